Source: an optimization exercise on an open RTL-to-GDS flow (aim: small area and a short achievable clock period). Production flows keep margins and buffers that such runs may drop.
The RTL was checked by simulation tests, not by an equivalence proof against the original design.
The runs stand in the order in which they began. Some may have run side by side, so a run need not build on the results above it, and the first need not be the original design.
The series may have gaps, and a smaller design here may also do less where the tests do not look.
Power figures rest on the tool's default switching activity, not on a simulated workload.

**design/flow/run.sh**
```bash
#!/bin/bash
# synth_recipe.tcl (not shown) runs the flow's synth.tcl, then flattens the netlist and writes it again
# the make line also repeats each setting of config.mk as NAME=value (left out here)
make -C /OpenROAD-flow-scripts/flow DESIGN_CONFIG=/design/flow/config.mk WORK_HOME=/design/flow/orfs CLKGATE_MAP_FILE= SYNTH_SCRIPT=/design/flow/synth_recipe.tcl finish
```
**design/flow/design.v**
```verilog
module alu (
    input wire [31:0] inst,
    input wire [31:0] regA, regB,
    input wire C_in, V_in,
    output reg [31:0] out,
    output wire update_CPSR, ignore_C_flag,
    output reg N_flag, Z_flag, C_flag, V_flag
  );
  wire reg_shift;
  assign reg_shift = inst[25];
  wire [3:0] opcode;
  assign opcode = inst[24:21];
  assign update_CPSR = (opcode == 4'b1000) || (opcode == 4'b1001) ||
                       (opcode == 4'b1010) || (opcode == 4'b1011) ||
                       inst[20];
  wire shifter_carry;
  wire [31:0] shifter_out;
  shifter s (.inst(inst), .reg_shift_value(regB), .ignore_C_flag(ignore_C_flag),
             .result(shifter_out), .carry(shifter_carry));
  always @(*) begin
    N_flag = out[31];
    Z_flag = (out == 0);
  end
  always @(*) begin
    case (opcode)
      4'b0000: begin out = regA & shifter_out; C_flag = shifter_carry; V_flag = V_in; end
      4'b0001: begin out = regA ^ shifter_out; C_flag = shifter_carry; V_flag = V_in; end
      4'b0010: begin out = regA + (~shifter_out + 1); C_flag = ~(regA < shifter_out);  V_flag = (regA[31] == ~(shifter_out[31])) & ( regA[31] != out[31]); end
      4'b0011: begin out = shifter_out + (~regA + 1); C_flag = ~(regA > shifter_out); V_flag = (~(regA[31]) == shifter_out[31]) & ( shifter_out[31] != out[31]); end
      4'b0100: begin {C_flag, out} = regA + shifter_out; V_flag = (regA[31] == shifter_out[31]) & ( regA[31] != out[31]); end
      4'b0101: begin {C_flag, out} = regA + shifter_out + C_in; V_flag = (regA[31] == shifter_out[31]) & ( regA[31] != out[31]); end
      4'b0110: begin out = regA + (~shifter_out + 1) + (~{31'b0,~C_in} + 1); C_flag = ~(regA < shifter_out);  V_flag = (regA[31] == ~(shifter_out[31])) & ( regA[31] != out[31]); end
      4'b0111: begin out = shifter_out + (~regA + 1) + (~{31'b0,~C_in} + 1); C_flag = ~( regA < (~C_in + shifter_out)); V_flag = (~(regA[31]) == shifter_out[31]) & ( shifter_out[31] != out[31]); end
      4'b1000: begin out = regA & shifter_out; C_flag = shifter_carry; V_flag = V_in; end
      4'b1001: begin out = regA ^ shifter_out; C_flag = shifter_carry; V_flag = V_in; end
      4'b1010: begin out = regA + (~shifter_out + 1); C_flag = ~(regA < shifter_out);  V_flag = (regA[31] == ~(shifter_out[31])) & ( regA[31] != out[31]); end
      4'b1011: begin {C_flag, out} = regA + shifter_out; V_flag = (regA[31] == shifter_out[31]) & ( regA[31] != out[31]); end
      4'b1110: begin out = regA | shifter_out; C_flag = shifter_carry;  V_flag = V_in; end
      4'b1101: begin out = shifter_out; C_flag = shifter_carry; V_flag = V_in; end
      4'b1110: begin out = regA & (~shifter_out); C_flag = shifter_carry; V_flag = V_in; end
      4'b1111: begin out = ~(regA); C_flag = shifter_carry; V_flag = V_in; end
      default: begin out = 32'b0; C_flag = 1'b0;  V_flag = 1'b0; end
    endcase
  end
endmodule
module shifter (
  	input wire [31:0]	inst, reg_shift_value,
  	output reg [31:0] result,
    output reg carry, ignore_C_flag
	);
  wire reg_shift;
  wire [1:0] reg_shift_code;
  wire [4:0] reg_shift_imm;
  wire [3:0] imm_rotate_imm;
  wire [7:0] imm_shift_val;
  reg [31:0] imm_rotate_result_temp;
  assign reg_shift = ~inst[25];
  assign reg_shift_code = inst[6:5];
  assign reg_shift_imm = inst[11:7];
  assign imm_rotate_imm = inst[11:8];
  assign imm_shift_val = inst[7:0];
  always @(*) begin
    if (reg_shift && reg_shift_imm == 0)
      ignore_C_flag = 1;
    else if (!reg_shift && imm_rotate_imm == 0)
      ignore_C_flag = 1;
    else
      ignore_C_flag = 0;
  end
	always @(*) begin
    if (reg_shift) begin
      case (reg_shift_code)
        2'b00: begin result = reg_shift_value >> reg_shift_imm; carry = (reg_shift_imm == 0) ? 1'b0 : reg_shift_value[reg_shift_imm-5'd1]; end
        2'b01: begin result = reg_shift_value << reg_shift_imm; carry = reg_shift_value[5'd31-reg_shift_imm]; end
        2'b10: begin result = reg_shift_value >>> reg_shift_imm; carry = (reg_shift_imm == 0) ? 1'b0 : reg_shift_value[reg_shift_imm-5'd1]; end
        2'b11: begin result = {reg_shift_value, reg_shift_value} >> reg_shift_imm; carry = (reg_shift_imm == 0) ? 1'b0 : reg_shift_value[reg_shift_imm-5'd1]; end
      endcase
      imm_rotate_result_temp = 32'b0;
    end
    else begin
      imm_rotate_result_temp = { 24'b0, imm_shift_val };
      result = {imm_rotate_result_temp, imm_rotate_result_temp} >> ({1'b0, imm_rotate_imm} << 1);
      case (imm_rotate_imm)
        4'd1: carry = imm_shift_val[1];
        4'd2: carry = imm_shift_val[3];
        4'd3: carry = imm_shift_val[5];
        4'd4: carry = imm_shift_val[7];
        default: carry = 1'b0;
      endcase
    end
	end
endmodule
module cpsr (
    input wire clk, reset, update_CPSR, ignore_C_flag,
    input wire N_flag_temp, Z_flag_temp, C_flag_temp, V_flag_temp,
    output reg N_flag, Z_flag, C_flag, V_flag
  );
  always @(posedge clk) begin
    if (reset) begin
      N_flag <= 0;
      Z_flag <= 0;
      V_flag <= 0;
      C_flag <= 0;
    end
    else if (update_CPSR) begin
      N_flag <= N_flag_temp;
      Z_flag <= Z_flag_temp;
      V_flag <= V_flag_temp;
      if (~ignore_C_flag)
        C_flag <= C_flag_temp;
    end
  end
endmodule
module decode_inst (
    input wire [31:0] inst,
    input wire Z_flag, N_flag, C_flag, V_flag,
    input wire noop_curr,
    output wire noop_next,
    output reg [16:0] ctrl
  );
  always @(*) begin
    case (inst[27:25])
      3'b101:        ctrl[15:14] = 3'b11;
      3'b000:    ctrl[15:14] = 3'b00;
      3'b001:    ctrl[15:14] = 3'b00;
      3'b010:   begin
                        if (inst[20])
                          ctrl[15:14] = 3'b01;
                        else
                          ctrl[15:14] = 3'b10;
                      end
      default: ctrl[15:14] = 3'b00;
    endcase
  end
  assign noop_next = ctrl[15:14] == 3'b11;
  always @(*) begin
    ctrl[13:10] = inst[19:16];
    if (ctrl[15:14] == 3'b11)
      ctrl[5:2] = 14;
    else
      ctrl[5:2] = inst[15:12];
    if (ctrl[15:14] == 3'b10)
      ctrl[9:6] = inst[15:12];
    else
      ctrl[9:6] = inst[3:0];
  end
  wire branch_link = ctrl[15:14] == 3'b11 && inst[24];
  wire data_write = ctrl[15:14] == 3'b00;
  wire load_write = ctrl[15:14] == 3'b01;
  wire ls_preindex = inst[24];
  wire writeback_bit = inst[21];
  wire str_reg_writeback = (ctrl[15:14] == 3'b10) && (!ls_preindex || writeback_bit);
  always @(*) begin
    ctrl[1:1] = ctrl[0:0] && (branch_link || data_write || load_write);
    ctrl[16:16] = ctrl[0:0] && (ctrl[15:14] == 3'b10);
  end
  reg cond_valid;
  always @(*) begin
    case (inst[31:28])
     	4'b0000: begin cond_valid =  Z_flag; end
  	  4'b0001: begin cond_valid = ~Z_flag; end
  	  4'b0010: begin cond_valid =  C_flag; end
  	  4'b0011: begin cond_valid = ~C_flag; end
  	  4'b0100: begin cond_valid =  N_flag; end
  	  4'b0101: begin cond_valid = ~N_flag; end
  	  4'b0110: begin cond_valid =  V_flag; end
  	  4'b0111: begin cond_valid = ~V_flag; end
  	  4'b1000: begin cond_valid =  C_flag && ~Z_flag; end
  	  4'b1001: begin cond_valid = ~C_flag || Z_flag; end
  	  4'b1010: begin cond_valid =  N_flag == V_flag; end
  	  4'b1011: begin cond_valid =  N_flag != V_flag; end
  	  4'b1100: begin cond_valid = (Z_flag == 0) && (N_flag == V_flag); end
  	  4'b1101: begin cond_valid = (Z_flag == 0) && (N_flag != V_flag); end
  	  4'b1110: begin cond_valid =  1'b1; end
  	  4'b1111: begin cond_valid =  1'b0; end
	     default: begin cond_valid =  1'b0; end
    endcase
  end
  always @(*) ctrl[0:0] = cond_valid && !noop_curr;
endmodule
module regfile (
    input wire clk,
    input wire reset,
    input wire write_en,
    input wire [3:0] write_reg,
    input wire [31:0] write_data,
    input wire [3:0] read_regA,
    input wire [3:0] read_regB,
    output reg [31:0] data_regA,
    output reg [31:0] data_regB
  );
  reg [31:0] data [0:15];
  integer i;
  always @(posedge clk) begin
    if (reset) begin
      for (i = 0; i < 16; i = i + 1)
        data[i] <= 32'b0;
      data_regA <= 32'b0;
      data_regB <= 32'b0;
    end else begin
      if (write_en)
        data[write_reg] <= write_data;
      data_regA <= (write_en && write_reg == read_regA) ? write_data : data[read_regA];
      data_regB <= (write_en && write_reg == read_regB) ? write_data : data[read_regB];
    end
  end
endmodule
module update_pc(
    input wire [16:0] ctrl,
    input wire stall,
    input wire [31:0] pc_in,
    input wire [31:0] inst,
    output reg [31:0] pc_out
  );
  wire branch_inst = ctrl[15:14] == 3'b11;
  wire cond_execute = ctrl[0:0];
  wire [23:0] offset_field;
  wire [31:0] extended_offset;
  assign offset_field = inst[23:0];
  sign_extend #(.IN(24), .OUT(32)) s (.in_wire(offset_field),
   .out_wire(extended_offset));
  always @ (*) begin
    if (stall)
      pc_out = pc_in;
    else if (branch_inst && cond_execute)
      pc_out = pc_in + (extended_offset << 2);  
    else
      pc_out = pc_in + 4;
  end
endmodule
module sign_extend
  #(parameter IN=8,
    parameter OUT=16) (
	input wire [IN-1:0] in_wire,
	output wire [OUT-1:0] out_wire
  );
  assign out_wire = { {OUT-IN {in_wire[IN-1]}}, in_wire };
endmodule
module datapath (
    input wire clk, reset,
    input wire [16:0] decd_ctrl, exec_ctrl, memw_ctrl, wrbk_ctrl,
    input wire [31:0] decd_inst, exec_inst, memw_inst, wrbk_inst, pc_curr, alu_output,
    input wire [31:0] mem_read_data, data_regA, data_regB,
    output wire [31:0] mem_read_addr, mem_write_addr,
    output reg [31:0] mem_write_data, reg_write_data,
    output reg [31:0] alu_inA, alu_inB,
    output reg stall
  );
  reg [31:0] adjusted_mem_address;
  reg [31:0] data_write_value;
  reg [31:0] memw_alu_out, wrbk_alu_out;
  reg [31:0] wrbk_prepost_index;
  reg [31:0] memw_store_addr_buffer, memw_store_data_buffer;
  reg [31:0] exec_bnl_target, memw_bnl_target, wrbk_bnl_target;
  wire [3:0] forwarding_reg = memw_ctrl[5:2];
  wire [31:0] forwarding_data = memw_alu_out;
  wire [3:0] regfile_bypass_reg = wrbk_ctrl[5:2];
  wire [31:0] regfile_bypass_data = reg_write_data;
  reg [3:0] str_delay_reg_buffer;
  reg [31:0] str_delay_data_buffer;
  reg str_delay_write_executed;
  wire [3:0] memw_store_addr_reg = memw_ctrl[13:10];
  wire [3:0] memw_store_data_reg = memw_ctrl[9:6];
  wire data_inst_after_ldr_to_reg = (exec_ctrl[5:2] == decd_ctrl[13:10] || exec_ctrl[5:2] == decd_ctrl[9:6])
         && exec_ctrl[15:14] == 3'b01 && exec_ctrl[0:0]
         && decd_ctrl[15:14] == 3'b00 && decd_ctrl[0:0];
  always @(*) begin
    if (data_inst_after_ldr_to_reg || 0)
      stall = 1;
    else 
      stall = 0;
  end
  always @(*) begin
    if (exec_ctrl[13:10] == forwarding_reg && memw_ctrl[0:0])
      alu_inA = forwarding_data;
    else if (exec_ctrl[13:10] == regfile_bypass_reg && wrbk_ctrl[0:0])
      alu_inA = regfile_bypass_data;
    else
      alu_inA = data_regA;
    if (exec_ctrl[9:6] == forwarding_reg && memw_ctrl[0:0])
      alu_inB = forwarding_data;
    else if (exec_ctrl[9:6] == regfile_bypass_reg && wrbk_ctrl[0:0])
      alu_inB = regfile_bypass_data;
    else
      alu_inB = data_regB;
  end
  reg [31:0] raw_mem_address;
  always @(*) begin
    if (memw_store_addr_reg == regfile_bypass_reg && wrbk_ctrl[0:0])
      raw_mem_address = regfile_bypass_data;
    else if (memw_store_addr_reg == str_delay_reg_buffer && str_delay_write_executed)
      raw_mem_address = str_delay_data_buffer;
    else
      raw_mem_address = memw_store_addr_buffer;
    if (memw_store_data_reg == regfile_bypass_reg && wrbk_ctrl[0:0])
      mem_write_data = regfile_bypass_data;
    else if (memw_store_data_reg == str_delay_reg_buffer && str_delay_write_executed)
      mem_write_data = str_delay_data_buffer;
    else
      mem_write_data = memw_store_data_buffer;
  end
  always @(posedge clk) begin
    exec_bnl_target <= pc_curr + 4;
    memw_bnl_target <= exec_bnl_target;
    wrbk_bnl_target <= memw_bnl_target;
    memw_alu_out <= alu_output;
    wrbk_alu_out <= memw_alu_out;
    str_delay_reg_buffer <= wrbk_ctrl[5:2];
    str_delay_data_buffer <= reg_write_data;
    str_delay_write_executed <= wrbk_ctrl[0:0];
    wrbk_prepost_index <= adjusted_mem_address;
  end
  wire wrbk_ldr_str = wrbk_ctrl[15:14] == 3'b01
                   || wrbk_ctrl[15:14] == 3'b10;
  always @(*) begin
    if (wrbk_ctrl[15:14] == 3'b11)  
      reg_write_data = wrbk_bnl_target;
    else if (wrbk_ctrl[15:14] == 3'b00)  
      reg_write_data = wrbk_alu_out;
    else if (wrbk_ctrl[15:14] == 3'b01)  
      reg_write_data = mem_read_data;
    else
      reg_write_data = 32'b0;
  end
  wire [11:0] ls_imm_offset = memw_inst[11:0];
  wire add_not_sub = memw_inst[23];
  wire memw_ldr_str = memw_ctrl[15:14] == 3'b01
                   || memw_ctrl[15:14] == 3'b10;
  reg [31:0] mem_access_addr;
  always @(posedge clk) begin
    memw_store_addr_buffer <= data_regA;
    memw_store_data_buffer <= data_regB;
  end
  assign mem_write_addr = mem_access_addr;
  assign mem_read_addr = mem_access_addr;
  always @(*) begin
    if (add_not_sub)
      adjusted_mem_address = raw_mem_address + ls_imm_offset;
    else
      adjusted_mem_address = raw_mem_address + ~{20'b0, ls_imm_offset} + 1;
  end
  wire ls_preindex = memw_inst[24];
  always @(*) begin
    if (memw_ldr_str)
      if (ls_preindex)
        mem_access_addr = adjusted_mem_address;
      else
        mem_access_addr = raw_mem_address;
    else
        mem_access_addr = 32'b0;
  end
endmodule
module cpu(
    input wire clk,
    input wire resetn,
    output wire [7:0] imem_addr,
    input wire [31:0] imem_rdata,
    output wire [9:0] dmem_addr,
    output wire dmem_we,
    output wire [31:0] dmem_wdata,
    input wire [31:0] dmem_rdata,
    output wire wb_en,
    output wire [3:0] wb_reg,
    output wire [31:0] wb_data
  );
  wire reset;
  assign reset = !resetn;
  reg [31:0] pc_curr;
  wire [31:0] pc_next;
  wire [31:0] next_inst;
  assign next_inst = pc_curr + 4;
  wire ftch_noop, stall;
  reg decd_noop;
  wire reg_write_en;
  wire [31:0] alu_output;
  wire [31:0] data_regA, data_regB;
  wire [3:0] read_regA, read_regB, write_reg;
  wire [31:0] reg_write_data;
  wire [31:0] alu_inA, alu_inB;
  wire update_CPSR, ignore_C_flag;
  wire N_flag, Z_flag, C_flag, V_flag;
  wire N_flag_temp, Z_flag_temp, C_flag_temp, V_flag_temp;
  wire [31:0] mem_access_addr, mem_read_addr, mem_write_addr;
  wire [31:0] mem_read_data, mem_write_data;
  wire mem_write_en;
  wire [31:0] code_mem_out;
  reg [31:0] ftch_inst, decd_inst, exec_inst, wrbk_inst, memw_inst;
  always @(*) begin
    ftch_inst = imem_rdata;
  end
  always @(posedge clk) begin
    if (reset) begin
      decd_inst <= 32'b0;
      exec_inst <= 32'b0;
      wrbk_inst <= 32'b0;
      memw_inst <= 32'b0;
    end else if (stall) begin
      decd_inst <= decd_inst;
      exec_inst <= 32'b0;
      memw_inst <= exec_inst;
      wrbk_inst <= memw_inst;
    end else begin
      decd_inst <= ftch_inst;
      exec_inst <= decd_inst;
      memw_inst <= exec_inst;
      wrbk_inst <= memw_inst;
    end
  end
  wire [16:0] decd_ctrl;
  reg [16:0] exec_ctrl;
  reg [16:0] memw_ctrl;
  reg [16:0] wrbk_ctrl;
  always @(posedge clk) begin
    if (reset) begin
      exec_ctrl <= (17'b0);
      memw_ctrl <= (17'b0);
      wrbk_ctrl <= (17'b0);
    end else if (stall) begin
      exec_ctrl <= (17'b0);
      memw_ctrl <= exec_ctrl;
      wrbk_ctrl <= memw_ctrl;
    end else begin
      exec_ctrl <= decd_ctrl;
      memw_ctrl <= exec_ctrl;
      wrbk_ctrl <= memw_ctrl;
    end
  end
  assign mem_write_en = memw_ctrl[16:16];
  assign read_regA = decd_ctrl[13:10];
  assign read_regB = decd_ctrl[9:6];
  assign write_reg = wrbk_ctrl[5:2];
  assign reg_write_en = wrbk_ctrl[1:1] && wrbk_ctrl[0:0];
  always @(posedge clk) begin
    if (reset)
      decd_noop <= 1;
    else if (pc_curr == 0)
      decd_noop <= 0;
    else
      decd_noop <= ftch_noop;
  end
  update_pc u (.inst(decd_inst), .stall(stall), .ctrl(decd_ctrl), .pc_in(pc_curr), .pc_out(pc_next));
  cpsr c (.clk(clk), .reset(reset), .update_CPSR(update_CPSR), .ignore_C_flag(ignore_C_flag),
      .N_flag_temp(N_flag_temp), .Z_flag_temp(Z_flag_temp), .C_flag_temp(C_flag_temp), .V_flag_temp(V_flag_temp),
      .N_flag(N_flag), .Z_flag(Z_flag), .C_flag(C_flag), .V_flag(V_flag));
  assign imem_addr = reset ? 8'b0 : pc_next[9:2];
  decode_inst di (.inst(decd_inst), .ctrl(decd_ctrl), .noop_curr(decd_noop), .noop_next(ftch_noop),
      .Z_flag(Z_flag), .C_flag(C_flag), .N_flag(N_flag), .V_flag(V_flag));
  regfile r (.clk(clk), .reset(reset), .write_en(reg_write_en),
      .write_reg(write_reg), .write_data(reg_write_data), .read_regA(read_regA),
      .data_regA(data_regA), .read_regB(read_regB), .data_regB(data_regB));
  alu a (.inst(exec_inst), .regA(alu_inA), .regB(alu_inB),
      .C_in(C_flag), .V_in(V_flag),
      .out(alu_output), .update_CPSR(update_CPSR), .ignore_C_flag(ignore_C_flag),
      .N_flag(N_flag_temp), .Z_flag(Z_flag_temp), .C_flag(C_flag_temp), .V_flag(V_flag_temp));
  assign dmem_addr = mem_read_addr[11:2];
  assign dmem_we = mem_write_en;
  assign dmem_wdata = mem_write_data;
  assign mem_read_data = dmem_rdata;
  datapath d (.clk(clk), .reset(reset), .decd_inst(decd_inst), .exec_inst(exec_inst), .memw_inst(memw_inst), .wrbk_inst(wrbk_inst),
      .decd_ctrl(decd_ctrl), .exec_ctrl(exec_ctrl), .memw_ctrl(memw_ctrl), .wrbk_ctrl(wrbk_ctrl),
      .pc_curr(pc_curr), .alu_output(alu_output), .alu_inA(alu_inA), .alu_inB(alu_inB), .stall(stall),
      .mem_read_data(mem_read_data), .data_regA(data_regA), .data_regB(data_regB), .reg_write_data(reg_write_data),
      .mem_write_addr(mem_write_addr), .mem_read_addr(mem_read_addr), .mem_write_data(mem_write_data));
  always @(posedge clk) begin
    if (reset)
      pc_curr <= 0;
    else
      if (!stall)
        if (write_reg == 15)
          pc_curr <= alu_output;
        else
          pc_curr <= pc_next;
  end
  assign wb_en = reg_write_en;
  assign wb_reg = write_reg;
  assign wb_data = reg_write_data;
endmodule
```
**design/flow/constraint.sdc**
```tcl
create_clock -name core_clock -period 13.0 [get_ports {clk}]
set_input_delay 2.6000 -clock core_clock [delete_from_list [all_inputs] [get_ports {clk}]]
set_output_delay 2.6000 -clock core_clock [all_outputs]
set_load 0.01 [all_outputs]
```
**design/flow/config.mk**
```make
export PLATFORM = sky130hd
export DESIGN_NAME = cpu
export DESIGN_NICKNAME = cpu
export VERILOG_FILES = /design/flow/design.v
export SDC_FILE = /design/flow/constraint.sdc
export NUM_CORES = 4
export LEC_CHECK = 0
export CAP_MARGIN = 20
export CORE_MARGIN = 2
export CORE_UTILIZATION = 40
export PLACE_DENSITY = 0.6
export SLEW_MARGIN = 20
```
==> results of run 1 <==
==> layer usage <==
layer | global-route usage [%] | vias to the layer above
met5 | 0 | -
met4 | 25.7 | 16
met3 | 7.39 | 1046
met1 | 46.7 | 31367
li1 | - | 27390
met2 | 59.0 | 4179
==> state kept, by name, indices dropped and copies added (netlist names), 14 cells and up <==
signal,cells
d.exec_bnl_target,32
d.memw_alu_out,32
d.memw_bnl_target,32
d.memw_store_data_buffer,32
d.str_delay_data_buffer,32
d.wrbk_alu_out,32
d.wrbk_bnl_target,32
decd_inst,32
exec_ctrl,17
exec_inst,18
memw_ctrl,17
memw_inst,14
pc_curr,32
r.data,512
r.data_regA,32
r.data_regB,32
==> power by group <==
group / leakage, nW / internal, mW / switching [mW]
Sequential: 8.97 / 3.38 / 0.171
Clock: 1.51 / 1.48 / 1.26
Combinational: 17.5 / 1.84 / 3.09
Total: 28.0 / 6.70 / 4.52
==> per-stage QoR <==
stage          util (%)  setup slack (ps)
3_3_place_gp       43.9               423
2_1_floorplan         -              2990
4_1_cts            45.8              1090
5_1_grt            45.8               488
6_report           45.8               899
3_5_place_dp       43.9               399
==> critical path: cells and delay by family <==
| family | cells | cell delay [ps] |
|---|---|---|
| simple gates | 8 | 1720 |
| xor+xnor | 2 | 450 |
| compound gates | 16 | 4820 |
| mux | 3 | 850 |
| fa+ha+maj | 2 | 890 |
| buf+inv | 6 | 1370 |
==> final timing paths <==
check,start,endpoint,slack (ps),depth (start not counted)
setup / recovery,dmem_rdata[22],c.Z_flag,900,37
setup reg to reg,wrbk_ctrl[2],c.Z_flag,1870,37
hold reg to reg,d.exec_bnl_target[11],d.memw_bnl_target[11],320,0
hold / removal,d.exec_bnl_target[11],d.memw_bnl_target[11],320,0
==> logic make-up (layout without fill, tap and decap cells) <==
family,after synthesis,in the layout,share of synthesized area [%]
compound gates,1789,1789,18.8
xor+xnor,300,300,4.04
fa+ha+maj,286,286,5.55
buf+inv,779,1008,4.69
flops,960,960,37.3
mux,362,362,9.30
other cells,0,7,0
simple gates,2941,2941,20.3
==> layout by cell type, fill, tap and decap left out, drive strengths merged, types with 31 or more instances in the layout <==
cell type / netlist / final
o21ai: 309 / 309
buf: 127 / 472
a21o: 67 / 67
xor2: 80 / 80
nand2: 1007 / 1007
o22ai: 61 / 61
a2bb2oi: 38 / 38
mux2: 31 / 31
dfxtp: 448 / 448
o221ai: 50 / 50
o21bai: 32 / 32
a311oi: 104 / 104
a211oi: 105 / 105
a31oi: 91 / 91
nor2: 919 / 919
a221oi: 53 / 53
nor4: 37 / 37
o311ai: 58 / 58
o31ai: 68 / 68
clkbuf: 444 / 133
o211ai: 57 / 57
nand4: 39 / 39
inv: 198 / 204
mux2i: 139 / 139
and2: 134 / 134
nand2b: 57 / 57
edfxtp: 512 / 512
clkinv: 10 / 41
ha: 280 / 280
nand3: 287 / 287
clkdlybuf4s50: 0 / 152
nor3: 88 / 88
nor2b: 138 / 138
and3: 134 / 134
mux4: 192 / 192
xnor2: 220 / 220
a21oi: 419 / 419
o31a: 35 / 35
==> area by class of cell <==
| type | count | area (um2) | share of cell area (%) |
|---|---|---|---|
| Multi-Input combinational cell | 5678 | 38300 | 51.5 |
| Sequential cell | 960 | 24400 | 32.8 |
| Timing Repair Buffer | 624 | 5160 | 6.93 |
| Tap cell | 2175 | 2720 | 3.66 |
| Clock buffer | 133 | 2690 | 3.61 |
| Inverter | 208 | 781 | 1.05 |
| Clock inverter | 43 | 382 | 0.513 |
| Antenna cell | 7 | 17.5 | 0.0235 |
==> impl_metrics.py, run 1 <==
metrics = {
    "yosys": {
        "synth_common_cells": "nand2_1, nor2_1, edfxtp_1",
        "synth_top_area_share_pct": 23.6,
        "ys_types": 105,
        "synth_ff_type": "edfxtp_1",
        "synthArstFlopShare_pct": 0,
        "synth_area_um2": 65200,
        "ys_ff_latch": 960,
        "yosys-top-cells-area": "edfxtp_1, dfxtp_1, mux4_2",
        "yosysTopAreaCell": "edfxtp_1",
        "ys_warn_count": 8,
        "synth_most_common_cell": "nand2_1",
        "yosysSeqAreaShare_pct": 37.3,
        "mappedNetlistNets": 7769,
        "syn_area_per_cell_um2": 8.80,
        "synthCells": 7417,
        "synth_edf_count": 512,
    },
    "pwr": {
        "peakVddDrop_uv": 114,
        "p_leak_nw": 28.0,
        "power.total_mw": 11.2,
        "p_per_area_nw_per_um2": 151,
    },
    "worst_hold_path": {
        "hp-class": "flop to flop",
    },
    "sta": {
        "worst_pin_slew_ps": 1350,
        "hold_slack_ps": 322,
        "period_needed_ps": 12100,
        "max_freq_mhz": 82.6,
        "rsz0062_at_grt": "false",
        "maxSlewViolCount": 0,
        "slew_headroom_pct": 9.77,
        "setup_viol": 0,
        "fin_worst_skew_ps": 44.2,
        "hold_viol": 0,
        "period_share_pct": 93.1,
        "tns_ps": 0,
    },
    "cts": {
        "postCtsSetupBuffers": 0,
        "cts_htree_levels": 3,
        "cts_sinks": 960,
        "clk_path_buf_depth": 3,
        "cts_tree": "built",
        "root_buffer": "clkbuf_16",
        "cts.repair.resized": 0,
        "cts_buffers": 95,
        "clk-insertion-delay-late_ps": 730,
        "hold_buffers": 0,
        "path_clk_slew_ps": 70,
    },
    "cells_and_area": {
        "drive_gt1_share_pct": 13.3,
        "areaGrowthSynthToFinish_pct": 14.0,
        "fin_cells": 9828,
        "nFillCells": 15855,
        "postLayoutCellArea_um2": 74400,
        "nNetsFinal": 7919,
    },
    "grt": {
        "groute.usage.overall_pct": 37.6,
        "overflow": 0,
        "antenna_found_initial": 16,
        "grt_max_degree": 161,
        "grt_pass1_wl_mm": 455,
        "grt_pass1_vias": 61097,
    },
    "setup_path": {
        "cp-start-kind": "input pin",
        "worstPathRequired_ps": 13630,
        "worstSetupPathType": "input pin to flop",
        "cp_max_fo": 7,
        "slowest_delay_ps": 870,
        "crit_slowest_cell": "o31ai_1",
        "worstSetupEndpointType": "flop",
        "cpMostUsedCell": "buf_4",
        "worstPathArrival_ps": 12730,
    },
    "detailed_routing": {
        "drcViolationCount": 0,
        "postRouteAntennaNets": 0,
        "wl_met3_mm": 31.8,
        "num_vias": 63998,
        "routed-wl-met2_mm": 145,
        "drt-met1-wl_mm": 121,
        "highest-signal-layer": "met5",
        "viasPerCell": 6.51,
        "avgRoutedWirePerCell_um": 33.0,
        "wl_mm": 324,
        "firstDrtPassIters": 9,
        "dr.first_iter.drc_count": 8832,
    },
    "floorplanning": {
        "row_count": 148,
        "die_area_um2": 166000,
        "die_y_um": 408,
        "start_util_pct": 40.2,
        "core_um2": 162000,
        "fp.dieW_um": 408,
        "io_pins": 154,
    },
    "place": {
        "dpl.hpwl_mm": 229,
        "dp_cells": 9643,
        "portBuffers": 153,
        "placedInstanceArea_um2": 71300,
        "place.gp.congestion": 1.11,
    },
    "outcome": {
        "status": "no timing/DRC/antenna violations",
    },
    "run": {
        "drv_cap": 0,
    },
}
==> run 2: changes to the inputs <==
==> design/flow/design.v (replaced) <==
module cpu(
    input wire clk,
    input wire resetn,
    output wire [7:0] imem_addr,
    input wire [31:0] imem_rdata,
    output wire [9:0] dmem_addr,
    output wire dmem_we,
    output wire [31:0] dmem_wdata,
    input wire [31:0] dmem_rdata,
    output wire wb_en,
    output wire [3:0] wb_reg,
    output wire [31:0] wb_data
  );
  wire rst = !resetn;
  reg [31:0] pc;
  reg [31:0] d_inst;
  reg        d_noop;
  reg        fN, fZ, fC, fV;
  reg [25:0] e_inst;           
  reg [1:0]  e_type;
  reg [3:0]  e_ra, e_rb, e_wr;
  reg        e_rwe, e_mwe, e_ex;
  reg [31:0] e_opA, e_opB;     
  reg [1:0]  m_type;
  reg [3:0]  m_ra, m_rb, m_wr;
  reg        m_rwe, m_mwe, m_ex;
  reg [31:0] m_alu;
  reg [11:0] m_off;            
  reg [11:0] m_base;           
  reg [31:0] m_sdata;          
  reg        w_load;
  reg [3:0]  w_wr;
  reg        w_rwe, w_ex;
  reg [31:0] w_res;            
  reg [31:0] e_bnl, m_bnl;
  reg [31:0] rf [0:15];
  wire [2:0] d_code = d_inst[27:25];
  wire d_is_b  = (d_code == 3'b101);
  wire d_is_ls = (d_code == 3'b010);
  wire [1:0] d_type = d_is_b ? 2'b11 :
                      d_is_ls ? (d_inst[20] ? 2'b01 : 2'b10) : 2'b00;
  wire d_is_data  = (d_type == 2'b00);
  wire d_is_load  = (d_type == 2'b01);
  wire d_is_store = (d_type == 2'b10);
  wire [3:0] d_ra = d_inst[19:16];
  wire [3:0] d_wr = d_is_b ? 4'd14 : d_inst[15:12];
  wire [3:0] d_rb = d_is_store ? d_inst[15:12] : d_inst[3:0];
  reg cond_valid;
  always @(*) begin
    case (d_inst[31:28])
      4'b0000: cond_valid =  fZ;
      4'b0001: cond_valid = ~fZ;
      4'b0010: cond_valid =  fC;
      4'b0011: cond_valid = ~fC;
      4'b0100: cond_valid =  fN;
      4'b0101: cond_valid = ~fN;
      4'b0110: cond_valid =  fV;
      4'b0111: cond_valid = ~fV;
      4'b1000: cond_valid =  fC & ~fZ;
      4'b1001: cond_valid = ~fC | fZ;
      4'b1010: cond_valid =  fN == fV;
      4'b1011: cond_valid =  fN != fV;
      4'b1100: cond_valid = ~fZ & (fN == fV);
      4'b1101: cond_valid = ~fZ & (fN != fV);
      4'b1110: cond_valid =  1'b1;
      default: cond_valid =  1'b0;
    endcase
  end
  wire d_ex  = cond_valid & ~d_noop;
  wire d_rwe = d_ex & ((d_is_b & d_inst[24]) | d_is_data | d_is_load);
  wire d_mwe = d_ex & d_is_store;
  wire stall = (e_type == 2'b01) & e_ex & d_is_data & d_ex &
               ((e_wr == d_ra) | (e_wr == d_rb));
  wire [31:0] pc_inc = pc + 32'd4;
  wire [31:0] pc_br  = pc + {{6{d_inst[23]}}, d_inst[23:0], 2'b00};
  wire take_b = d_is_b & d_ex;
  wire [31:0] pc_next = stall ? pc : (take_b ? pc_br : pc_inc);
  assign imem_addr = rst ? 8'b0 : pc_next[9:2];
  wire [31:0] rwd = w_load ? dmem_rdata : w_res;
  wire rf_we = w_rwe;
  wire fwdA_m = (e_ra == m_wr) & m_ex;
  wire fwdA_w = (e_ra == w_wr) & w_ex;
  wire fwdB_m = (e_rb == m_wr) & m_ex;
  wire fwdB_w = (e_rb == w_wr) & w_ex;
  wire [31:0] A = fwdA_m ? m_alu : fwdA_w ? rwd : e_opA;
  wire [31:0] B = fwdB_m ? m_alu : fwdB_w ? rwd : e_opB;
  wire [3:0] op   = e_inst[24:21];
  wire       imm  = e_inst[25];
  wire       upd  = (op[3:2] == 2'b10) | e_inst[20];
  wire [4:0] n    = e_inst[11:7];
  wire [1:0] sc   = e_inst[6:5];
  wire [3:0] rr   = e_inst[11:8];
  wire [4:0] rot_amt = imm ? {rr, 1'b0} : ((sc == 2'b01) ? (5'd0 - n) : n);
  wire [31:0] rot_in = imm ? {24'b0, e_inst[7:0]} : B;
  wire [31:0] r0 = rot_amt[0] ? {rot_in[0],    rot_in[31:1]}  : rot_in;
  wire [31:0] r1 = rot_amt[1] ? {r0[1:0],   r0[31:2]}   : r0;
  wire [31:0] r2 = rot_amt[2] ? {r1[3:0],   r1[31:4]}   : r1;
  wire [31:0] r3 = rot_amt[3] ? {r2[7:0],   r2[31:8]}   : r2;
  wire [31:0] r4 = rot_amt[4] ? {r3[15:0],  r3[31:16]}  : r3;
  wire [31:0] mask = imm ? 32'hFFFFFFFF :
                     (sc == 2'b11) ? 32'hFFFFFFFF :
                     (sc == 2'b01) ? (32'hFFFFFFFF << n) : (32'hFFFFFFFF >> n);
  wire [31:0] S = r4 & mask;
  wire sh_carry = r4[31];
  wire ignC = imm ? (rr == 4'd0) : (n == 5'd0);
  wire is_sub = (op == 4'd2) | (op == 4'd6) | (op == 4'd10);
  wire is_rsb = (op == 4'd3) | (op == 4'd7);
  wire use_c  = (op == 4'd5) | (op == 4'd6) | (op == 4'd7);
  wire cin    = use_c ? fC : (is_sub | is_rsb);
  wire [31:0] X = A ^ {32{is_rsb}};
  wire [31:0] Y = S ^ {32{is_sub}};
  wire [33:0] sum_full = {1'b0, X, 1'b1} + {1'b0, Y, cin};
  wire [31:0] sum = sum_full[32:1];
  wire        cout = sum_full[33];
  wire [31:0] xy_x = X ^ Y;
  wire [31:0] xy_o = X | Y;
  wire hz = ~sum[2] & (xy_x[31:3] == xy_o[30:2]);
  wire sum_small = hz & (fC ? (sum[1:0] != 2'b11) : (sum[1:0] == 2'b00));
  wire sum_zero  = hz & (sum[1:0] == 2'b00);
  wire s_wrap = (S[31:1] == 31'b0) & (~S[0] | fC);
  wire c_rsc  = s_wrap ? (~cout & sum_small) : (~cout | sum_small);
  wire c_sbc  = cout | (~fC & (A == S));
  wire is_arith = (op[3:1] == 3'b001) | (op[3:2] == 2'b01) | (op[3:1] == 3'b101);
  reg [31:0] logic_out;
  always @(*) begin
    case (op)
      4'd0, 4'd8:  logic_out = A & S;
      4'd1, 4'd9:  logic_out = A ^ S;
      4'd13:       logic_out = S;
      4'd14:       logic_out = A | S;
      4'd15:       logic_out = ~A;
      default:     logic_out = 32'b0;
    endcase
  end
  wire [31:0] alu_out = is_arith ? sum : logic_out;
  wire flag_N = alu_out[31];
  wire flag_Z = is_arith ? sum_zero : (logic_out == 32'b0);
  wire flag_C = (op == 4'd6) ? c_sbc :
                (op == 4'd7) ? c_rsc :
                is_arith ? cout :
                (op == 4'd12) ? 1'b0 : sh_carry;
  wire flag_V = is_arith ? ((X[31] == Y[31]) & (X[31] != sum[31])) :
                (op == 4'd12) ? 1'b0 : fV;
  wire fwdM_a = (m_ra == w_wr) & w_ex;
  wire fwdM_d = (m_rb == w_wr) & w_ex;
  wire [11:0] base = fwdM_a ? rwd[11:0] : m_base;
  wire [11:0] maddr = base + m_off;
  assign dmem_addr  = maddr[11:2];
  assign dmem_we    = m_mwe;
  assign dmem_wdata = fwdM_d ? rwd : m_sdata;
  wire [11:0] e_off = e_inst[11:0];
  wire [11:0] e_adj = ~e_inst[24] ? 12'd0 : (e_inst[23] ? e_off : (12'd0 - e_off));
  always @(posedge clk) begin
    if (rst)
      d_inst <= 32'b0;
    else if (!stall)
      d_inst <= imem_rdata;
    if (rst)
      d_noop <= 1'b1;
    else if (pc == 32'b0)
      d_noop <= 1'b0;
    else
      d_noop <= d_is_b;
    if (rst)
      pc <= 32'b0;
    else if (!stall)
      pc <= (w_wr == 4'd15) ? alu_out : pc_next;
    e_bnl <= pc_inc;
    m_bnl <= e_bnl;
    if (stall) begin
      e_inst <= 26'b0;
      e_type <= 2'b0;
      e_ra <= 4'b0; e_rb <= 4'b0; e_wr <= 4'b0;
      e_rwe <= 1'b0; e_mwe <= 1'b0; e_ex <= 1'b0;
    end else begin
      e_inst <= d_inst[25:0];
      e_type <= d_type;
      e_ra <= d_ra; e_rb <= d_rb; e_wr <= d_wr;
      e_rwe <= d_rwe; e_mwe <= d_mwe; e_ex <= d_ex;
    end
    if (rst) begin
      fN <= 1'b0; fZ <= 1'b0; fC <= 1'b0; fV <= 1'b0;
    end else if (upd) begin
      fN <= flag_N; fZ <= flag_Z; fV <= flag_V;
      if (!ignC)
        fC <= flag_C;
    end
    m_type <= e_type;
    m_ra <= e_ra; m_rb <= e_rb; m_wr <= e_wr;
    m_rwe <= e_rwe; m_ex <= e_ex;
    m_mwe <= rst ? 1'b0 : e_mwe;
    m_alu <= alu_out;
    m_off <= e_adj;
    m_base  <= ((e_ra == w_wr) & w_ex) ? rwd[11:0] : e_opA[11:0];
    m_sdata <= ((e_rb == w_wr) & w_ex) ? rwd : e_opB;
    w_load <= (m_type == 2'b01);
    w_wr <= m_wr;
    w_ex <= m_ex;
    w_rwe <= rst ? 1'b0 : m_rwe;
    w_res <= (m_type == 2'b11) ? m_bnl :
             (m_type == 2'b10) ? 32'b0 : m_alu;
  end
  wire [31:0] rf_wd = rwd & {32{resetn}};
  genvar gi;
  generate
    for (gi = 0; gi < 16; gi = gi + 1) begin : g_rf
      always @(posedge clk)
        if (rst | (rf_we & (w_wr == gi)))
          rf[gi] <= rf_wd;
    end
  endgenerate
  always @(posedge clk) begin
    e_opA <= (rf_we & (w_wr == d_ra)) ? rwd : rf[d_ra];
    e_opB <= (rf_we & (w_wr == d_rb)) ? rwd : rf[d_rb];
  end
  assign wb_en   = w_rwe;
  assign wb_reg  = w_wr;
  assign wb_data = rwd;
endmodule
==> impl_metrics.py, run 2 <==
metrics = {
    "yosys": {
        "synth_ff_type": "edfxtp_1",
        "ys_types": 87,
        "yosysTopAreaCell": "edfxtp_1",
        "yosysSeqAreaShare_pct": 49.4,
        "mappedNetlistNets": 4944,
        "ys_ff_latch": 888,
        "synth_top_area_share_pct": 33.1,
        "syn_area_per_cell_um2": 9.86,
        "synth_area_um2": 46400,
        "synthArstFlopShare_pct": 0,
        "synth_most_common_cell": "edfxtp_1",
        "synth_common_cells": "edfxtp_1, a22oi_1, a21oi_1",
        "synth_edf_count": 512,
        "synthCells": 4704,
        "yosys-top-cells-area": "edfxtp_1, dfxtp_1, a22oi_1",
        "ys_warn_count": 2,
    },
    "pwr": {
        "p_int_mw": 6.16,
        "seqPwrFrac_pct": 38.7,
        "p_switching_mw": 3.69,
        "p_per_area_nw_per_um2": 184,
        "p_clk_share_pct": 29.2,
        "p_sw_share_pct": 37.5,
        "pwr-share-comb_pct": 32.1,
        "p_leak_nw": 19.8,
        "peakVddDrop_uv": 129,
    },
    "cells_and_area": {
        "nNetsFinal": 5019,
        "final_util_pct": 46.7,
        "final_common_cell": "edfxtp_1",
        "areaGrowthSynthToFinish_pct": 15.3,
        "nFillCells": 10668,
        "drive_gt1_share_pct": 9.09,
        "ff_latch_area_um2": 22900,
        "final_cell_mix": "edfxtp_1, a22oi_1, a21oi_1, dfxtp_1, nand2_1",
        "largest_reg_flops": 512,
        "regMostFlops": "rf",
        "multi_input_area_um2": 22000,
    },
    "sta": {
        "maxSlewViolCount": 0,
        "max_freq_mhz": 100,
        "worst_pin_slew_ps": 1220,
        "slew_headroom_pct": 17.7,
        "fin_worst_skew_ps": 60.6,
        "period_share_pct": 76.6,
        "tns_ps": 0,
        "period_needed_ps": 9960,
        "hold_viol": 0,
        "rsz0062_at_grt": "false",
        "setup_viol": 0,
    },
    "cts": {
        "root_buffer": "clkbuf_16",
        "clk_path_buf_depth": 3,
        "cts_htree_levels": 3,
        "cts.repair.resized": 0,
        "cts_sinks": 888,
        "postCtsSetupBuffers": 0,
        "hold_buffers": 0,
        "path_clk_slew_ps": 60,
        "cts_buffers": 95,
        "clk-insertion-delay-late_ps": 730,
        "cts_tree": "built",
    },
    "setup_path": {
        "worstPathRequired_ps": 10400,
        "cp-start-kind": "input pin",
        "worstSetupEndpointType": "output port",
        "worstSetupPathType": "input pin to output port",
        "r2r.worst_path.cells": 27,
        "r2r-start": "w_wr[0]",
        "worstPathArrival_ps": 7360,
        "rr_endpoint": "fC",
        "reg2reg_slack_ps": 4190,
        "cp_max_fo": 6,
    },
    "detailed_routing": {
        "avgRoutedWirePerCell_um": 33.6,
        "num_vias": 42544,
        "wl_mm": 214,
        "viasPerCell": 6.67,
        "drcViolationCount": 0,
        "postRouteAntennaNets": 0,
        "firstDrtPassIters": 10,
        "dr.first_iter.drc_count": 7168,
    },
    "floorplanning": {
        "core_um2": 115000,
        "die_area_um2": 119000,
        "row_count": 124,
        "io_pins": 154,
        "fp.dieW_um": 345,
        "start_util_pct": 40.5,
        "die_y_um": 345,
    },
    "grt": {
        "grt_pass1_vias": 39729,
        "grt_max_degree": 65,
        "groute.usage.overall_pct": 35.2,
        "overflow": 0,
        "antenna_found_initial": 10,
        "grt_pass1_wl_mm": 297,
    },
    "worst_hold_path": {
        "hold_end": "m_bnl[16]",
        "min_from": "e_bnl[16]",
        "hold_depth": 0,
        "hp-class": "flop to flop",
    },
    "outcome": {
        "status": "no timing/DRC/antenna violations",
    },
    "place": {
        "dpl.hpwl_mm": 141,
        "portBuffers": 153,
        "place.gp.congestion": 1.05,
    },
    "run": {
        "drv_cap": 0,
    },
}
-- run 2: changes by cell type after synthesis, moves of 108 or more --
cell / delta
a22oi_1: +364
mux4_2: -185
nor2b_1: -119
and3_1: -111
nor2_1: -609
nand2_1: -660
nand3_1: -130
clkbuf_1: -173
ha_1: -108
-- run 2: worst max path at each step --
stage                   end  depth (start not counted)           start  slack [ps]
3_5_place_dp             fC                         26  dmem_rdata[10]        2670
2_1_floorplan  dmem_addr[9]                         14   dmem_rdata[0]        4760
6_report       dmem_addr[9]                         16   dmem_rdata[0]        3040
3_3_place_gp         pc[25]                         25   dmem_rdata[2]        2550
5_1_grt        dmem_addr[9]                         16   dmem_rdata[0]        2840
4_1_cts        dmem_addr[9]                         16   dmem_rdata[0]        3040
-- run 2: power by group through the flow --
stage                     registers (mW)  clock network, mW  logic, mW
after floorplan                     3.72                  0       1.67
after global placement              3.85                  0       3.02
after detailed placement            3.85                  0       3.01
after CTS                           3.79               2.88       3.03
after global routing                3.84               2.99       3.28
final                               3.81               2.88       3.16
-- run 2: final cells by class --
class	instances	area share, %
Tap cell	1512	3.54
Inverter	221	1.55
Sequential cell	888	42.8
Clock buffer	127	4.99
Multi-Input combinational cell	3280	41.1
Antenna cell	2	0.00935
Timing Repair Buffer	293	4.82
Clock inverter	53	1.23
-- run 2: per-layer routing --
| metal | vias to the layer above | wire length (um) | GRT usage (%) |
|---|---|---|---|
| li1 | 17879 | - | - |
| met1 | 20621 | 85000 | 48.9 |
| met2 | 3378 | 85900 | 48.9 |
| met3 | 650 | 29700 | 9.83 |
| met4 | 16 | 13800 | 19.9 |
| met5 | - | 109 | 0 |
-- run 2: metrics by stage --
step / power, mW / hold WS, ps / instances / cell area, um2 / worst slack, ps
global route: 10.1 / 322 / 6374 / 53500 / 2840
detailed placement: 6.86 / 312 / 6193 / 50100 / 2670
global placement: 6.86 / 312 / 6193 / 50100 / 2550
CTS: 9.70 / 308 / 6373 / 53500 / 3040
floorplan: 5.40 / 310 / 4704 / 46400 / 4760
finish: 9.85 / 314 / 6376 / 53500 / 3040
-- run 2: critical path, cell delays in order --
cell and delay [ps]:
clkdlybuf4s50_1 400, mux2i_1 730, inv_1 260, or4_1 570, a41oi_1 310, o21bai_1 130
a21o_1 260, a21o_1 230, a21o_1 200, and2_1 170, o21a_1 210, o31a_1 280
o21a_1 200, nor2_1 110, xnor2_1 120, clkdlybuf4s50_1 550
-- run 2: cells by family (layout without fill, tap and decap cells) --
family / count (synthesis) / in the layout / synth area share, %
adders and majority gates: 175 / 175 / 4.75
and+or+nand+nor: 1204 / 1204 / 12.2
muxes: 105 / 105 / 2.57
xor gates and xnor gates: 229 / 229 / 4.32
AOI/OAI and AO/OA: 1567 / 1567 / 22.4
other: 0 / 2 / 0
DFF: 888 / 888 / 49.4
buffers and inverters: 536 / 694 / 4.40
==> run 3: changes to the inputs <==
--- a/design/flow/config.mk
+++ b/design/flow/config.mk
@@ -11,2 +11,3 @@
 export PLACE_DENSITY = 0.6
+export SETUP_SLACK_MARGIN = 5
 export SLEW_MARGIN = 20
==> impl_metrics.py, run 3 <==
metrics = {
    "outcome": {
        "status": "no timing/DRC/antenna violations",
    },
    "detailed_routing": {
        "viasPerCell": 6.70,
        "postRouteAntennaNets": 0,
        "firstDrtPassIters": 9,
        "avgRoutedWirePerCell_um": 33.8,
        "dr.first_iter.drc_count": 7678,
        "num_vias": 43272,
        "drcViolationCount": 0,
        "wl_mm": 218,
    },
    "yosys": {
        "yosys-top-cells-area": "edfxtp_1, dfxtp_1, a22oi_1",
        "ys_warn_count": 2,
        "synth_ff_type": "edfxtp_1",
        "yosysTopAreaCell": "edfxtp_1",
        "synthArstFlopShare_pct": 0,
        "mappedNetlistNets": 4944,
        "synth_top_area_share_pct": 33.1,
        "synth_most_common_cell": "edfxtp_1",
        "ys_types": 87,
        "synthCells": 4704,
        "syn_area_per_cell_um2": 9.86,
        "synth_common_cells": "edfxtp_1, a22oi_1, a21oi_1",
        "synth_edf_count": 512,
        "yosysSeqAreaShare_pct": 49.4,
        "ys_ff_latch": 888,
        "synth_area_um2": 46400,
    },
    "place": {
        "pre_cts_ws_ps": 2600,
        "dp_cells": 6197,
        "place.gp.congestion": 1.07,
        "dpl.hpwl_mm": 142,
        "placedInstanceArea_um2": 50200,
        "portBuffers": 153,
    },
    "cells_and_area": {
        "nFillCells": 10537,
        "regMostFlops": "rf",
        "largest_reg_flops": 512,
        "postLayoutCellArea_um2": 55200,
        "fin_cells": 6457,
        "final_common_cell": "edfxtp_1",
        "final_util_pct": 48.2,
        "areaGrowthSynthToFinish_pct": 19.0,
        "final_cell_mix": "edfxtp_1, a22oi_1, dfxtp_1, a21oi_1, nand2_1",
        "drive_gt1_share_pct": 13.7,
        "nNetsFinal": 5104,
    },
    "setup_path": {
        "crit_family": "compound AO/OA/AOI/OAI gates",
        "crit_slowest_cell": "or4_4",
        "path_cells": "buf_6 > mux2i_4 > inv_2 > or4_4 > a41oi_2 > o21bai_1 > a21o_1 > a21o_1 > a21o_1 > and2_4 > o21a_1 > o31a_1 > buf_4 > buf_6 > nor3_2 > nor2_1 > buf_2",
        "slowest_delay_ps": 420,
        "cp_max_fo": 3,
        "worstPathRequired_ps": 10400,
        "critical_path_buf_inv_count": 5,
        "worstSetupEndpointType": "output port",
        "worstSetupPathType": "input pin to output port",
        "worstPathArrival_ps": 5600,
        "cp-start-kind": "input pin",
        "cpMostUsedCell": "a21o_1",
    },
    "floorplanning": {
        "die_area_um2": 119000,
        "fp.dieW_um": 345,
        "start_util_pct": 40.5,
        "core_um2": 115000,
        "die_y_um": 345,
        "io_pins": 154,
        "row_count": 124,
    },
    "sta": {
        "period_needed_ps": 8200,
        "slew_headroom_pct": 22.9,
        "hold_viol": 0,
        "maxSlewViolCount": 0,
        "fin_worst_skew_ps": 72.3,
        "hold_slack_ps": 321,
        "rsz0062_at_grt": "true",
        "worst_pin_slew_ps": 1150,
        "max_freq_mhz": 122,
        "worst_slack_ps": 4800,
        "tns_ps": 0,
        "period_share_pct": 63.0,
        "setup_viol": 0,
    },
    "grt": {
        "use_met2_pct": 50.5,
        "grt_max_degree": 66,
        "overflow": 0,
        "grt_pass1_wl_mm": 301,
        "use_met1_pct": 49.0,
        "groute.usage.overall_pct": 35.7,
        "busiest_layer": "met2",
        "antenna_found_initial": 8,
        "grt_util_met3_pct": 11.0,
        "grt_pass1_vias": 39843,
    },
    "cts": {
        "cts_sinks": 888,
        "cts_tree": "built",
        "clk_path_buf_depth": 3,
        "cts_buffers": 92,
        "cts_htree_levels": 3,
        "clk-insertion-delay-late_ps": 720,
        "path_clk_slew_ps": 60,
        "hold_buffers": 0,
        "root_buffer": "clkbuf_16",
    },
    "pwr": {
        "p_per_area_nw_per_um2": 183,
        "p_leak_nw": 20.5,
        "power.total_mw": 10.1,
        "peakVddDrop_uv": 109,
    },
    "run": {
        "drv_cap": 0,
    },
    "worst_hold_path": {
        "hp-class": "flop to flop",
    },
}
-- run 3: cell counts after synthesis --
No cell type changed its count.
-- run 3: layout make-up --
type	instances	area [um2]	area share, %
clock inverters	50	684	1.24
inverters	221	832	1.51
well taps	1512	1890	3.43
diodes	3	7.51	0.0136
clock buffers	122	2520	4.56
multi-input cells	3281	23100	41.9
flip-flops and latches	888	22900	41.5
repair buffers	380	3240	5.87
-- run 3: worst paths after layout --
kind | start | endpoint | slack [ps] | depth (start not counted)
min reg2reg | e_bnl[21] | m_bnl[21] | 320 | 0
max reg2reg | e_inst[7] | pc[13] | 5150 | 24
min | e_bnl[21] | m_bnl[21] | 320 | 0
max | dmem_rdata[0] | dmem_addr[8] | 4800 | 17
-- run 3: kinds of logic after synthesis --
logic type | after synthesis | synth area share [%]
AOI/OAI and AO/OA | 1567 | 22.4
xor gates and xnor gates | 229 | 4.32
adders and majority gates | 175 | 4.75
buffers and inverters | 536 | 4.40
DFF | 888 | 49.4
muxes | 105 | 2.57
and+or+nand+nor | 1204 | 12.2
-- run 3: per-layer routing --
layer,part of all wire [%],vias to the layer above
met1,39,20954
met2,41,3577
li1,-,18050
met3,14,683
met5,0.043,-
met4,6.2,8
-- run 3: worst register-to-register path, cell delays in order, from the launching register on --
cell and delay [ps]:
dfxtp_2 720, inv_1 430, ha_1 540, mux2i_4 90, buf_4 300, nor2_2 890, nor4b_1 540, a221oi_2 110
and2_1 220, a211oi_1 450, a22oi_2 150, xor2_1 180, ha_1 390, nor2b_2 190, o211ai_1 110, buf_4 170
a211oi_4 330, nor3_4 90, nor3_1 280, o21a_1 160, nor2_1 40, xor2_1 140, o221ai_1 890, o211ai_1 210
a21oi_1 170
-- run 3: report_power, final --
group          total (mW)  switching, mW  internal (mW)
Combinational        3.49           2.32           1.17
Clock                2.81           1.21           1.60
Sequential           3.83          0.309           3.52
Total                10.1           3.83           6.29
-- run 3: timing repair --
action / in CTS / in global routing
endpoints found under the hold margin: 0 / 0
endpoints found under the setup margin: 68 / 41
gates resized for setup: 122 / 139
setup buffers: 34 / 49
cloned: 1 / 0
pin swaps: 29 / 58
==> run 4: changes to the inputs <==
==> design/flow/design.v (replaced) <==
module alu_unit (
    input wire [25:0] inst,            
    input wire sA_m, sA_l, sA_w, sA_r,
    input wire sB_m, sB_l, sB_w, sB_r,
    input wire [31:0] m_alu, rdata, w_res, opA, opB,
    input wire fC, fV,
    output wire [31:0] alu_out,
    output wire upd, ignC,
    output wire flag_N, flag_Z, flag_C, flag_V
  );
  wire [31:0] A = ({32{sA_m}} & m_alu) | ({32{sA_l}} & rdata) |
                  ({32{sA_w}} & w_res) | ({32{sA_r}} & opA);
  wire [3:0] op   = inst[24:21];
  wire       imm  = inst[25];
  wire [4:0] n    = inst[11:7];
  wire [1:0] sc   = inst[6:5];
  wire [3:0] rr   = inst[11:8];
  assign upd = (op[3:2] == 2'b10) | inst[20];
  wire [4:0] rot_amt = imm ? {rr, 1'b0} : ((sc == 2'b01) ? (5'd0 - n) : n);
  wire [31:0] rot_in = ({32{sB_m}} & m_alu) | ({32{sB_l}} & rdata) |
                       ({32{sB_w}} & w_res) | ({32{sB_r}} & opB) |
                       ({32{imm}} & {24'b0, inst[7:0]});
  wire [31:0] r0 = rot_amt[0] ? {rot_in[0],    rot_in[31:1]}  : rot_in;
  wire [31:0] r1 = rot_amt[1] ? {r0[1:0],   r0[31:2]}   : r0;
  wire [31:0] r2 = rot_amt[2] ? {r1[3:0],   r1[31:4]}   : r1;
  wire [31:0] r3 = rot_amt[3] ? {r2[7:0],   r2[31:8]}   : r2;
  wire [31:0] r4 = rot_amt[4] ? {r3[15:0],  r3[31:16]}  : r3;
  wire [31:0] mask = imm ? 32'hFFFFFFFF :
                     (sc == 2'b11) ? 32'hFFFFFFFF :
                     (sc == 2'b01) ? (32'hFFFFFFFF << n) : (32'hFFFFFFFF >> n);
  wire [31:0] S = r4 & mask;
  wire sh_carry = r4[31];
  assign ignC = imm ? (rr == 4'd0) : (n == 5'd0);
  wire is_sub = (op == 4'd2) | (op == 4'd6) | (op == 4'd10);
  wire is_rsb = (op == 4'd3) | (op == 4'd7);
  wire use_c  = (op == 4'd5) | (op == 4'd6) | (op == 4'd7);
  wire cin    = use_c ? fC : (is_sub | is_rsb);
  wire [31:0] X = A ^ {32{is_rsb}};
  wire [31:0] Y = S ^ {32{is_sub}};
  wire [33:0] sum_full = {1'b0, X, 1'b1} + {1'b0, Y, cin};
  wire [31:0] sum = sum_full[32:1];
  wire        cout = sum_full[33];
  wire [31:0] xy_x = X ^ Y;
  wire [31:0] xy_o = X | Y;
  wire hz = ~sum[2] & (xy_x[31:3] == xy_o[30:2]);
  wire sum_small = hz & (fC ? (sum[1:0] != 2'b11) : (sum[1:0] == 2'b00));
  wire sum_zero  = hz & (sum[1:0] == 2'b00);
  wire s_wrap = (S[31:1] == 31'b0) & (~S[0] | fC);
  wire c_rsc  = s_wrap ? (~cout & sum_small) : (~cout | sum_small);
  wire c_sbc  = cout | (~fC & (A == S));
  wire is_arith = (op[3:1] == 3'b001) | (op[3:2] == 2'b01) | (op[3:1] == 3'b101);
  reg [31:0] logic_out;
  always @(*) begin
    case (op)
      4'd0, 4'd8:  logic_out = A & S;
      4'd1, 4'd9:  logic_out = A ^ S;
      4'd13:       logic_out = S;
      4'd14:       logic_out = A | S;
      4'd15:       logic_out = ~A;
      default:     logic_out = 32'b0;
    endcase
  end
  assign alu_out = is_arith ? sum : logic_out;
  assign flag_N = alu_out[31];
  assign flag_Z = is_arith ? sum_zero : (logic_out == 32'b0);
  assign flag_C = (op == 4'd6) ? c_sbc :
                  (op == 4'd7) ? c_rsc :
                  is_arith ? cout :
                  (op == 4'd12) ? 1'b0 : sh_carry;
  assign flag_V = is_arith ? ((X[31] == Y[31]) & (X[31] != sum[31])) :
                  (op == 4'd12) ? 1'b0 : fV;
endmodule
module decode_inst (
    input wire [31:0] inst,
    input wire noop,
    input wire fN, fZ, fC, fV,
    input wire [1:0] e_type,
    input wire e_ex,
    input wire [3:0] e_wr,
    output wire [1:0] d_type,
    output wire [3:0] d_ra, d_rb, d_wr,
    output wire d_ex, d_rwe, d_mwe, d_is_b,
    output wire stall, take_b
  );
  wire [2:0] code = inst[27:25];
  assign d_is_b  = (code == 3'b101);
  wire is_ls = (code == 3'b010);
  assign d_type = d_is_b ? 2'b11 :
                  is_ls ? (inst[20] ? 2'b01 : 2'b10) : 2'b00;
  wire is_data  = (d_type == 2'b00);
  wire is_load  = (d_type == 2'b01);
  wire is_store = (d_type == 2'b10);
  assign d_ra = inst[19:16];
  assign d_wr = d_is_b ? 4'd14 : inst[15:12];
  assign d_rb = is_store ? inst[15:12] : inst[3:0];
  reg cond_valid;
  always @(*) begin
    case (inst[31:28])
      4'b0000: cond_valid =  fZ;
      4'b0001: cond_valid = ~fZ;
      4'b0010: cond_valid =  fC;
      4'b0011: cond_valid = ~fC;
      4'b0100: cond_valid =  fN;
      4'b0101: cond_valid = ~fN;
      4'b0110: cond_valid =  fV;
      4'b0111: cond_valid = ~fV;
      4'b1000: cond_valid =  fC & ~fZ;
      4'b1001: cond_valid = ~fC | fZ;
      4'b1010: cond_valid =  fN == fV;
      4'b1011: cond_valid =  fN != fV;
      4'b1100: cond_valid = ~fZ & (fN == fV);
      4'b1101: cond_valid = ~fZ & (fN != fV);
      4'b1110: cond_valid =  1'b1;
      default: cond_valid =  1'b0;
    endcase
  end
  assign d_ex  = cond_valid & ~noop;
  assign d_rwe = d_ex & ((d_is_b & inst[24]) | is_data | is_load);
  assign d_mwe = d_ex & is_store;
  assign stall = (e_type == 2'b01) & e_ex & is_data & d_ex &
                 ((e_wr == d_ra) | (e_wr == d_rb));
  assign take_b = d_is_b & d_ex;
endmodule
module fetch_addr (
    input wire rst, stall, take_b,
    input wire [7:0] pc_w,        
    input wire [7:0] off,         
    output wire [7:0] imem_addr
  );
  wire [7:0] nxt = stall ? pc_w : (take_b ? (pc_w + off) : (pc_w + 8'd1));
  assign imem_addr = rst ? 8'b0 : nxt;
endmodule
module mem_addr (
    input wire fwd,                    
    input wire [11:0] rdata, base_reg, off,
    output wire [9:0] addr
  );
  wire [11:0] base = fwd ? rdata : base_reg;
  wire [11:0] sum = base + off;
  assign addr = sum[11:2];
endmodule
module cpu(
    input wire clk,
    input wire resetn,
    output wire [7:0] imem_addr,
    input wire [31:0] imem_rdata,
    output wire [9:0] dmem_addr,
    output wire dmem_we,
    output wire [31:0] dmem_wdata,
    input wire [31:0] dmem_rdata,
    output wire wb_en,
    output wire [3:0] wb_reg,
    output wire [31:0] wb_data
  );
  wire rst = !resetn;
  reg [31:0] pc;
  reg [31:0] d_inst;
  reg        d_noop;
  reg        fN, fZ, fC, fV;
  reg [25:0] e_inst;           
  reg [1:0]  e_type;
  reg [3:0]  e_ra, e_rb, e_wr;
  reg        e_rwe, e_mwe, e_ex;
  reg [3:0]  x_ra, x_rb;       
  reg [1:0]  m_type;
  reg [3:0]  m_ra, m_rb, m_wr;
  reg        m_rwe, m_mwe, m_ex;
  reg [31:0] m_alu;
  reg [11:0] m_off;            
  reg [11:0] m_base;           
  reg [31:0] m_sdata;          
  reg        sM_a, sM_d;       
  reg sA_m, sA_l, sA_w, sB_m, sB_l, sB_w;
  reg        w_load;
  reg [3:0]  w_wr;
  reg        w_rwe, w_ex;
  reg [31:0] w_res;            
  reg [31:0] e_bnl, m_bnl;
  reg [511:0] rf;
  wire [1:0] d_type;
  wire [3:0] d_ra, d_rb, d_wr;
  wire d_ex, d_rwe, d_mwe, d_is_b, stall, take_b;
  decode_inst u_dec (.inst(d_inst), .noop(d_noop),
      .fN(fN), .fZ(fZ), .fC(fC), .fV(fV),
      .e_type(e_type), .e_ex(e_ex), .e_wr(e_wr),
      .d_type(d_type), .d_ra(d_ra), .d_rb(d_rb), .d_wr(d_wr),
      .d_ex(d_ex), .d_rwe(d_rwe), .d_mwe(d_mwe), .d_is_b(d_is_b),
      .stall(stall), .take_b(take_b));
  fetch_addr u_fa (.rst(rst), .stall(stall), .take_b(take_b),
      .pc_w(pc[9:2]), .off(d_inst[7:0]), .imem_addr(imem_addr));
  wire [31:0] pc_inc = pc + 32'd4;
  wire [31:0] pc_br  = pc + {{6{d_inst[23]}}, d_inst[23:0], 2'b00};
  wire [31:0] pc_nxt = take_b ? pc_br : pc_inc;
  wire [31:0] rwd = w_load ? dmem_rdata : w_res;
  wire rf_we = w_rwe;
  reg [31:0] e_opA, e_opB;
  integer ri;
  always @(*) begin
    e_opA = 32'b0;
    e_opB = 32'b0;
    for (ri = 0; ri < 16; ri = ri + 1) begin
      e_opA = e_opA | (rf[32*ri +: 32] & {32{x_ra == ri}});
      e_opB = e_opB | (rf[32*ri +: 32] & {32{x_rb == ri}});
    end
  end
  wire sA_r = ~(sA_m | sA_l | sA_w);
  wire sB_r = ~(sB_m | sB_l | sB_w | e_inst[25]);
  wire [31:0] alu_out;
  wire upd, ignC, flag_N, flag_Z, flag_C, flag_V;
  alu_unit u_alu (.inst(e_inst),
      .sA_m(sA_m), .sA_l(sA_l), .sA_w(sA_w), .sA_r(sA_r),
      .sB_m(sB_m), .sB_l(sB_l), .sB_w(sB_w), .sB_r(sB_r),
      .m_alu(m_alu), .rdata(dmem_rdata), .w_res(w_res), .opA(e_opA), .opB(e_opB),
      .fC(fC), .fV(fV), .alu_out(alu_out), .upd(upd), .ignC(ignC),
      .flag_N(flag_N), .flag_Z(flag_Z), .flag_C(flag_C), .flag_V(flag_V));
  mem_addr u_ma (.fwd(sM_a), .rdata(dmem_rdata[11:0]), .base_reg(m_base), .off(m_off),
      .addr(dmem_addr));
  assign dmem_we    = m_mwe;
  assign dmem_wdata = sM_d ? dmem_rdata : m_sdata;
  wire [3:0] n_ra = stall ? 4'd0 : d_ra;
  wire [3:0] n_rb = stall ? 4'd0 : d_rb;
  wire n_imm = ~stall & d_inst[25];
  wire n_wload = (m_type == 2'b01);
  wire nA_m = (n_ra == e_wr) & e_ex;
  wire nA_w = (n_ra == m_wr) & m_ex & ~nA_m;
  wire nB_m = (n_rb == e_wr) & e_ex & ~n_imm;
  wire nB_w = (n_rb == m_wr) & m_ex & ~(nB_m | n_imm);
  wire [31:0] n_wres = (m_type == 2'b11) ? m_bnl :
                       (m_type == 2'b10) ? 32'b0 : m_alu;
  wire nM_a = (e_ra == m_wr) & m_ex;
  wire nM_d = (e_rb == m_wr) & m_ex;
  wire [11:0] n_base  = ((e_ra == w_wr) & w_ex) ? rwd[11:0] : e_opA[11:0];
  wire [31:0] n_sdata = ((e_rb == w_wr) & w_ex) ? rwd : e_opB;
  wire [11:0] e_off = e_inst[11:0];
  wire [11:0] e_adj = ~e_inst[24] ? 12'd0 : (e_inst[23] ? e_off : (12'd0 - e_off));
  always @(posedge clk) begin
    if (rst)
      d_inst <= 32'b0;
    else if (!stall)
      d_inst <= imem_rdata;
    if (rst)
      d_noop <= 1'b1;
    else if (pc == 32'b0)
      d_noop <= 1'b0;
    else
      d_noop <= d_is_b;
    if (rst)
      pc <= 32'b0;
    else if (!stall)
      pc <= (w_wr == 4'd15) ? alu_out : pc_nxt;
    e_bnl <= pc_inc;
    m_bnl <= e_bnl;
    x_ra <= d_ra;
    x_rb <= d_rb;
    if (stall) begin
      e_inst <= 26'b0;
      e_type <= 2'b0;
      e_ra <= 4'b0; e_rb <= 4'b0; e_wr <= 4'b0;
      e_rwe <= 1'b0; e_mwe <= 1'b0; e_ex <= 1'b0;
    end else begin
      e_inst <= d_inst[25:0];
      e_type <= d_type;
      e_ra <= d_ra; e_rb <= d_rb; e_wr <= d_wr;
      e_rwe <= d_rwe; e_mwe <= d_mwe; e_ex <= d_ex;
    end
    if (rst) begin
      fN <= 1'b0; fZ <= 1'b0; fC <= 1'b0; fV <= 1'b0;
    end else if (upd) begin
      fN <= flag_N; fZ <= flag_Z; fV <= flag_V;
      if (!ignC)
        fC <= flag_C;
    end
    m_type <= e_type;
    m_ra <= e_ra; m_rb <= e_rb; m_wr <= e_wr;
    m_rwe <= e_rwe; m_ex <= e_ex;
    m_mwe <= rst ? 1'b0 : e_mwe;
    m_alu <= alu_out;
    m_off <= e_adj;
    m_base  <= (nM_a & ~n_wload) ? n_wres[11:0] : n_base;
    m_sdata <= (nM_d & ~n_wload) ? n_wres : n_sdata;
    sM_a <= nM_a & n_wload;
    sM_d <= nM_d & n_wload;
    sA_m <= nA_m; sA_l <= nA_w & n_wload; sA_w <= nA_w & ~n_wload;
    sB_m <= nB_m; sB_l <= nB_w & n_wload; sB_w <= nB_w & ~n_wload;
    w_load <= n_wload;
    w_wr <= m_wr;
    w_ex <= m_ex;
    w_rwe <= rst ? 1'b0 : m_rwe;
    w_res <= n_wres;
  end
  wire [31:0] rf_wd = rwd & {32{resetn}};
  genvar gi;
  generate
    for (gi = 0; gi < 16; gi = gi + 1) begin : g_rf
      always @(posedge clk)
        if (rst | (rf_we & (w_wr == gi)))
          rf[32*gi +: 32] <= rf_wd;
    end
  endgenerate
  assign wb_en   = w_rwe;
  assign wb_reg  = w_wr;
  assign wb_data = rwd;
endmodule
--- a/design/flow/config.mk
+++ b/design/flow/config.mk
@@ -7,2 +7,3 @@
 export LEC_CHECK = 0
+export ABC_AREA = 1
 export CAP_MARGIN = 20
@@ -13 +14,2 @@
 export SLEW_MARGIN = 20
+export SYNTH_HIERARCHICAL = 1
==> impl_metrics.py, run 4 <==
metrics = {
    "outcome": {
        "status": "no timing/DRC/antenna violations",
    },
    "setup_path": {
        "worstSetupEndpointType": "flop",
        "rr_endpoint": "fC",
        "cp-start-kind": "flop",
        "slowest_delay_ps": 680,
        "worstSetupPathType": "flop to flop",
        "r2r-start": "x_rb[2]",
        "crit_slowest_cell": "a2111oi_0",
        "reg2reg_slack_ps": 5310,
        "crit_family": "simple AND/OR/NAND/NOR gates",
        "critical_path_buf_inv_count": 6,
        "r2r.worst_path.cells": 39,
        "worstPathRequired_ps": 13620,
        "worstPathArrival_ps": 8310,
        "cp_max_fo": 25,
    },
    "place": {
        "place.gp.congestion": 1.03,
        "dp_cells": 8069,
        "dpl.hpwl_mm": 153,
        "placedInstanceArea_um2": 53200,
        "portBuffers": 153,
        "pre_cts_ws_ps": 5150,
    },
    "grt": {
        "grt_max_degree": 91,
        "overflow": 0,
        "grt_pass1_wl_mm": 310,
        "groute.usage.overall_pct": 33.6,
        "grt_pass1_vias": 44759,
        "antenna_found_initial": 20,
    },
    "cts": {
        "root_buffer": "clkbuf_16",
        "cts_sinks": 832,
        "clk_path_buf_depth": 3,
        "path_clk_slew_ps": 60,
        "cts_tree": "built",
        "cts_htree_levels": 3,
        "clk-insertion-delay-late_ps": 710,
        "cts_buffers": 91,
    },
    "sta": {
        "maxSlewViolCount": 0,
        "slew_headroom_pct": 19.1,
        "worst_pin_slew_ps": 1210,
        "hold_viol": 0,
        "hold_slack_ps": 300,
        "rsz0062_at_grt": "false",
        "period_needed_ps": 7690,
        "period_share_pct": 59.2,
        "setup_viol": 0,
        "worst_slack_ps": 5310,
        "fin_worst_skew_ps": 68.0,
        "tns_ps": 0,
        "max_freq_mhz": 130,
    },
    "yosys": {
        "synthCells": 6432,
        "mappedNetlistNets": 6679,
        "synth_area_um2": 49800,
        "syn_area_per_cell_um2": 7.74,
        "ys_warn_count": 9,
    },
    "cells_and_area": {
        "fin_cells": 8245,
        "nNetsFinal": 6779,
        "drive_gt1_share_pct": 6.47,
        "nFillCells": 12475,
        "final_util_pct": 45.5,
        "final_common_cell": "nand2_1",
        "final_cell_mix": "nand2_1, inv_1, nor2_1, edfxtp_1, nand3_1",
        "postLayoutCellArea_um2": 56300,
        "regMostFlops": "rf",
        "largest_reg_flops": 512,
        "areaGrowthSynthToFinish_pct": 13.0,
    },
    "pwr": {
        "p_per_area_nw_per_um2": 164,
        "p_leak_nw": 24.9,
        "peakVddDrop_uv": 97.3,
        "power.total_mw": 9.21,
    },
    "floorplanning": {
        "core_um2": 124000,
        "die_area_um2": 127000,
        "io_pins": 154,
        "start_util_pct": 40.3,
        "die_y_um": 357,
        "row_count": 129,
        "fp.dieW_um": 357,
    },
    "run": {
        "drv_cap": 0,
    },
    "detailed_routing": {
        "drcViolationCount": 0,
        "wl_mm": 220,
        "dr.first_iter.drc_count": 7191,
        "num_vias": 48289,
        "avgRoutedWirePerCell_um": 26.7,
        "postRouteAntennaNets": 0,
        "firstDrtPassIters": 7,
        "viasPerCell": 5.86,
    },
    "worst_hold_path": {
        "hp-class": "flop to flop",
        "hold_depth": 0,
        "min_from": "e_bnl[25]",
        "hold_end": "m_bnl[25]",
    },
}
-- run 4: cell types whose count changed in the layout (fill, tap and decap cells not counted), moves of 34 or more --
cell	delta
a22oi_1	-381
mux2i_1	-45
o21ai_0	+119
xnor2_1	-94
buf_4	-111
and2_1	-47
nand2b_1	-34
nand3_1	+238
o22ai_1	+157
a21oi_1	-106
dfxtp_1	-56
inv_1	+748
nor2_1	+352
nand2_1	+1144
-- run 4: metal layers --
layer	track usage, %	routed length, um	vias up
li1	-	-	21693
met1	47.0	89600	22790
met2	47.8	88700	3210
met3	9.10	29400	582
met4	16.2	12100	14
met5	0	101	-
-- run 4: repair_timing --
action	CTS	global route
buffers inserted	0	3
endpoints found under the setup margin	0	1
hold buffers	0	0
resized for setup	0	1
-- run 4: area by class of cell --
| class | count | area (um2) | area share [%] |
|---|---|---|---|
| Tap cell | 1637 | 2050 | 3.64 |
| Sequential cell | 832 | 21800 | 38.7 |
| Clock buffer | 117 | 2480 | 4.40 |
| Multi-Input combinational cell | 4342 | 23300 | 41.4 |
| Clock inverter | 47 | 488 | 0.867 |
| Inverter | 999 | 3760 | 6.68 |
| Timing Repair Buffer | 266 | 2380 | 4.23 |
| Antenna cell | 5 | 12.5 | 0.0222 |
-- run 4: where the power goes --
group	total (mW)	switching [mW]	internal (mW)
registers	3.56	0.242	3.32
clock network	2.63	1.15	1.48
logic	3.02	2.14	0.884
-- run 4: worst max path at each step --
| stage | from | to | slack, ps | depth (start not counted) |
|---|---|---|---|---|
| 2_1_floorplan | dmem_rdata[2] | dmem_addr[7] | 6720 | 8 |
| 3_3_place_gp | dmem_rdata[3] | fC | 5220 | 29 |
| 3_5_place_dp | dmem_rdata[25] | fC | 5150 | 27 |
| 4_1_cts | dmem_rdata[3] | dmem_addr[4] | 5370 | 9 |
| 5_1_grt | x_rb[1] | fC | 5010 | 40 |
| 6_report | x_rb[2] | fC | 5310 | 39 |
==> run 5: changes to the inputs <==
==> design/flow/flow/run.sh (new file) <==
#!/bin/bash
set -euo pipefail
bash standard.sh SETUP_SLACK_MARGIN=6.5 finish > standard_flow.log 2>&1
==> design/flow/standard.sh (new file) <==
#!/bin/bash
# synth_recipe.tcl (not shown) runs the flow's synth.tcl, then flattens the netlist and writes it again
# the make line also repeats each setting of config.mk as NAME=value (left out here)
make -C /OpenROAD-flow-scripts/flow DESIGN_CONFIG=/design/flow/config.mk WORK_HOME=/design/flow/orfs CLKGATE_MAP_FILE= SYNTH_SCRIPT=/design/flow/synth_recipe.tcl "${@:-finish}"
removed: design/flow/run.sh
==> impl_metrics.py, run 5 <==
metrics = {
    "outcome": {
        "status": "no timing/DRC/antenna violations",
    },
    "cts": {
        "root_buffer": "clkbuf_16",
        "cts_buffers": 91,
        "cts_tree": "built",
        "hold_buffers": 0,
        "cts_sinks": 832,
        "clk-insertion-delay-late_ps": 720,
        "cts_htree_levels": 3,
        "path_clk_slew_ps": 60,
        "clk_path_buf_depth": 3,
    },
    "setup_path": {
        "worstPathRequired_ps": 10400,
        "worstSetupEndpointType": "output port",
        "cp_max_fo": 4,
        "worstPathArrival_ps": 3960,
        "worstSetupPathType": "input pin to output port",
        "cp-start-kind": "input pin",
    },
    "detailed_routing": {
        "drcViolationCount": 0,
        "viasPerCell": 5.88,
        "firstDrtPassIters": 8,
        "num_vias": 48831,
        "postRouteAntennaNets": 0,
        "avgRoutedWirePerCell_um": 26.9,
        "wl_mm": 223,
        "dr.first_iter.drc_count": 7618,
    },
    "sta": {
        "hold_viol": 0,
        "setup_viol": 0,
        "period_share_pct": 50.5,
        "worst_pin_slew_ps": 1250,
        "fin_worst_skew_ps": 63.1,
        "max_freq_mhz": 152,
        "rsz0062_at_grt": "true",
        "tns_ps": 0,
        "maxSlewViolCount": 0,
        "period_needed_ps": 6560,
        "slew_headroom_pct": 16.7,
    },
    "cells_and_area": {
        "nFillCells": 12367,
        "final_common_cell": "nand2_1",
        "largest_reg_flops": 512,
        "multi_input_area_um2": 24400,
        "final_util_pct": 47.0,
        "areaGrowthSynthToFinish_pct": 16.6,
        "drive_gt1_share_pct": 10.4,
        "final_cell_mix": "nand2_1, inv_1, nor2_1, edfxtp_1, nand3_1",
        "nNetsFinal": 6833,
        "ff_latch_area_um2": 21800,
        "regMostFlops": "rf",
    },
    "floorplanning": {
        "die_y_um": 357,
        "core_um2": 124000,
        "die_area_um2": 127000,
        "fp.dieW_um": 357,
        "io_pins": 154,
        "start_util_pct": 40.3,
        "row_count": 129,
    },
    "yosys": {
        "synth_area_um2": 49800,
        "ys_warn_count": 9,
        "mappedNetlistNets": 6679,
        "synthCells": 6432,
        "syn_area_per_cell_um2": 7.74,
    },
    "pwr": {
        "p_clk_share_pct": 28.0,
        "p_sw_share_pct": 38.7,
        "p_int_mw": 5.77,
        "p_switching_mw": 3.64,
        "peakVddDrop_uv": 97.8,
        "seqPwrFrac_pct": 37.8,
        "p_per_area_nw_per_um2": 162,
        "p_leak_nw": 25.7,
        "pwr-share-comb_pct": 34.2,
    },
    "place": {
        "dpl.hpwl_mm": 153,
        "place.gp.congestion": 1.03,
        "portBuffers": 153,
    },
    "worst_hold_path": {
        "hp-class": "flop to flop",
    },
    "grt": {
        "grt_pass1_vias": 45165,
        "groute.usage.overall_pct": 34.0,
        "antenna_found_initial": 16,
        "grt_max_degree": 91,
        "overflow": 0,
        "grt_pass1_wl_mm": 314,
    },
    "run": {
        "drv_cap": 0,
    },
}
## run 5: final timing paths
check	end	slack, ps	start	depth (start not counted)
setup reg to reg	fC	6500	x_rb[0]	39
hold / removal	m_bnl[25]	300	e_bnl[25]	0
hold reg to reg	m_bnl[25]	300	e_bnl[25]	0
setup / recovery	dmem_addr[5]	6440	dmem_rdata[6]	10
## run 5: cell type report
cell class                 instances  area share [%]
clock buffer                     117            4.27
antenna                            4          0.0172
sequential                       832            37.5
timing repair buffer             320            5.27
inverter                         999            6.53
clock inverter                    47           0.840
multi-input combinational       4342            42.0
tap                             1637            3.53
## run 5: worst max-delay path, cell delays in order
cell and delay [ps]:
buf_8 100, nand2_2 60, nand2_2 80, ha_4 340, nand2_4 100, o21ai_4 180, inv_1 50, nand2_1 70
xor2_1 200, buf_2 170
## run 5: metal layers
metal / share of wire, % / global-route usage, % / vias to the layer above
met5: 0.031 / 0 / -
met4: 5.8 / 16.8 / 8
met3: 14 / 9.35 / 654
met2: 40 / 48.4 / 3380
met1: 40 / 47.2 / 22989
li1: - / - / 21800
## run 5: power groups by stage
stage | logic, mW | clock network, mW | registers (mW)
floorplan | 1.69 | 0 | 3.51
global placement | 2.88 | 0 | 3.60
detailed placement | 2.89 | 0 | 3.60
CTS | 2.99 | 2.65 | 3.55
global route | 3.41 | 2.75 | 3.60
finish | 3.21 | 2.64 | 3.56
## run 5: what timing repair did
item	4_1_cts	5_1_grt
resized for setup	353	148
gates cloned	6	1
buffers inserted	20	32
pin swaps	51	59
hold endpoints to repair	0	0
setup endpoints to repair	118	83
## run 5: metrics by stage
stage | cells | worst slack (ps) | cell area [um2] | power, mW | hold slack, ps
after floorplan | 6432 | 6720 | 49800 | 5.19 | 310
after global placement | 8067 | 5220 | 53200 | 6.48 | 310
after detailed placement | 8069 | 5150 | 53200 | 6.49 | 314
after CTS | 8259 | 6350 | 57200 | 9.19 | 302
after global routing | 8295 | 6280 | 58100 | 9.76 | 326
final | 8298 | 6440 | 58100 | 9.41 | 303
==> run 6: changes to the inputs <==
--- a/design/flow/design.v
+++ b/design/flow/design.v
@@ -163,3 +163,3 @@
   reg        e_rwe, e_mwe, e_ex;
-  reg [3:0]  x_ra, x_rb;       
+  reg [15:0] x_ra, x_rb;       
   reg [1:0]  m_type;
@@ -201,4 +201,4 @@
     for (ri = 0; ri < 16; ri = ri + 1) begin
-      e_opA = e_opA | (rf[32*ri +: 32] & {32{x_ra == ri}});
-      e_opB = e_opB | (rf[32*ri +: 32] & {32{x_rb == ri}});
+      e_opA = e_opA | (rf[32*ri +: 32] & {32{x_ra[ri]}});
+      e_opB = e_opB | (rf[32*ri +: 32] & {32{x_rb[ri]}});
     end
@@ -252,4 +252,4 @@
     m_bnl <= e_bnl;
-    x_ra <= d_ra;
-    x_rb <= d_rb;
+    x_ra <= 16'd1 << d_ra;
+    x_rb <= 16'd1 << d_rb;
     if (stall) begin
==> design/flow/run.sh (new file) <==
#!/bin/bash
# synth_recipe.tcl (not shown) runs the flow's synth.tcl, then flattens the netlist and writes it again
# the make line also repeats each setting of config.mk as NAME=value (left out here)
make -C /OpenROAD-flow-scripts/flow DESIGN_CONFIG=/design/flow/config.mk WORK_HOME=/design/flow/orfs CLKGATE_MAP_FILE= SYNTH_SCRIPT=/design/flow/synth_recipe.tcl finish
removed: design/flow/flow/run.sh
removed: design/flow/standard.sh
==> impl_metrics.py, run 6 <==
metrics = {
    "setup_path": {
        "worstSetupPathType": "input pin to output port",
        "worstSetupEndpointType": "output port",
        "critical_path_buf_inv_count": 3,
        "rr_endpoint": "pc[9]",
        "crit_slowest_cell": "clkdlybuf4s50_1",
        "slowest_delay_ps": 630,
        "worstPathArrival_ps": 5230,
        "reg2reg_slack_ps": 6210,
        "worstPathRequired_ps": 10400,
        "cp-start-kind": "input pin",
        "cpMostUsedCell": "nand2_1",
        "r2r-start": "x_rb[11]",
        "cp_max_fo": 4,
        "path_cells": "clkdlybuf4s50_1 > nand2_1 > nand2_1 > ha_1 > nand2_1 > o21ai_0 > inv_1 > nand2_1 > xor2_2 > clkdlybuf4s50_1",
        "crit_family": "buffers and inverters",
        "r2r.worst_path.cells": 28,
    },
    "cts": {
        "cts_htree_levels": 3,
        "clk-insertion-delay-late_ps": 700,
        "cts_sinks": 856,
        "root_buffer": "clkbuf_16",
        "path_clk_slew_ps": 70,
        "cts_buffers": 93,
        "clk_path_buf_depth": 3,
        "hold_buffers": 0,
        "cts_tree": "built",
    },
    "sta": {
        "worst_pin_slew_ps": 1200,
        "hold_viol": 0,
        "period_share_pct": 60.2,
        "setup_viol": 0,
        "slew_headroom_pct": 19.6,
        "period_needed_ps": 7830,
        "max_freq_mhz": 128,
        "fin_worst_skew_ps": 41.9,
        "tns_ps": 0,
        "maxSlewViolCount": 0,
        "rsz0062_at_grt": "false",
    },
    "place": {
        "portBuffers": 153,
        "place.gp.congestion": 1.03,
        "placedInstanceArea_um2": 52700,
        "dpl.hpwl_mm": 144,
        "dp_cells": 7803,
    },
    "floorplanning": {
        "fp.dieW_um": 355,
        "start_util_pct": 40.4,
        "die_area_um2": 126000,
        "core_um2": 122000,
        "io_pins": 154,
        "die_y_um": 355,
        "row_count": 128,
    },
    "worst_hold_path": {
        "hold_depth": 0,
        "hp-class": "flop to flop",
        "min_from": "e_bnl[7]",
        "hold_end": "m_bnl[7]",
    },
    "pwr": {
        "peakVddDrop_uv": 109,
        "p_per_area_nw_per_um2": 166,
        "p_leak_nw": 24.2,
    },
    "detailed_routing": {
        "postRouteAntennaNets": 0,
        "avgRoutedWirePerCell_um": 26.5,
        "firstDrtPassIters": 6,
        "wl_mm": 211,
        "viasPerCell": 5.90,
        "dr.first_iter.drc_count": 6811,
        "drcViolationCount": 0,
        "num_vias": 47078,
    },
    "grt": {
        "grt_pass1_vias": 44562,
        "grt_max_degree": 71,
        "antenna_found_initial": 14,
        "grt_pass1_wl_mm": 303,
        "groute.usage.overall_pct": 32.7,
        "overflow": 0,
    },
    "outcome": {
        "status": "no timing/DRC/antenna violations",
    },
    "cells_and_area": {
        "largest_reg_flops": 512,
        "nFillCells": 12171,
        "multi_input_area_um2": 23800,
        "drive_gt1_share_pct": 7.49,
        "postLayoutCellArea_um2": 55900,
        "regMostFlops": "rf",
        "fin_cells": 7980,
        "nNetsFinal": 6521,
        "ff_latch_area_um2": 22300,
        "final_cell_mix": "nand2_1, inv_1, edfxtp_1, nor2_1, nand3_1",
        "areaGrowthSynthToFinish_pct": 13.3,
        "final_common_cell": "nand2_1",
    },
    "yosys": {
        "ys_warn_count": 9,
        "mappedNetlistNets": 6451,
        "synthCells": 6204,
        "synth_area_um2": 49300,
        "syn_area_per_cell_um2": 7.95,
    },
    "run": {
        "drv_cap": 0,
    },
}
## run 6: cell types whose count changed in the layout (fill, tap and decap cells not counted), sizes merged, moves of 42 or more
| cell | previous run | this run |
|---|---|---|
| nand4 | 89 | 150 |
| buf | 179 | 102 |
| o22ai | 255 | 20 |
| nand2 | 1525 | 1888 |
| inv | 993 | 630 |
| o21ai | 371 | 316 |
| nand3 | 412 | 454 |
| a221oi | 63 | 143 |
| clkdlybuf4s50 | 86 | 151 |
| nor2 | 654 | 489 |
## run 6: worst register-to-register path: cells and delay by family (launching register included)
| family | cells | cell delay (ps) |
|---|---|---|
| DFF | 1 | 310 |
| xor gates and xnor gates | 1 | 210 |
| buffers and inverters | 4 | 610 |
| and+or+nand+nor | 14 | 2680 |
| adders and majority gates | 1 | 430 |
| AOI/OAI and AO/OA | 8 | 2510 |
## run 6: where the power goes
part | switching (mW) | internal, mW
sequential | 0.269 | 3.40
clock | 1.17 | 1.53
combinational | 2.02 | 0.855
## run 6: layout make-up
type	count	share of cell area, %
clock buffers	121	4.62
well taps	1625	3.64
multi-input cells	4443	42.6
inverters	626	4.21
diodes	1	0.00448
flip-flops and latches	856	39.9
clock inverters	54	0.911
repair buffers	254	4.13
## run 6: how the worst max path moves through the flow
stage / from / end / slack [ps] / cells past startpoint
finish: dmem_rdata[5] / dmem_addr[5] / 5170 / 10
global route: dmem_rdata[9] / dmem_addr[9] / 5030 / 11
CTS: dmem_rdata[6] / dmem_addr[5] / 5020 / 10
detailed placement: dmem_rdata[2] / dmem_addr[7] / 4980 / 10
global placement: dmem_rdata[2] / dmem_addr[7] / 4950 / 10
floorplan: dmem_rdata[2] / dmem_addr[7] / 6720 / 8
## run 6: per-layer routing
metal,global-route usage (%),share of wire [%],vias up
met4,14.0,4.6,18
met1,44.9,41,22464
met3,8.51,12,468
met5,0,0.052,-
met2,48.5,42,2939
li1,-,-,21189
## run 6: through the flow
stage	total power, mW	setup WS [ps]	hold slack [ps]	util (%)
after detailed placement	6.48	4980	312	43.2
after global placement	6.46	4950	312	43.2
after global routing	9.58	5030	329	45.8
after CTS	9.17	5020	314	45.7
after floorplan	5.21	6720	310	-
final	9.25	5170	308	45.8
## run 6: repair_timing
item	in CTS	in global routing
buffers inserted	0	0
pin swaps	0	1
setup endpoints to repair	1	3
gates resized for setup	1	6
==> run 7: changes to the inputs <==
--- a/design/flow/design.v
+++ b/design/flow/design.v
@@ -5,6 +5,9 @@
     input wire [31:0] m_alu, rdata, w_res, opA, opB,
-    input wire fC, fV,
+    input wire fN, fZ, fC, fV,
+    input wire rst,
+    input wire pc_alu,                 
+    input wire [31:0] pc_other,        
     output wire [31:0] alu_out,
-    output wire upd, ignC,
-    output wire flag_N, flag_Z, flag_C, flag_V
+    output wire [31:0] pc_d,           
+    output wire fN_d, fZ_d, fC_d, fV_d   
   );
@@ -17,3 +20,3 @@
   wire [3:0] rr   = inst[11:8];
-  assign upd = (op[3:2] == 2'b10) | inst[20];
+  wire upd = (op[3:2] == 2'b10) | inst[20];
   wire [4:0] rot_amt = imm ? {rr, 1'b0} : ((sc == 2'b01) ? (5'd0 - n) : n);
@@ -32,3 +35,3 @@
   wire sh_carry = r4[31];
-  assign ignC = imm ? (rr == 4'd0) : (n == 5'd0);
+  wire ignC = imm ? (rr == 4'd0) : (n == 5'd0);
   wire is_sub = (op == 4'd2) | (op == 4'd6) | (op == 4'd10);
@@ -39,7 +42,19 @@
   wire [31:0] Y = S ^ {32{is_sub}};
-  wire [33:0] sum_full = {1'b0, X, 1'b1} + {1'b0, Y, cin};
-  wire [31:0] sum = sum_full[32:1];
-  wire        cout = sum_full[33];
   wire [31:0] xy_x = X ^ Y;
+  wire [31:0] xy_a = X & Y;
   wire [31:0] xy_o = X | Y;
+  wire [31:0] g0 = {xy_a[31:1], xy_a[0] | (xy_x[0] & cin)};
+  wire [31:0] p0 = xy_x;
+  wire [31:0] g1, p1, g2, p2, g3, p3, g4, p4, g5;
+  assign g1 = g0 | (p0 & {g0[30:0], 1'b0});
+  assign p1 = p0 & {p0[30:0], 1'b0};
+  assign g2 = g1 | (p1 & {g1[29:0], 2'b0});
+  assign p2 = p1 & {p1[29:0], 2'b0};
+  assign g3 = g2 | (p2 & {g2[27:0], 4'b0});
+  assign p3 = p2 & {p2[27:0], 4'b0};
+  assign g4 = g3 | (p3 & {g3[23:0], 8'b0});
+  assign p4 = p3 & {p3[23:0], 8'b0};
+  assign g5 = g4 | (p4 & {g4[15:0], 16'b0});
+  wire [31:0] sum = xy_x ^ {g5[30:0], cin};
+  wire        cout = g5[31];
   wire hz = ~sum[2] & (xy_x[31:3] == xy_o[30:2]);
@@ -49,3 +64,3 @@
   wire c_rsc  = s_wrap ? (~cout & sum_small) : (~cout | sum_small);
-  wire c_sbc  = cout | (~fC & (A == S));
+  wire c_sbc  = cout | (~fC & (&xy_x));
   wire is_arith = (op[3:1] == 3'b001) | (op[3:2] == 2'b01) | (op[3:1] == 3'b101);
@@ -54,7 +69,7 @@
     case (op)
-      4'd0, 4'd8:  logic_out = A & S;
-      4'd1, 4'd9:  logic_out = A ^ S;
-      4'd13:       logic_out = S;
-      4'd14:       logic_out = A | S;
-      4'd15:       logic_out = ~A;
+      4'd0, 4'd8:  logic_out = xy_a;
+      4'd1, 4'd9:  logic_out = xy_x;
+      4'd13:       logic_out = Y;
+      4'd14:       logic_out = xy_o;
+      4'd15:       logic_out = ~X;
       default:     logic_out = 32'b0;
@@ -63,10 +78,17 @@
   assign alu_out = is_arith ? sum : logic_out;
-  assign flag_N = alu_out[31];
-  assign flag_Z = is_arith ? sum_zero : (logic_out == 32'b0);
-  assign flag_C = (op == 4'd6) ? c_sbc :
-                  (op == 4'd7) ? c_rsc :
-                  is_arith ? cout :
-                  (op == 4'd12) ? 1'b0 : sh_carry;
-  assign flag_V = is_arith ? ((X[31] == Y[31]) & (X[31] != sum[31])) :
-                  (op == 4'd12) ? 1'b0 : fV;
+  wire flag_N = alu_out[31];
+  wire flag_Z = is_arith ? sum_zero : (logic_out == 32'b0);
+  wire flag_C = (op == 4'd6) ? c_sbc :
+                (op == 4'd7) ? c_rsc :
+                is_arith ? cout :
+                (op == 4'd12) ? 1'b0 : sh_carry;
+  wire flag_V = is_arith ? ((X[31] == Y[31]) & (X[31] != sum[31])) :
+                (op == 4'd12) ? 1'b0 : fV;
+  wire wr_f = ~rst & upd;
+  wire wr_c = ~rst & upd & ~ignC;
+  assign fN_d = wr_f ? flag_N : (fN & ~rst);
+  assign fZ_d = wr_f ? flag_Z : (fZ & ~rst);
+  assign fV_d = wr_f ? flag_V : (fV & ~rst);
+  assign fC_d = wr_c ? flag_C : (fC & ~rst);
+  assign pc_d = pc_alu ? alu_out : pc_other;
 endmodule
@@ -208,3 +230,6 @@
   wire [31:0] alu_out;
-  wire upd, ignC, flag_N, flag_Z, flag_C, flag_V;
+  wire [31:0] pc_d;
+  wire fN_d, fZ_d, fC_d, fV_d;
+  wire pc_alu = ~rst & ~stall & (w_wr == 4'd15);
+  wire [31:0] pc_other = rst ? 32'b0 : (stall ? pc : pc_nxt);
   alu_unit u_alu (.inst(e_inst),
@@ -213,4 +238,5 @@
       .m_alu(m_alu), .rdata(dmem_rdata), .w_res(w_res), .opA(e_opA), .opB(e_opB),
-      .fC(fC), .fV(fV), .alu_out(alu_out), .upd(upd), .ignC(ignC),
-      .flag_N(flag_N), .flag_Z(flag_Z), .flag_C(flag_C), .flag_V(flag_V));
+      .fN(fN), .fZ(fZ), .fC(fC), .fV(fV), .rst(rst),
+      .pc_alu(pc_alu), .pc_other(pc_other), .alu_out(alu_out), .pc_d(pc_d),
+      .fN_d(fN_d), .fZ_d(fZ_d), .fC_d(fC_d), .fV_d(fV_d));
   mem_addr u_ma (.fwd(sM_a), .rdata(dmem_rdata[11:0]), .base_reg(m_base), .off(m_off),
@@ -246,6 +272,3 @@
       d_noop <= d_is_b;
-    if (rst)
-      pc <= 32'b0;
-    else if (!stall)
-      pc <= (w_wr == 4'd15) ? alu_out : pc_nxt;
+    pc <= pc_d;
     e_bnl <= pc_inc;
@@ -265,9 +288,3 @@
     end
-    if (rst) begin
-      fN <= 1'b0; fZ <= 1'b0; fC <= 1'b0; fV <= 1'b0;
-    end else if (upd) begin
-      fN <= flag_N; fZ <= flag_Z; fV <= flag_V;
-      if (!ignC)
-        fC <= flag_C;
-    end
+    fN <= fN_d; fZ <= fZ_d; fC <= fC_d; fV <= fV_d;
     m_type <= e_type;
==> design/flow/flow/run.sh (new file) <==
#!/bin/bash
set -euo pipefail
bash standard.sh SETUP_SLACK_MARGIN=7 finish > standard_flow.log 2>&1
==> design/flow/standard.sh (new file) <==
#!/bin/bash
# synth_recipe.tcl (not shown) runs the flow's synth.tcl, then flattens the netlist and writes it again
# the make line also repeats each setting of config.mk as NAME=value (left out here)
make -C /OpenROAD-flow-scripts/flow DESIGN_CONFIG=/design/flow/config.mk WORK_HOME=/design/flow/orfs CLKGATE_MAP_FILE= SYNTH_SCRIPT=/design/flow/synth_recipe.tcl "${@:-finish}"
removed: design/flow/run.sh
==> impl_metrics.py, run 7 <==
metrics = {
    "outcome": {
        "status": "no timing/DRC/antenna violations",
    },
    "sta": {
        "hold_viol": 0,
        "worst_pin_slew_ps": 1250,
        "fin_worst_skew_ps": 67.0,
        "rsz0062_at_grt": "true",
        "period_share_pct": 51.6,
        "period_needed_ps": 6710,
        "maxSlewViolCount": 0,
        "max_freq_mhz": 149,
        "hold_slack_ps": 321,
        "tns_ps": 0,
        "slew_headroom_pct": 16.8,
        "setup_viol": 0,
        "worst_slack_ps": 6290,
    },
    "cells_and_area": {
        "ff_latch_area_um2": 22300,
        "postLayoutCellArea_um2": 58800,
        "nFillCells": 11723,
        "largest_reg_flops": 512,
        "fin_cells": 8212,
        "drive_gt1_share_pct": 16.5,
        "final_common_cell": "nand2_1",
        "areaGrowthSynthToFinish_pct": 20.9,
        "regMostFlops": "rf",
        "multi_input_area_um2": 25500,
        "nNetsFinal": 6709,
        "final_cell_mix": "nand2_1, inv_1, edfxtp_1, nor2_1, nand3_1",
    },
    "detailed_routing": {
        "drt-met1-wl_mm": 93.3,
        "viasPerCell": 5.91,
        "drcViolationCount": 0,
        "routed-wl-met2_mm": 93.0,
        "highest-signal-layer": "met5",
        "num_vias": 48524,
        "avgRoutedWirePerCell_um": 27.6,
        "wl_met3_mm": 28.5,
        "dr.first_iter.drc_count": 7403,
        "postRouteAntennaNets": 0,
        "wl_mm": 226,
        "firstDrtPassIters": 8,
    },
    "place": {
        "pre_cts_ws_ps": 5110,
        "placedInstanceArea_um2": 52200,
        "portBuffers": 153,
        "dpl.hpwl_mm": 150,
        "dp_cells": 7876,
        "place.gp.congestion": 1.05,
    },
    "yosys": {
        "syn_area_per_cell_um2": 7.71,
        "synth_area_um2": 48600,
        "ys_warn_count": 9,
        "mappedNetlistNets": 6495,
        "synthCells": 6307,
    },
    "grt": {
        "antenna_found_initial": 14,
        "overflow": 0,
        "grt_max_degree": 95,
        "groute.usage.overall_pct": 35.0,
        "grt_pass1_wl_mm": 319,
        "grt_pass1_vias": 45271,
    },
    "setup_path": {
        "worstSetupPathType": "input pin to output port",
        "cp-start-kind": "input pin",
        "cp_max_fo": 4,
        "worstPathRequired_ps": 10400,
        "worstSetupEndpointType": "output port",
        "worstPathArrival_ps": 4110,
    },
    "run": {
        "drv_cap": 0,
    },
    "cts": {
        "cts_buffers": 94,
        "clk-insertion-delay-late_ps": 730,
        "cts_tree": "built",
        "root_buffer": "clkbuf_16",
        "cts_htree_levels": 3,
        "clk_path_buf_depth": 3,
        "path_clk_slew_ps": 60,
        "cts_sinks": 856,
    },
    "pwr": {
        "p_per_area_nw_per_um2": 166,
        "p_leak_nw": 25.3,
        "peakVddDrop_uv": 119,
    },
    "floorplanning": {
        "core_um2": 120000,
        "start_util_pct": 40.4,
        "io_pins": 154,
        "die_area_um2": 124000,
        "fp.dieW_um": 353,
        "row_count": 127,
        "die_y_um": 353,
    },
    "worst_hold_path": {
        "hp-class": "flop to flop",
    },
}
## run 7: cell count changes in the layout (fill, tap and decap cells not counted), moves of 30 or more
| cell | before | now |
|---|---|---|
| nand2_1 | 1866 | 1917 |
| a22o_1 | 105 | 74 |
| a21oi_1 | 238 | 162 |
| o221ai_1 | 35 | 3 |
| buf_4 | 101 | 254 |
| a21oi_2 | 4 | 40 |
| inv_2 | 46 | 82 |
| ha_1 | 178 | 76 |
| inv_1 | 574 | 543 |
| nand2_2 | 15 | 52 |
| dlygate4sd2_1 | 0 | 30 |
| clkdlybuf4s50_1 | 151 | 38 |
| nand3_2 | 24 | 82 |
| o21ai_0 | 270 | 230 |
## run 7: timing repair
item	in CTS	in global routing
pin swaps	99	101
cloned	7	0
setup endpoints to repair	138	106
hold buffers	0	0
gates resized for setup	674	337
setup buffers	101	53
## run 7: path summary, 6_finish.rpt
check	end	cells past startpoint	slack [ps]	start
hold reg to reg	m_bnl[24]	0	320	e_bnl[24]
setup reg to reg	pc[13]	28	7170	x_rb[11]
hold / removal	m_bnl[24]	0	320	e_bnl[24]
setup / recovery	dmem_addr[3]	9	6290	dmem_rdata[4]
## run 7: routing by layer
metal	vias to the layer above	track usage [%]
li1	21633	-
met1	23127	50.0
met2	3199	50.5
met3	551	7.66
met4	14	15.6
met5	-	0
## run 7: worst max-delay path: stages
cell and delay (ps):
buf_12 110, nand2_4 60, nand2_4 100, ha_4 340
nand2_4 90, o21ai_4 150, a21oi_2 60, xnor2_2 360
buf_2 220
## run 7: per-stage QoR
step / util [%] / power (mW)
4_1_cts: 47.7 / 9.35
2_1_floorplan: - / 5.13
3_5_place_dp: 43.4 / 6.45
3_3_place_gp: 43.4 / 6.46
6_report: 48.9 / 9.75
5_1_grt: 48.9 / 10.1
## run 7: cell type report
type                       count  area share (%)
clock inverter                56           0.861
sequential                   856            38.0
timing repair inverter         3          0.0681
timing repair buffer         409            5.84
clock buffer                 116            4.23
multi-input combinational   4515            43.4
antenna                        3          0.0128
tap                         1612            3.43
inverter                     642            4.19
## run 7: power breakdown
part	switching, mW	leakage [nW]	internal [mW]	total [mW]
Sequential	0.304	8.11	3.38	3.68
Clock	1.20	1.46	1.45	2.65
Combinational	2.27	15.7	1.14	3.41
Total	3.78	25.3	5.97	9.75
==> run 8: changes to the inputs <==
--- a/design/flow/design.v
+++ b/design/flow/design.v
@@ -156,7 +156,7 @@
     input wire fwd,                    
-    input wire [11:0] rdata, base_reg, off,
+    input wire [11:0] rdata,
+    input wire [11:0] pre,             
     output wire [9:0] addr
   );
-  wire [11:0] base = fwd ? rdata : base_reg;
-  wire [11:0] sum = base + off;
+  wire [11:0] sum = (rdata & {12{fwd}}) + pre;
   assign addr = sum[11:2];
@@ -190,4 +190,3 @@
   reg [31:0] m_alu;
-  reg [11:0] m_off;            
-  reg [11:0] m_base;           
+  reg [11:0] m_pre;            
   reg [31:0] m_sdata;          
@@ -215,3 +214,3 @@
   wire [31:0] pc_nxt = take_b ? pc_br : pc_inc;
-  wire [31:0] rwd = w_load ? dmem_rdata : w_res;
+  wire [31:0] rwd = ({32{w_load}} & dmem_rdata) | w_res;
   wire rf_we = w_rwe;
@@ -241,6 +240,5 @@
       .fN_d(fN_d), .fZ_d(fZ_d), .fC_d(fC_d), .fV_d(fV_d));
-  mem_addr u_ma (.fwd(sM_a), .rdata(dmem_rdata[11:0]), .base_reg(m_base), .off(m_off),
-      .addr(dmem_addr));
+  mem_addr u_ma (.fwd(sM_a), .rdata(dmem_rdata[11:0]), .pre(m_pre), .addr(dmem_addr));
   assign dmem_we    = m_mwe;
-  assign dmem_wdata = sM_d ? dmem_rdata : m_sdata;
+  assign dmem_wdata = ({32{sM_d}} & dmem_rdata) | m_sdata;
   wire [3:0] n_ra = stall ? 4'd0 : d_ra;
@@ -254,3 +252,3 @@
   wire [31:0] n_wres = (m_type == 2'b11) ? m_bnl :
-                       (m_type == 2'b10) ? 32'b0 : m_alu;
+                       (m_type == 2'b00) ? m_alu : 32'b0;
   wire nM_a = (e_ra == m_wr) & m_ex;
@@ -294,5 +292,4 @@
     m_alu <= alu_out;
-    m_off <= e_adj;
-    m_base  <= (nM_a & ~n_wload) ? n_wres[11:0] : n_base;
-    m_sdata <= (nM_d & ~n_wload) ? n_wres : n_sdata;
+    m_pre   <= e_adj + ((nM_a & n_wload) ? 12'b0 : nM_a ? n_wres[11:0] : n_base);
+    m_sdata <= (nM_d & n_wload) ? 32'b0 : nM_d ? n_wres : n_sdata;
     sM_a <= nM_a & n_wload;
--- a/design/flow/config.mk
+++ b/design/flow/config.mk
@@ -11,2 +11,3 @@
 export CORE_UTILIZATION = 40
+export CTS_BUF_LIST = sky130_fd_sc_hd__clkbuf_8
 export PLACE_DENSITY = 0.6
==> impl_metrics.py, run 8 <==
metrics = {
    "outcome": {
        "status": "no timing/DRC/antenna violations",
    },
    "pwr": {
        "p_leak_nw": 25.1,
        "peakVddDrop_uv": 125,
        "p_per_area_nw_per_um2": 158,
        "power.total_mw": 9.02,
    },
    "yosys": {
        "syn_area_per_cell_um2": 7.76,
        "synthCells": 6282,
        "synth_area_um2": 48700,
        "ys_warn_count": 9,
        "mappedNetlistNets": 6482,
    },
    "sta": {
        "worst_slack_ps": 6520,
        "max_freq_mhz": 154,
        "rsz0062_at_grt": "true",
        "slew_headroom_pct": 12.0,
        "worst_pin_slew_ps": 1310,
        "maxSlewViolCount": 0,
        "hold_slack_ps": 324,
        "setup_viol": 0,
        "fin_worst_skew_ps": 58.2,
        "period_share_pct": 49.9,
        "hold_viol": 0,
        "period_needed_ps": 6480,
        "tns_ps": 0,
    },
    "run": {
        "drv_cap": 0,
    },
    "grt": {
        "grt_max_degree": 61,
        "grt_pass1_vias": 45031,
        "antenna_found_initial": 11,
        "grt_pass1_wl_mm": 312,
        "groute.usage.overall_pct": 34.3,
        "overflow": 0,
    },
    "setup_path": {
        "cp_max_fo": 3,
        "slowest_delay_ps": 270,
        "timing.critical_path.from": "dmem_rdata[1]",
        "cp-start-kind": "input pin",
        "worstSetupPathType": "input pin to output port",
        "path_cells": "buf_12 > nand2_4 > inv_2 > ha_4 > nand4_1 > nand2_2 > buf_6 > a21oi_4 > xnor2_2 > buf_2",
        "crit_slowest_cell": "ha_4",
        "worstSetupEndpointType": "output port",
        "worstPathArrival_ps": 3880,
        "r2r-start": "x_rb[7]",
        "worstPathRequired_ps": 10400,
    },
    "cells_and_area": {
        "drive_gt1_share_pct": 13.5,
        "nNetsFinal": 6674,
        "final_cell_mix": "nand2_1, inv_1, nand3_1, edfxtp_1, nor2_1",
        "final_common_cell": "nand2_1",
        "areaGrowthSynthToFinish_pct": 17.3,
        "fin_cells": 8214,
        "regMostFlops": "rf",
        "largest_reg_flops": 512,
    },
    "place": {
        "place.gp.congestion": 1.04,
        "portBuffers": 153,
        "dp_cells": 7878,
        "pre_cts_ws_ps": 5100,
        "dpl.hpwl_mm": 151,
    },
    "cts": {
        "cts_sinks": 844,
        "hold_buffers": 0,
        "cts_tree": "built",
        "root_buffer": "clkbuf_8",
        "cts_buffers": 146,
        "path_clk_slew_ps": 60,
        "cts_htree_levels": 4,
        "clk_path_buf_depth": 3,
        "clk-insertion-delay-late_ps": 900,
    },
    "floorplanning": {
        "die_y_um": 353,
        "row_count": 128,
        "fp.dieW_um": 353,
        "core_um2": 121000,
        "die_area_um2": 125000,
        "start_util_pct": 40.1,
        "io_pins": 154,
    },
    "detailed_routing": {
        "firstDrtPassIters": 7,
        "postRouteAntennaNets": 0,
        "wl_mm": 221,
        "avgRoutedWirePerCell_um": 26.9,
        "num_vias": 48798,
        "drcViolationCount": 0,
        "dr.first_iter.drc_count": 7678,
        "viasPerCell": 5.94,
    },
    "worst_hold_path": {
        "hp-class": "flop to flop",
        "min_from": "e_bnl[13]",
    },
}
[run 8: final cells by class]
| class | instances | area, um2 |
|---|---|---|
| fill | 11979 | 64200 |
| multi-input combinational | 4503 | 24800 |
| sequential | 844 | 22100 |
| timing repair buffer | 332 | 2900 |
| inverter | 647 | 2460 |
| clock buffer | 162 | 2230 |
| tap | 1625 | 2030 |
| clock inverter | 99 | 669 |
| antenna | 2 | 5.00 |
[run 8: path summary, 6_finish.rpt]
kind                  endpoint  slack [ps]  cells past startpoint
hold reg to reg      m_bnl[13]         320                      0
setup reg to reg            fC        7150                     35
hold / removal       m_bnl[13]         320                      0
setup / recovery  dmem_addr[4]        6520                     10
[run 8: report_power, final]
part,total (mW),switching (mW),internal (mW),leakage [nW]
clock,2.48,1.18,1.29,1.60
combinational,2.86,1.95,0.912,15.5
sequential,3.68,0.346,3.33,8.01
[run 8: critical path: cells and delay by family]
family	cells	cell delay, ps
buffers and inverters	4	430
XOR/XNOR	1	170
adder cells (fa/ha/maj)	1	270
AND/OR/NAND/NOR	3	340
AO/OA/AOI/OAI	1	60
[run 8: what timing repair did]
action | CTS | global route
gates resized for setup | 539 | 173
setup endpoints to repair | 139 | 71
cloned | 3 | 1
pin swaps | 65 | 69
setup buffers | 43 | 24
[run 8: routing by layer]
layer | share of wire, % | vias to the layer above | track usage, %
met5 | 0.040 | - | 0
met4 | 5.6 | 14 | 16.3
met3 | 14 | 584 | 9.60
met2 | 41 | 3496 | 49.3
met1 | 40 | 23138 | 47.4
li1 | - | 21566 | -
[run 8: per-stage QoR]
step	area [um2]	utilization, %
floorplan	48900	-
global placement	52300	43.1
detailed placement	52300	43.1
CTS	56300	46.4
global route	57200	47.1
finish	57200	47.1
==> run 9: changes to the inputs <==
==> design/flow/flow/run.sh (replaced) <==
#!/bin/bash
# The standard layout (standard.sh: standard synthesis, floorplan, place,
# CTS, route) with three layout knobs changed; clock period and constraints
# are the standard flow's own:
#  - repair may resize a cell to one of another footprint;
#  - ports are buffered with buf_2 cells.
set -euo pipefail
bash standard.sh SETUP_SLACK_MARGIN=7 MATCH_CELL_FOOTPRINT=0 \
  "BUFFER_PORTS_ARGS=-buffer_cell sky130_fd_sc_hd__buf_2" finish > standard_flow.log 2>&1
==> impl_metrics.py, run 9 <==
metrics = {
    "floorplanning": {
        "start_util_pct": 40.1,
        "die_y_um": 353,
        "die_area_um2": 125000,
        "row_count": 128,
        "fp.dieW_um": 353,
        "core_um2": 121000,
        "io_pins": 154,
    },
    "grt": {
        "groute.usage.overall_pct": 34.4,
        "overflow": 0,
        "antenna_found_initial": 6,
        "grt_pass1_wl_mm": 312,
        "grt_pass1_vias": 44963,
        "grt_max_degree": 76,
    },
    "place": {
        "portBuffers": 153,
        "place.gp.congestion": 1.03,
        "dpl.hpwl_mm": 153,
    },
    "yosys": {
        "mappedNetlistNets": 6482,
        "synthCells": 6282,
        "synth_area_um2": 48700,
        "syn_area_per_cell_um2": 7.76,
        "ys_warn_count": 9,
    },
    "detailed_routing": {
        "viasPerCell": 5.92,
        "wl_mm": 222,
        "firstDrtPassIters": 8,
        "drcViolationCount": 0,
        "dr.first_iter.drc_count": 7441,
        "num_vias": 48566,
        "postRouteAntennaNets": 0,
        "avgRoutedWirePerCell_um": 27.1,
    },
    "setup_path": {
        "worstSetupEndpointType": "output port",
        "worstPathArrival_ps": 3880,
        "r2r.worst_path.cells": 29,
        "reg2reg_slack_ps": 7120,
        "worstPathRequired_ps": 10400,
        "worstSetupPathType": "input pin to output port",
        "cp-start-kind": "input pin",
        "cp_max_fo": 6,
    },
    "cts": {
        "cts_sinks": 844,
        "path_clk_slew_ps": 60,
        "hold_buffers": 0,
        "cts_htree_levels": 4,
        "cts_buffers": 145,
        "clk-insertion-delay-late_ps": 880,
        "clk_path_buf_depth": 3,
        "cts_tree": "built",
        "root_buffer": "clkbuf_8",
    },
    "sta": {
        "max_freq_mhz": 154,
        "fin_worst_skew_ps": 47.0,
        "slew_headroom_pct": 18.6,
        "rsz0062_at_grt": "true",
        "period_needed_ps": 6480,
        "worst_pin_slew_ps": 1210,
        "hold_viol": 0,
        "maxSlewViolCount": 0,
        "period_share_pct": 49.9,
        "tns_ps": 0,
        "setup_viol": 0,
    },
    "worst_hold_path": {
        "hp-class": "flop to flop",
        "hold_depth": 0,
    },
    "outcome": {
        "status": "no timing/DRC/antenna violations",
    },
    "cells_and_area": {
        "areaGrowthSynthToFinish_pct": 15.6,
        "nNetsFinal": 6660,
        "final_cell_mix": "nand2_1, inv_1, nand3_1, edfxtp_1, nor2_1",
        "final_common_cell": "nand2_1",
        "ff_latch_area_um2": 22100,
        "nFillCells": 12124,
        "largest_reg_flops": 512,
        "regMostFlops": "rf",
        "multi_input_area_um2": 24600,
        "drive_gt1_share_pct": 14.3,
    },
    "pwr": {
        "peakVddDrop_uv": 115,
        "p_per_area_nw_per_um2": 159,
        "p_leak_nw": 24.9,
        "power.total_mw": 8.93,
    },
    "run": {
        "drv_cap": 0,
    },
}
==> run 9: changes by cell type in the layout (fill, tap and decap cells not counted), moves of 6 or more <==
cell,delta
a21oi_1,+9
a21oi_4,-13
buf_2,+124
buf_4,-26
clkdlybuf4s50_1,-40
dlygate4sd2_1,-52
inv_1,+11
inv_2,-8
inv_4,-6
nor2_1,+9
nor2_2,-10
==> run 9: per-layer routing <==
layer	global-route usage, %	share of wire [%]	wire, um
met1	46.9	40	88600
met2	49.6	41	90800
met3	9.63	13	29600
met4	18.1	6.0	13300
met5	0	0.0045	10
==> run 9: area by class of cell <==
type / instances / area share (%)
timing repair buffer: 319 / 4.00
antenna: 5 / 0.0222
clock inverter: 99 / 1.15
tap: 1625 / 3.61
sequential: 844 / 39.2
clock buffer: 163 / 3.98
inverter: 647 / 4.35
multi-input combinational: 4503 / 43.7
==> run 9: path summary, 6_finish.rpt <==
path,startpoint,to
max,dmem_rdata[0],dmem_addr[9]
min,e_bnl[26],m_bnl[26]
max reg2reg,x_rb[2],fC
min reg2reg,e_bnl[26],m_bnl[26]
==> run 9: worst max-delay path, cell delays in order <==
cell and delay [ps]:
buf_2 270, nand3_1 300, o21ai_4 300, nand3_2 110, nand3_2 70, nand2_1 60
nand2_2 90, buf_6 90
==> run 9: timing repair <==
| action | 4_1_cts | 5_1_grt |
|---|---|---|
| cloned | 3 | 0 |
| buffers inserted | 22 | 23 |
| setup endpoints to repair | 89 | 74 |
| pin swaps | 42 | 78 |
| resized for setup | 187 | 162 |
==> run 9: stage by stage <==
step / setup WS [ps] / util, % / area [um2] / instances / hold slack (ps)
after floorplan: 6870 / - / 48900 / 6282 / 310
after global placement: 5520 / 42.5 / 51600 / 7888 / 312
after detailed placement: 5580 / 42.5 / 51700 / 7888 / 312
after CTS: 6540 / 45.7 / 55500 / 8175 / 326
after global routing: 6490 / 46.4 / 56300 / 8203 / 332
final: 6520 / 46.4 / 56300 / 8205 / 326
==> run 9: power by group <==
group | switching (mW) | internal [mW] | leakage (nW) | total, mW
Sequential | 0.354 | 3.33 | 8.01 | 3.69
Combinational | 1.95 | 0.841 | 15.3 | 2.79
Clock | 1.17 | 1.28 | 1.60 | 2.45
Total | 3.48 | 5.45 | 24.9 | 8.93
==> run 10: changes to the inputs <==
--- a/design/flow/design.v
+++ b/design/flow/design.v
@@ -42,7 +42,9 @@
   wire [31:0] Y = S ^ {32{is_sub}};
-  wire [31:0] xy_x = X ^ Y;
+  wire inv = is_rsb ^ is_sub;
+  wire [31:0] as_x = A ^ S;
+  wire [31:0] xy_x = as_x ^ {32{inv}};
   wire [31:0] xy_a = X & Y;
   wire [31:0] xy_o = X | Y;
-  wire [31:0] g0 = {xy_a[31:1], xy_a[0] | (xy_x[0] & cin)};
-  wire [31:0] p0 = xy_x;
+  wire [31:0] g0 = {xy_a[31:1], xy_a[0] | (xy_o[0] & cin)};
+  wire [31:0] p0 = xy_o;
   wire [31:0] g1, p1, g2, p2, g3, p3, g4, p4, g5;
@@ -57,3 +59,3 @@
   assign g5 = g4 | (p4 & {g4[15:0], 16'b0});
-  wire [31:0] sum = xy_x ^ {g5[30:0], cin};
+  wire [31:0] sum = as_x ^ ({g5[30:0], cin} ^ {32{inv}});
   wire        cout = g5[31];
@@ -70,3 +72,3 @@
       4'd0, 4'd8:  logic_out = xy_a;
-      4'd1, 4'd9:  logic_out = xy_x;
+      4'd1, 4'd9:  logic_out = as_x;
       4'd13:       logic_out = Y;
@@ -160,3 +162,13 @@
   );
-  wire [11:0] sum = (rdata & {12{fwd}}) + pre;
+  wire [11:0] a = rdata & {12{fwd}};
+  wire [11:0] g0 = a & pre;
+  wire [11:0] p0 = a | pre;
+  wire [11:0] g1 = g0 | (p0 & {g0[10:0], 1'b0});
+  wire [11:0] p1 = p0 & {p0[10:0], 1'b0};
+  wire [11:0] g2 = g1 | (p1 & {g1[9:0], 2'b0});
+  wire [11:0] p2 = p1 & {p1[9:0], 2'b0};
+  wire [11:0] g3 = g2 | (p2 & {g2[7:0], 4'b0});
+  wire [11:0] p3 = p2 & {p2[7:0], 4'b0};
+  wire [11:0] g4 = g3 | (p3 & {g3[3:0], 8'b0});
+  wire [11:0] sum = a ^ (pre ^ {g4[10:0], 1'b0});
   assign addr = sum[11:2];
==> impl_metrics.py, run 10 <==
metrics = {
    "outcome": {
        "status": "no timing/DRC/antenna violations",
    },
    "run": {
        "drv_cap": 0,
    },
    "place": {
        "place.gp.congestion": 1.07,
        "pre_cts_ws_ps": 6300,
        "dpl.hpwl_mm": 156,
        "placedInstanceArea_um2": 52500,
        "portBuffers": 153,
        "dp_cells": 8300,
    },
    "grt": {
        "antenna_found_initial": 12,
        "grt_pass1_wl_mm": 323,
        "groute.usage.overall_pct": 34.9,
        "overflow": 0,
        "grt_pass1_vias": 47314,
        "grt_max_degree": 68,
    },
    "sta": {
        "rsz0062_at_grt": "true",
        "slew_headroom_pct": 6.54,
        "setup_viol": 0,
        "hold_viol": 0,
        "worst_pin_slew_ps": 1400,
        "fin_worst_skew_ps": 47.8,
        "worst_slack_ps": 6730,
        "period_share_pct": 48.2,
        "tns_ps": 0,
        "period_needed_ps": 6270,
        "maxSlewViolCount": 0,
        "max_freq_mhz": 160,
    },
    "cts": {
        "path_clk_slew_ps": 60,
        "clk_path_buf_depth": 3,
        "root_buffer": "clkbuf_8",
        "cts_htree_levels": 4,
        "cts_sinks": 844,
        "clk-insertion-delay-late_ps": 880,
        "cts_buffers": 146,
        "cts_tree": "built",
    },
    "cells_and_area": {
        "nFillCells": 12457,
        "areaGrowthSynthToFinish_pct": 14.5,
        "multi_input_area_um2": 25100,
        "final_cell_mix": "nand2_1, inv_1, nand3_1, edfxtp_1, nor2_1",
        "ff_latch_area_um2": 22100,
        "nNetsFinal": 6978,
        "drive_gt1_share_pct": 12.9,
        "fin_cells": 8613,
        "largest_reg_flops": 512,
        "final_util_pct": 46.1,
        "regMostFlops": "rf",
        "postLayoutCellArea_um2": 57100,
        "final_common_cell": "nand2_1",
    },
    "setup_path": {
        "rr_endpoint": "fZ",
        "r2r.worst_path.cells": 22,
        "crit_cells": 13,
        "slowest_delay_ps": 120,
        "worstSetupEndpointType": "output port",
        "critical_path_buf_inv_count": 3,
        "worstPathRequired_ps": 10400,
        "reg2reg_slack_ps": 7080,
        "cp_max_fo": 4,
        "worstPathArrival_ps": 3670,
        "cpMostUsedCell": "nand2_1",
        "worstSetupPathType": "input pin to output port",
        "path_cells": "buf_12 > nand2_8 > nand2_8 > buf_6 > nand2_2 > nand2_1 > nand2_1 > nand2_1 > nand2_1 > nand3_1 > nand2_1 > nand2_2 > buf_6",
        "r2r-start": "x_rb[7]",
        "crit_family": "simple AND/OR/NAND/NOR gates",
        "cp-start-kind": "input pin",
        "crit_slowest_cell": "buf_12",
    },
    "floorplanning": {
        "die_area_um2": 127000,
        "io_pins": 154,
        "row_count": 129,
        "core_um2": 124000,
        "die_y_um": 357,
        "start_util_pct": 40.3,
        "fp.dieW_um": 357,
    },
    "worst_hold_path": {
        "hp-class": "flop to flop",
        "min_from": "e_bnl[29]",
        "hold_end": "m_bnl[29]",
        "hold_depth": 0,
    },
    "pwr": {
        "peakVddDrop_uv": 121,
        "p_leak_nw": 26.0,
        "p_per_area_nw_per_um2": 156,
    },
    "detailed_routing": {
        "firstDrtPassIters": 8,
        "postRouteAntennaNets": 0,
        "drcViolationCount": 0,
        "viasPerCell": 5.97,
        "num_vias": 51390,
        "wl_mm": 230,
        "avgRoutedWirePerCell_um": 26.7,
        "dr.first_iter.drc_count": 7729,
    },
    "yosys": {
        "synthCells": 6676,
        "synth_area_um2": 49800,
        "syn_area_per_cell_um2": 7.46,
        "ys_warn_count": 9,
        "mappedNetlistNets": 6803,
    },
}
## run 10: cell count changes in the layout (fill, tap and decap cells not counted), sizes merged, moves of 14 or more
cell and change:
a21oi -24, a22o +20, buf -18, ha -71, inv +48, nand2 +310
nand3 +141, nand4 +18, nor2 +21, o21ai -21, o221ai +14, o22ai +21
xor2 -26
## run 10: power by group
group	internal [mW]	switching, mW
logic	0.749	2.04
clock network	1.34	1.16
registers	3.31	0.282
## run 10: how the worst max path moves through the flow
stage / slack, ps / from / end
3_3_place_gp: 6340 / resetn / imem_addr[6]
5_1_grt: 6680 / dmem_rdata[2] / dmem_addr[8]
6_report: 6730 / dmem_rdata[2] / dmem_addr[7]
2_1_floorplan: 7010 / dmem_rdata[2] / dmem_addr[3]
3_5_place_dp: 6300 / resetn / imem_addr[6]
4_1_cts: 6760 / dmem_rdata[2] / dmem_addr[7]
## run 10: final cells by class
class | count | share of cell area [%]
multi-input cells | 4868 | 44.0
flip-flops and latches | 844 | 38.7
inverters | 687 | 4.56
clock buffers | 168 | 4.05
repair buffers | 304 | 3.94
well taps | 1637 | 3.59
clock inverters | 100 | 1.17
diodes | 5 | 0.0219
## run 10: metal layers
layer | up-vias | routed length (um) | part of all wire [%] | global-route usage (%)
li1 | 22903 | - | - | -
met1 | 24189 | 91200 | 40 | 47.7
met2 | 3628 | 94100 | 41 | 50.3
met3 | 652 | 31500 | 14 | 10.2
met4 | 18 | 13200 | 5.7 | 17.1
met5 | - | 118 | 0.051 | 0
## run 10: per-stage QoR
step / power (mW) / hold slack, ps
2_1_floorplan: 5.05 / 310
3_3_place_gp: 6.19 / 311
3_5_place_dp: 6.19 / 312
4_1_cts: 8.73 / 319
5_1_grt: 9.21 / 314
6_report: 8.89 / 309
## run 10: repair_timing
action	4_1_cts	5_1_grt
gates resized for setup	183	134
cloned	6	0
endpoints found under the setup margin	37	49
pin swaps	42	74
setup buffers	17	17
hold buffers	0	0
==> run 11: changes to the inputs <==
--- a/design/flow/design.v
+++ b/design/flow/design.v
@@ -49,12 +49,18 @@
   wire [31:0] p0 = xy_o;
-  wire [31:0] g1, p1, g2, p2, g3, p3, g4, p4, g5;
-  assign g1 = g0 | (p0 & {g0[30:0], 1'b0});
-  assign p1 = p0 & {p0[30:0], 1'b0};
-  assign g2 = g1 | (p1 & {g1[29:0], 2'b0});
-  assign p2 = p1 & {p1[29:0], 2'b0};
-  assign g3 = g2 | (p2 & {g2[27:0], 4'b0});
-  assign p3 = p2 & {p2[27:0], 4'b0};
-  assign g4 = g3 | (p3 & {g3[23:0], 8'b0});
-  assign p4 = p3 & {p3[23:0], 8'b0};
-  assign g5 = g4 | (p4 & {g4[15:0], 16'b0});
+  reg [31:0] g5, pp;
+  integer bi, bs;
+  always @(*) begin
+    g5 = g0;
+    pp = p0;
+    for (bs = 1; bs < 32; bs = bs * 2)
+      for (bi = 2 * bs - 1; bi < 32; bi = bi + 2 * bs) begin
+        g5[bi] = g5[bi] | (pp[bi] & g5[bi - bs]);
+        pp[bi] = pp[bi] & pp[bi - bs];
+      end
+    for (bs = 8; bs >= 1; bs = bs / 2)
+      for (bi = 3 * bs - 1; bi < 32; bi = bi + 2 * bs) begin
+        g5[bi] = g5[bi] | (pp[bi] & g5[bi - bs]);
+        pp[bi] = pp[bi] & pp[bi - bs];
+      end
+  end
   wire [31:0] sum = as_x ^ ({g5[30:0], cin} ^ {32{inv}});
--- a/design/flow/config.mk
+++ b/design/flow/config.mk
@@ -10,5 +10,4 @@
 export CORE_MARGIN = 2
-export CORE_UTILIZATION = 40
-export CTS_BUF_LIST = sky130_fd_sc_hd__clkbuf_8
-export PLACE_DENSITY = 0.6
+export CORE_UTILIZATION = 50
+export PLACE_DENSITY = 0.7
 export SETUP_SLACK_MARGIN = 5
==> impl_metrics.py, run 11 <==
metrics = {
    "sta": {
        "max_freq_mhz": 161,
        "slew_headroom_pct": 12.3,
        "rsz0062_at_grt": "true",
        "tns_ps": 0,
        "setup_viol": 0,
        "fin_worst_skew_ps": 38.0,
        "period_needed_ps": 6210,
        "hold_viol": 0,
        "worst_slack_ps": 6790,
        "worst_pin_slew_ps": 1300,
        "period_share_pct": 47.8,
        "maxSlewViolCount": 0,
    },
    "grt": {
        "grt_max_degree": 76,
        "grt_pass1_vias": 44717,
        "groute.usage.overall_pct": 40.3,
        "grt_pass1_wl_mm": 294,
        "overflow": 0,
        "antenna_found_initial": 15,
    },
    "cts": {
        "clk-insertion-delay-late_ps": 700,
        "root_buffer": "clkbuf_16",
        "hold_buffers": 0,
        "cts_buffers": 91,
        "cts_sinks": 844,
        "path_clk_slew_ps": 60,
        "clk_path_buf_depth": 3,
        "cts_htree_levels": 3,
        "cts_tree": "built",
    },
    "yosys": {
        "syn_area_per_cell_um2": 7.71,
        "ys_warn_count": 9,
        "synth_area_um2": 48600,
        "synthCells": 6304,
        "mappedNetlistNets": 6431,
    },
    "cells_and_area": {
        "final_common_cell": "nand2_1",
        "areaGrowthSynthToFinish_pct": 13.0,
        "largest_reg_flops": 512,
        "fin_cells": 7753,
        "final_cell_mix": "nand2_1, inv_1, edfxtp_1, nand3_1, nor2_1",
        "final_util_pct": 56.8,
        "nNetsFinal": 6528,
        "drive_gt1_share_pct": 12.6,
        "regMostFlops": "rf",
        "postLayoutCellArea_um2": 54900,
    },
    "run": {
        "drv_cap": 0,
    },
    "place": {
        "dpl.hpwl_mm": 141,
        "dp_cells": 7558,
        "placedInstanceArea_um2": 50700,
        "pre_cts_ws_ps": 6430,
        "place.gp.congestion": 1.07,
        "portBuffers": 153,
    },
    "pwr": {
        "p_switching_mw": 3.33,
        "p_sw_share_pct": 37.5,
        "seqPwrFrac_pct": 41.4,
        "p_int_mw": 5.54,
        "pwr-share-comb_pct": 29.0,
        "p_per_area_nw_per_um2": 162,
        "peakVddDrop_uv": 112,
        "p_leak_nw": 24.5,
        "p_clk_share_pct": 29.6,
    },
    "floorplanning": {
        "fp.dieW_um": 316,
        "die_area_um2": 99700,
        "start_util_pct": 50.3,
        "io_pins": 154,
        "row_count": 114,
        "die_y_um": 316,
        "core_um2": 96600,
    },
    "detailed_routing": {
        "avgRoutedWirePerCell_um": 26.5,
        "drcViolationCount": 0,
        "num_vias": 48926,
        "firstDrtPassIters": 10,
        "postRouteAntennaNets": 0,
        "wl_mm": 206,
        "dr.first_iter.drc_count": 8127,
        "viasPerCell": 6.31,
    },
    "setup_path": {
        "crit_slowest_cell": "a21oi_4",
        "worstSetupPathType": "input pin to output port",
        "cp-start-kind": "input pin",
        "worstPathArrival_ps": 3610,
        "cp_max_fo": 6,
        "slowest_delay_ps": 170,
        "path_cells": "buf_6 > nand2_2 > nand2_4 > nand2_4 > inv_1 > a21oi_4 > nand3_2 > nand2_1 > nand2_1 > buf_2",
        "worstPathRequired_ps": 10400,
        "worstSetupEndpointType": "output port",
    },
    "worst_hold_path": {
        "hp-class": "flop to flop",
    },
    "outcome": {
        "status": "no timing/DRC/antenna violations",
    },
}
## run 11: routing by layer
metal,track usage (%),part of all wire [%],up-vias
met5,0,0.050,-
met3,12.6,16,770
met1,55.1,37,22558
met4,22.6,7.0,14
met2,56.3,40,4064
li1,-,-,21520
## run 11: power by group through the flow
| stage | clock network, mW | logic [mW] | registers (mW) |
|---|---|---|---|
| after floorplan | 0 | 1.44 | 3.58 |
| after detailed placement | 0 | 2.35 | 3.69 |
| after global routing | 2.73 | 2.71 | 3.70 |
| after global placement | 0 | 2.34 | 3.69 |
| after CTS | 2.62 | 2.42 | 3.65 |
| final | 2.63 | 2.57 | 3.67 |
## run 11: worst paths after layout
kind                  from            to  slack, ps  depth (start not counted)
min reg2reg       e_bnl[8]      m_bnl[8]        320                          0
max reg2reg        x_rb[4]      m_alu[9]       7150                         25
max          dmem_rdata[8]  dmem_addr[7]       6790                         10
min               e_bnl[8]      m_bnl[8]        320                          0
## run 11: per-stage QoR
step	total power [mW]	hold slack (ps)
finish	8.87	320
CTS	8.68	313
floorplan	5.02	310
detailed placement	6.05	312
global route	9.13	320
global placement	6.03	311
## run 11: timing repair
item | 4_1_cts | 5_1_grt
buffers inserted | 14 | 7
cloned | 3 | 1
endpoints found under the setup margin | 35 | 44
resized for setup | 186 | 80
pin swaps | 50 | 32
## run 11: critical path: cells and delay by family
kind / cells / cell delay [ps]
buffers and inverters: 3 / 330
AO/OA/AOI/OAI: 1 / 170
AND/OR/NAND/NOR: 6 / 500
## run 11: area by class of cell
class	instances	area, um2
fillers	8800	41700
inverters	654	2480
repair buffers	279	1930
well taps	1276	1600
flip-flops and latches	844	22100
clock inverters	51	523
clock buffers	114	2470
multi-input cells	4531	23800
diodes	4	10.0

-- port drivers added, routing unchanged --
Ports are ideal in the flow. The routed layouts listed here were re-timed in OpenROAD. Step 1 assumes that a clkbuf_16 drives the clock port and a buf_2 every other input. Step 2 moves the port delays by t, midway between the first and last clock arrival at a register: inputs arrive t later, outputs are due t later. That takes back most of the time a late clock gives input paths. Three values: ideal ports, drivers, drivers and shift; two values: the first two.
run	shift t [ns]	setup WS [ns]	worst setup path after step 2	clock arrival spread, ns	worst data-port slew with drivers (ns)
run 1	0.780	0.899 / 0.918 / 0.138	input to register	0.045 / 0.045	0.12
run 2	0.768	3.036 / 3.013 / 2.451	input to register	0.064 / 0.063	0.09
run 3	0.758	4.804 / 4.764 / 4.307	input to register	0.073 / 0.073	0.08
run 4	0.752	5.308 / 5.308 / 4.681	input to register	0.069 / 0.069	0.17
run 5	0.759	6.437 / 6.293 / 5.673	input to register	0.064 / 0.064	0.27
run 6	0.764	5.170 / 5.132 / 4.968	input to register	0.042 / 0.042	0.08
run 7	0.762	6.294 / 6.229 / 6.131	input to register	0.067 / 0.067	0.30
run 8	0.946	6.517 / 6.464 / 6.182	input to register	0.062 / 0.061	0.20
run 9	0.930	6.518 / 6.482 / 6.133	input to register	0.049 / 0.048	0.16
run 10	0.929	6.732 / 6.683 / 6.314	input to register	0.047 / 0.048	0.27
run 11	0.752	6.786 / 6.718 / 6.392	input to register	0.040 / 0.040	0.18
After both steps setup and hold are still met in every run listed. The setup slack of run 5, which loses most, moves by -0.144 ns with the drivers and by -0.764 ns with both steps.
